From an optimization exercise on the open Yosys and OpenROAD flow, aimed at small area; shortcuts taken in it are not production practice. Function was checked by simulation only, so behaviour that the tests miss may differ from the original. Order is by start time. A run may have started before the one above it ended, and the first run may already hold edits. Some runs may be left out. An edit can pass the tests and still lose a function that they never use. The clock port is modelled as an ideal driver; clocking choices that lean on that would not hold on a real chip. Power and IR drop assume default switching activity.

`run.sh`:
```
#!/bin/bash
# synth_recipe.tcl (not shown) runs the flow's synth.tcl, then flattens the netlist and writes it again
# the make line also repeats each setting of config.mk as NAME=value (left out here)
make -C /OpenROAD-flow-scripts/flow DESIGN_CONFIG=/design/flow/config.mk WORK_HOME=/design/flow/orfs CLKGATE_MAP_FILE= SYNTH_SCRIPT=/design/flow/synth_recipe.tcl finish
```
`constraint.sdc`:
```
create_clock -name core_clock -period 12.0 [get_ports {clk}]
set_input_delay 2.4000 -clock core_clock [delete_from_list [all_inputs] [get_ports {clk}]]
set_output_delay 2.4000 -clock core_clock [all_outputs]
set_load 0.01 [all_outputs]
```
`config.mk`:
```
export PLATFORM = sky130hd
export DESIGN_NAME = top
export DESIGN_NICKNAME = top
export VERILOG_FILES = /design/flow/design.v
export SDC_FILE = /design/flow/constraint.sdc
export NUM_CORES = 4
export LEC_CHECK = 0
export CAP_MARGIN = 20
export CORE_MARGIN = 2
export CORE_UTILIZATION = 40
export SLEW_MARGIN = 20
```
`design.v`:
```
`timescale 1ns / 1ps
module adder(
    input wire [7:0] in1,
    input wire [7:0] in2,
    input wire sub,  
    output wire [7:0] out
    );
    reg [7:0] tmp;
    wire s0,s1,s2,s3,s4,s5,s6,s7;
    wire co0,co1,co2,co3,co4,co5,co6,co7;
    fa f0(in1[0],in2[0],1'b0,s0,co0);
    fa f1(in1[1],in2[1],co0,s1,co1);
    fa f2(in1[2],in2[2],co1,s2,co2);
    fa f3(in1[3],in2[3],co2,s3,co3);
    fa f4(in1[4],in2[4],co3,s4,co4);
    fa f5(in1[5],in2[5],co4,s5,co5);
    fa f6(in1[6],in2[6],co5,s6,co6);
    fa f7(in1[7],in2[7],co6,s7,co7);  
    assign out = {s7,s6,s5,s4,s3,s2,s1,s0} + sub;
endmodule 
module fa( input A,
       input B,
       input CIN,
       output S,
       output COUT
       );
       assign S = A^B^CIN;
       assign COUT = (A&B) | (CIN&A) | (CIN&B);
endmodule
`timescale 1ns / 1ps
module multiplier(
    input wire [7:0] in1,
    input wire [7:0] in2,
    output wire [7:0] out 
    );
    wire [8:0] A_out1, A_out2, A_out3, A_out4, A_out5, A_out6, A_out7, A_out8;
    wire [7:0] Q_out1, Q_out2, Q_out3, Q_out4, Q_out5, Q_out6, Q_out7, Q_out8;
    wire q0_1, q0_2, q0_3, q0_4, q0_5, q0_6, q0_7, q0_8; 
    Booth B1 (
        9'h000,in1,in2,1'b0,
        A_out1,Q_out1,q0_1
        );
    Booth B2 (
        A_out1,in1,Q_out1,q0_1,
        A_out2,Q_out2,q0_2
        );
    Booth B3 (
        A_out2,in1,Q_out2,q0_2,
        A_out3,Q_out3,q0_3
        );
    Booth B4 (
        A_out3,in1,Q_out3,q0_3,
        A_out4,Q_out4,q0_4
        );
    Booth B5 (
        A_out4,in1,Q_out4,q0_4,
        A_out5,Q_out5,q0_5
        );
    Booth B6 (
        A_out5,in1,Q_out5,q0_5,
        A_out6,Q_out6,q0_6
        );
    Booth B7 (
        A_out6,in1,Q_out6,q0_6,
        A_out7,Q_out7,q0_7
        );
    Booth B8 (
        A_out7,in1,Q_out7,q0_7,
        A_out8,Q_out8,q0_8
        );
    assign out = A_out8[7:0];  
endmodule
module Booth(
    input [8:0] A_in,
    input [7:0] M,
    input [7:0] Q_in,
    input  q0,
    output reg [8:0] A_out,
    output reg [7:0] Q_out,
    output reg q0_out
    );
    wire [8:0] sum, diff;
    assign sum = A_in + {M[7], M};
    assign diff = A_in - {M[7], M};
    always@(A_in,Q_in,M,q0,sum,diff)
    begin
        case({Q_in[0],q0})
            2'b00,2'b11: {A_out, Q_out, q0_out} = {A_in[8], A_in, Q_in};
            2'b01: {A_out, Q_out, q0_out} = {sum[8], sum, Q_in};
            default: {A_out, Q_out, q0_out} = {diff[8], diff, Q_in};
        endcase
    end
endmodule
`timescale 1ns / 1ps
module register(
    input wire [7:0] din,
    input wire clk,
    input wire reset,
    input wire ld,
    output reg [7:0] data
    );
    always@(posedge clk or posedge reset)
    begin
        if(reset == 1)
            data <= 0;
        else if(ld == 1)
            data <= din;
    end
endmodule
`timescale 1ns / 1ps
module controller(
    input wire clk,
    input wire reset,
    output reg [3:0] state,
    output reg [9:0] load, mul_en, add1_en, add2_en, mul_read, add1_read, add2_read  
    );
    parameter [3:0] s1 = 4'b0000,
                    s2 = 4'b0001,
                    s3 = 4'b0011,
                    s4 = 4'b0010,
                    s5 = 4'b0110,
                    s6 = 4'b0111,
                    s7 = 4'b1111,
                    s8 = 4'b1110,
                    s9 = 4'b1010,
                    s10 = 4'b1011,
                    s11 = 4'b1001,
                    s12 = 4'b1000;
    reg not_first_flag;  
    always@(posedge clk or posedge reset)
    begin
        if(reset)
            begin
                state <= s1;
                not_first_flag <= 1'b0;
            end
        else
        begin
            if(state == s3)
                not_first_flag <= 1'b1;
            case(state)
                s1: state <= s2;
                s2: state <= s3;
                s3: state <= s4;
                s4: state <= s5;
                s5: state <= s6;
                s6: state <= s7;
                s7: state <= s8;
                s8: state <= s9;
                s9: state <= s10;
                s10: state <= s11;
                s11: state <= s12;
                s12: state <= s1;
                default: state <= s1;
            endcase
        end       
    end
    always@(*)
    begin
        load = 0;
        mul_en = 0;
        add1_en = 0;
        add2_en = 0;
        mul_read = 0;
        add1_read = 0;
        add2_read = 0;
        case(state)
            s1: 
                begin
                    load = 10'b0000000001;
                    if(not_first_flag)
                    begin
                        mul_en = 0; 
                        add1_en = 10'b1000001000; 
                        add2_en = 10'b0001000100; 
                        mul_read = 0; 
                        add1_read = 10'b0000000100;
                        add2_read = 0;
                    end
                end
            s2: 
                begin
                    load = 10'b0000000010;
                    if(not_first_flag)
                    begin
                        mul_en = 0; 
                        add1_en = 0; 
                        add2_en = 10'b0010001000; 
                        mul_read = 0; 
                        add1_read = 10'b0000001000;
                        add2_read = 0;
                    end
                end
            s3:
                begin
                    load = 10'b0000000100; 
                    mul_en = 0; 
                    add1_en = 0; 
                    add2_en = 0; 
                    mul_read = 0; 
                    add1_read = 0;
                    add2_read = 0;
                end
            s4:
                begin
                    load = 10'b0000001000;
                    mul_en = 0;
                    add1_en = 0; 
                    add2_en = 0; 
                    mul_read = 0;
                    add1_read = 0;
                    add2_read = 0;
                end
            s5:
                begin
                    load = 10'b0000010000;
                    mul_en = 0;
                    add1_en = 0; 
                    add2_en = 0; 
                    mul_read = 0;
                    add1_read = 0;
                    add2_read = 0;
                end
            s6:
                begin
                    load = 10'b0000100000;
                    mul_en = 10'b0000010001;  
                    add1_en = 0; 
                    add2_en = 0; 
                    mul_read = 0;
                    add1_read = 0;
                    add2_read = 0;
                end
            s7:
                begin
                    load = 10'b0001000000;
                    mul_en = 10'b0000100010;  
                    add1_en = 0; 
                    add2_en = 0; 
                    mul_read = 10'b0000000001;  
                    add1_read = 0;
                    add2_read = 0;
                end
            s8:
                begin
                    load = 10'b0010000000;  
                    mul_en = 10'b0001000100;  
                    add1_en = 0; 
                    add2_en = 0; 
                    mul_read = 10'b0000000010;  
                    add1_read = 0;
                    add2_read = 0;
                end
            s9:
                begin
                    load = 10'b0100000000;  
                    mul_en = 10'b0010001000;  
                    add1_en = 0; 
                    add2_en = 0; 
                    mul_read = 10'b0000000100;  
                    add1_read = 0;
                    add2_read = 0;
                end
            s10:
                begin
                    load = 10'b1000000000;  
                    mul_en = 0; 
                    add1_en = 10'b0100000001; 
                    add2_en = 0; 
                    mul_read = 10'b0000001000;  
                    add1_read = 0;
                    add2_read = 0;
                end
            s11:
                begin
                    load = 10'b0100000000;  
                    mul_en = 0; 
                    add1_en = 10'b1000000010; 
                    add2_en = 10'b0000010001; 
                    mul_read = 0; 
                    add1_read = 10'b0000000001;
                    add2_read = 0;
                end
            s12:
                begin
                    load = 10'b1000000000;  
                    mul_en = 0; 
                    add1_en = 10'b0100000100; 
                    add2_en = 10'b0000100010; 
                    mul_read = 0; 
                    add1_read = 10'b0000000010;
                    add2_read = 0;
                end
            default: 
                load = 0;
        endcase
    end
endmodule
`timescale 1ns / 1ps
module datapath(
    input wire clk,
    input wire reset,
    input wire [3:0] state,
    input wire [7:0] next_in,
    input wire [9:0] load, mul_en, add1_en, add2_en, mul_read, add1_read, add2_read,  
    output wire [7:0] r1,r2,r3,r4,r5,r6,r7,r8,r9,r10,  
    output reg [7:0] f
    );
    parameter [3:0] s1 = 4'b0000,
                    s2 = 4'b0001,
                    s3 = 4'b0011,
                    s4 = 4'b0010,
                    s5 = 4'b0110,
                    s6 = 4'b0111,
                    s7 = 4'b1111,
                    s8 = 4'b1110,
                    s9 = 4'b1010,
                    s10 = 4'b1011,
                    s11 = 4'b1001,
                    s12 = 4'b1000;
    wire [7:0] sum1,sum2,prod;  
    reg [7:0] add11,add12,add21,add22,mul1,mul2;
    reg not_first_flag;  
    adder A1(add11,add12,1'b0,sum1);  
    adder A2(add21,~add22,1'b1,sum2);  
    multiplier M1(mul1,mul2,prod);
    register reg1((load[0]) ? next_in : (mul_read[0]) ? prod : (add1_read[0]) ? sum1 : (add2_read[0]) ? sum2 : 8'b0,
        clk,reset,
        load[0] || mul_read[0] || add1_read[0] || add2_read[0],
        r1);
    register reg2((load[1]) ? next_in : (mul_read[1]) ? prod : (add1_read[1]) ? sum1 : (add2_read[1]) ? sum2 : 8'b0,
        clk,reset,
        load[1] || mul_read[1] || add1_read[1] || add2_read[1],
        r2);
    register reg3((load[2]) ? next_in : (mul_read[2]) ? prod : (add1_read[2]) ? sum1 : (add2_read[2]) ? sum2 : 8'b0,
        clk,reset,
        load[2] || mul_read[2] || add1_read[2] || add2_read[2],
        r3);
    register reg4((load[3]) ? next_in : (mul_read[3]) ? prod : (add1_read[3]) ? sum1 : (add2_read[3]) ? sum2 : 8'b0,
        clk,reset,
        load[3] || mul_read[3] || add1_read[3] || add2_read[3],
        r4);
    register reg5((load[4]) ? next_in : (mul_read[4]) ? prod : (add1_read[4]) ? sum1 : (add2_read[4]) ? sum2 : 8'b0,
        clk,reset,
        load[4] || mul_read[4] || add1_read[4] || add2_read[4],
        r5);
    register reg6((load[5]) ? next_in : (mul_read[5]) ? prod : (add1_read[5]) ? sum1 : (add2_read[5]) ? sum2 : 8'b0,
        clk,reset,
        load[5] || mul_read[5] || add1_read[5] || add2_read[5],
        r6);
    register reg7((load[6]) ? next_in : (mul_read[6]) ? prod : (add1_read[6]) ? sum1 : (add2_read[6]) ? sum2 : 8'b0,
        clk,reset,
        load[6] || mul_read[6] || add1_read[6] || add2_read[6],
        r7);
    register reg8((load[7]) ? next_in : (mul_read[7]) ? prod : (add1_read[7]) ? sum1 : (add2_read[7]) ? sum2 : 8'b0,
        clk,reset,
        load[7] || mul_read[7] || add1_read[7] || add2_read[7],
        r8);
    register reg9((load[8]) ? next_in : (mul_read[8]) ? prod : (add1_read[8]) ? sum1 : (add2_read[8]) ? sum2 : 8'b0,
        clk,reset,
        load[8] || mul_read[8] || add1_read[8] || add2_read[8],
        r9);
    register reg10((load[9]) ? next_in : (mul_read[9]) ? prod : (add1_read[9]) ? sum1 : (add2_read[9]) ? sum2 : 8'b0,
        clk,reset,
        load[9] || mul_read[9] || add1_read[9] || add2_read[9],
        r10);
    always@(posedge clk or posedge reset)
    begin
        if(reset)
        begin
            f <= 0;     
            not_first_flag <= 1'b0;
        end
        else
        begin
            case(state)
                s1, s2, s3:
                    if(not_first_flag)
                        f <= sum2;
                s4:
                    not_first_flag <= 1'b1;
                s12:
                    f <= sum2;
                default: ;
            endcase
        end
    end
    always@(posedge clk)
    begin
        case(state)
            s1:
                begin
                    if(not_first_flag)
                    begin
                        add11 <= r4;
                        add12 <= r10;
                        add21 <= sum1;
                        add22 <= r7;
                    end
                end
            s2:
                begin
                    if(not_first_flag)
                    begin
                        add21 <= sum1;
                        add22 <= r8;
                    end
                end
            s6:  
                begin
                    mul1 <= r1;
                    mul2 <= r5;
                end
            s7:  
                begin
                    mul1 <= r2;
                    mul2 <= r6;
                end
            s8:  
                begin
                    mul1 <= r3;
                    mul2 <= r7;
                end
            s9:  
                begin
                    mul1 <= r4;
                    mul2 <= r8;
                end
            s10:  
                begin
                    add11 <= r1;
                    add12 <= r9;
                end
            s11:  
                begin
                    add11 <= r2;
                    add12 <= r10;
                    add21 <= sum1;
                    add22 <= r5;
                end
            s12:  
                begin
                    add11 <= r3;
                    add12 <= r9;
                    add21 <= sum1;
                    add22 <= r6;
                end
            default: ;
        endcase
    end
endmodule
`timescale 1ns / 1ps
module top(
    input wire clk,
    input wire reset,
    input wire [7:0] next_in,
    output wire [7:0] f
    );
    wire [7:0] r1,r2,r3,r4,r5,r6,r7,r8,r9,r10;  
    wire [9:0] load, mul_en, add1_en, add2_en, mul_read, add1_read, add2_read;
    wire [3:0] state;
    controller C1(
        clk,
        reset,
        state,
        load, mul_en, add1_en, add2_en, mul_read, add1_read, add2_read  
    );
    datapath DP1(
        clk,
        reset,
        state,
        next_in,
        load, mul_en, add1_en, add2_en, mul_read, add1_read, add2_read,  
        r1,r2,r3,r4,r5,r6,r7,r8,r9,r10,  
        f
    );
endmodule
```
==> impl_metrics.csv, run 1 <==
group,metric,value,unit
timing,min_period,11400,ps
final_layout,multi_input_area,7560,um^2
run,cap_viol_max_count,0,
die,die_h,176,um
die,core-area,28900,um^2
final_layout,layout_commonest_cell,"nand2_1",
timing,period_share,95.0,%
route,ant_nets,0,
cts,clk_pin_slew,60,ps
logic_synthesis,syn_area,11800,um^2
global_route,grt_pass1_vias,9566,
route,vias_per_cell,5.90,
die,io_pins,18,
power,leakagePower,5.49,nW
timing,skew,9.40,ps
outcome,status,"finished clean",
critical_path,reg2reg_depth,47,
timing,drv_slew,0,
logic_synthesis,synth.distinct_cells,97,
power,totalPowerFinal,1.61,mW
critical_path,reg2reg_slack,600,ps
logic_synthesis,synth-edff-count,48,
cts,clk_latency,420,ps
hold_path,hold_class,"reg -> reg",
critical_path,slowest_delay,620,ps
logic_synthesis,ys.flop_type,"dfrtp_1",
logic_synthesis,avgSynthCellArea,9.17,um^2
critical_path,crit_required,12290,ps
route,avgRoutedWirePerCell,19.4,um
final_layout,drive_above_1_share,15.6,%
logic_synthesis,yosys_warnings,4,
cts,htree_levels,4,
critical_path,endpoint_kind,"flop",
timing,finalSetupTns,0,ps
timing,setup_viol,0,
cts,numCtsBuffers,17,
critical_path,cp.arrival,11690,ps
logic_synthesis,synth.net_count,1378,
hold_path,hp-start,"DP1.reg9.data[3]",
global_route,grt_max_degree,75,
final_layout,stdcell_count,1689,
cts,root_buffer,"clkbuf_16",
die,initial_core_util,40.8,%
global_route,grt_overflow,0,
cts,clock_sinks,142,
global_route,grt_pass1_wl,52400,um
die,rows,62,
die,die_x,176,um
placement,place_inst,1644,
die,die_area,30900,um^2
route,drt-initial-drc-count,1065,
logic_synthesis,ys_ff_latch,142,
critical_path,r2r_start,"DP1.mul1[0]",
cts,cts_buffer_depth,2,
final_layout,syn2layout_area_growth,11.6,%
critical_path,worst_path_max_delay_cell,"or4_4",
placement,numPortBuffers,17,
route,drc_errors,0,
final_layout,final_nets,1383,
power,p_per_area,122,nW/um^2
critical_path,start_kind,"flop",
cts,cts_tree,"built",
placement,hpwlAfterDp,24000,um
logic_synthesis,synth-seq-area-share,32.2,%
timing,max_freq,87.8,MHz
critical_path,cp_max_fo,13,
placement,gp_congestion,0.868,
final_layout,register_area,3790,um^2
route,routed_wl,32800,um
logic_synthesis,syn_inst,1286,
final_layout,final_cell_mix,"nand2_1, nor2_1, dfrtp_1, mux2_2, a21oi_1",
global_route,track_usage,21.4,%
timing,worst_pin_slew,1000,ps
global_route,grt_antenna_before_repair,1,
hold_path,whs_path_depth,1,
timing,hold_violations,0,
critical_path,crit_start,"DP1.mul1[0]",
final_layout,nFillCells,2771,
timing,maxSlewHeadroom,32.7,%
power,ir_drop,0.122,mV
route,dr.pass1.iters,8,
critical_path,cp_common_cell,"ha_1",
logic_synthesis,postSynth.asyncResetShare,66.2,%
route,vias,9965,
critical_path,setup.worst_path.class,"reg -> reg",
routing by layer:
layer / vias to the layer above / track usage, % / wire (um)
li1: 4715 / - / -
met1: 4837 / 28.8 / 14300
met2: 354 / 35.0 / 15500
met3: 59 / 3.35 / 2040
met4: 0 / 7.27 / 876
met5: - / 0 / 0
sequential cells by signal (all words and copies together) (netlist names):
| register | flops |
|---|---|
| DP1.mul2 | 8 |
| DP1.mul1 | 8 |
| DP1.reg5.data | 8 |
| DP1.add21 | 8 |
| DP1.reg2.data | 8 |
| DP1.reg8.data | 8 |
| DP1.reg3.data | 8 |
| DP1.reg9.data | 8 |
| DP1.f | 8 |
| C1.state | 4 |
| DP1.reg7.data | 8 |
| DP1.reg1.data | 8 |
| DP1.reg10.data | 8 |
| DP1.not_first_flag | 1 |
| DP1.add12 | 8 |
| DP1.add11 | 8 |
| DP1.reg6.data | 8 |
| C1.not_first_flag | 1 |
| DP1.add22 | 8 |
| DP1.reg4.data | 8 |
synth_stat cells (all sizes together) (4+ instances only):
master | instances | area, um^2
nand2 | 160 | 601
nor2 | 107 | 409
dfrtp | 94 | 2350
mux2 | 74 | 833
a21oi | 69 | 353
xnor2 | 66 | 578
o21ai | 65 | 337
ha | 63 | 788
inv | 63 | 236
a222oi | 56 | 561
clkbuf | 50 | 188
edfxtp | 48 | 1440
xor2 | 46 | 403
nor3 | 31 | 171
nand3 | 24 | 120
a21o | 22 | 165
buf | 20 | 97.6
fa | 19 | 380
nor2b | 14 | 87.6
or3 | 14 | 92.6
nor4 | 13 | 87.6
a31oi | 12 | 96.3
and3 | 12 | 80.1
o21a | 10 | 75.1
and2 | 9 | 57.6
mux2i | 9 | 93.8
o31ai | 9 | 114
a221oi | 7 | 85.1
nand4 | 7 | 43.8
a22oi | 6 | 50.1
a31o | 6 | 52.6
nand2b | 6 | 37.5
or2 | 6 | 40.0
or4 | 6 | 48.8
a21boi | 5 | 37.5
o21bai | 4 | 30.0
xnor3 | 4 | 90.1
critical path: cells and delay by family (launching register included):
kind / cells / cell delay (ps)
simple gates: 10 / 2940
xor+xnor: 5 / 1020
compound gates: 20 / 3480
fa+ha+maj: 7 / 2230
flops: 1 / 400
mux: 2 / 810
buf+inv: 3 / 350
area by class of cell:
class / instances / share of cell area [%]
multi-input cells: 1009 / 57.4
flip-flops and latches: 142 / 28.8
well taps: 384 / 3.65
repair buffers: 56 / 3.52
clock buffers: 20 / 3.47
inverters: 65 / 1.87
clock inverters: 12 / 1.21
diodes: 1 / 0.0190
power breakdown:
part / switching (mW) / leakage [nW] / internal (mW) / total [mW]
combinational: 0.203 / 3.64 / 0.177 / 0.379
sequential: 0.0677 / 1.55 / 0.614 / 0.681
clock: 0.207 / 0.299 / 0.340 / 0.547
final timing paths:
path	endpoint
max	DP1.reg2.data[7]
min	DP1.reg9.data[3]
max reg2reg	DP1.reg2.data[7]
min reg2reg	DP1.reg9.data[3]
max in group asynchronous	C1.state[3]
min in group asynchronous	DP1.reg7.data[7]
what timing repair did:
item                                    4_1_cts  5_1_grt
endpoints found under the setup margin        0        8
buffers inserted                              0       12
gates resized for setup                       0       15
hold buffers                                  0        0
cell families (layout without fill, tap and decap cells):
group | after synthesis | count (layout) | synth area share (%)
and+or+nand+nor | 421 | 421 | 16.8
AOI/OAI and AO/OA | 305 | 305 | 19.3
DFF | 142 | 142 | 32.2
buffers and inverters | 135 | 153 | 4.49
xor gates and xnor gates | 116 | 116 | 9.09
muxes | 85 | 85 | 8.25
adders and majority gates | 82 | 82 | 9.91
other | 0 | 1 | 0
through the flow:
stage	instance area [um^2]	util, %	hold WS (ps)	worst slack [ps]
6_report	13200	45.6	500	604
4_1_cts	13000	45.0	495	183
3_3_place_gp	12400	42.9	476	537
3_5_place_dp	12400	42.9	482	253
2_1_floorplan	11800	-	441	726
5_1_grt	13200	45.6	515	-66.9
==> run 2: changes to the inputs <==
==> design.v (replaced) <==
module fa(
    input wire a,
    input wire b,
    input wire c,
    output wire s,
    output wire co
    );
    assign s = a ^ b ^ c;
    assign co = (a & b) | (a & c) | (b & c);
endmodule
module ha(
    input wire a,
    input wire b,
    output wire s,
    output wire co
    );
    assign s = a ^ b;
    assign co = a & b;
endmodule
module top(
    input wire clk,
    input wire reset,
    input wire [7:0] next_in,
    output reg [7:0] f
    );
    reg [3:0] st;
    reg [7:0] r0, r1, r2, r3;
    wire pb = ~st[3] & st[2];
    wire pd = st[3] & ~st[2];
    wire [7:0] a = r0;
    wire [7:0] b = next_in;
    wire t0 = ~(~(a[0] & b[1])) & ~(~(a[1] & b[0]));
    wire t1, t2;
    fa ut1 (~(a[0] & b[2]), ~(a[1] & b[1]), ~(a[2] & b[0]), t1, t2);
    wire t3 = t0 & ~(t1);
    wire t4, t5;
    fa ut4 (~(a[0] & b[3]), ~(a[1] & b[2]), ~(a[2] & b[1]), t4, t5);
    wire t6, t7;
    fa ut6 (~(a[3] & b[0]), t2, t4, t6, t7);
    wire t8 = t3 & ~(t6);
    wire t9, t10;
    fa ut9 (~(a[0] & b[4]), ~(a[1] & b[3]), ~(a[2] & b[2]), t9, t10);
    wire t11, t12;
    fa ut11 (~(a[3] & b[1]), ~(a[4] & b[0]), t5, t11, t12);
    wire t13, t14;
    fa ut13 (t9, t7, t11, t13, t14);
    wire t15 = t8 & ~(t13);
    wire t16, t17;
    fa ut16 (~(a[0] & b[5]), ~(a[1] & b[4]), ~(a[2] & b[3]), t16, t17);
    wire t18, t19;
    fa ut18 (~(a[3] & b[2]), ~(a[4] & b[1]), ~(a[5] & b[0]), t18, t19);
    wire t20, t21;
    fa ut20 (t10, t16, t18, t20, t21);
    wire t22, t23;
    fa ut22 (t12, t20, t14, t22, t23);
    wire t24 = t15 & ~(t22);
    wire t25, t26;
    fa ut25 (~(a[0] & b[6]), ~(a[1] & b[5]), ~(a[2] & b[4]), t25, t26);
    wire t27, t28;
    fa ut27 (~(a[3] & b[3]), ~(a[4] & b[2]), ~(a[5] & b[1]), t27, t28);
    wire t29, t30;
    fa ut29 (~(a[6] & b[0]), t17, t19, t29, t30);
    wire t31, t32;
    fa ut31 (t25, t27, t21, t31, t32);
    wire t33, t34;
    fa ut33 (t29, t31, t23, t33, t34);
    wire t35 = t24 & ~(t33);
    wire t36, t37;
    fa ut36 (~(a[1] & b[6]), ~(a[2] & b[5]), ~(a[3] & b[4]), t36, t37);
    wire t38, t39;
    fa ut38 (~(a[4] & b[3]), ~(a[5] & b[2]), ~(a[6] & b[1]), t38, t39);
    wire t40, t41;
    fa ut40 ((a[7] & b[0]), (a[0] & b[7]), t26, t40, t41);
    wire t42, t43;
    fa ut42 (t28, t36, t38, t42, t43);
    wire t44, t45;
    fa ut44 (t30, t40, t42, t44, t45);
    wire t46, t47;
    fa ut46 (t32, t44, t34, t46, t47);
    wire t48 = t35 & ~(t46);
    wire t49, t50;
    fa ut49 (b[0], ~(a[2] & b[6]), ~(a[3] & b[5]), t49, t50);
    wire t51, t52;
    fa ut51 (~(a[4] & b[4]), ~(a[5] & b[3]), ~(a[6] & b[2]), t51, t52);
    wire t53, t54;
    fa ut53 ((a[7] & b[1]), (a[1] & b[7]), t37, t53, t54);
    wire t55, t56;
    fa ut55 (t39, t49, t51, t55, t56);
    wire t57, t58;
    fa ut57 (t41, t43, t53, t57, t58);
    wire t59, t60;
    fa ut59 (t55, t45, t57, t59, t60);
    wire t61 = ~(t48);
    wire t62, t63;
    fa ut62 (t59, t47, t61, t62, t63);
    wire t64, t65;
    fa ut64 (b[1], ~(a[3] & b[6]), ~(a[4] & b[5]), t64, t65);
    wire t66, t67;
    fa ut66 (~(a[5] & b[4]), ~(a[6] & b[3]), (a[7] & b[2]), t66, t67);
    wire t68, t69;
    fa ut68 ((a[2] & b[7]), t50, t52, t68, t69);
    wire t70, t71;
    fa ut70 (t64, t66, t54, t70, t71);
    wire t72, t73;
    fa ut72 (t56, t68, t58, t72, t73);
    wire t74, t75;
    fa ut74 (t70, t60, t72, t74, t75);
    wire t76 = t74 ^ t63;
    wire t77 = ~(t74) | ~(t63);
    wire t78, t79;
    fa ut78 (b[2], ~(a[4] & b[6]), ~(a[5] & b[5]), t78, t79);
    wire t80, t81;
    fa ut80 (~(a[6] & b[4]), (a[7] & b[3]), (a[3] & b[7]), t80, t81);
    wire t82, t83;
    fa ut82 (t65, t78, t67, t82, t83);
    wire t84, t85;
    fa ut84 (t80, t69, t82, t84, t85);
    wire t86, t87;
    fa ut86 (t71, t84, t73, t86, t87);
    wire t88 = ~(t77);
    wire t89, t90;
    fa ut89 (t75, t86, t88, t89, t90);
    wire t91, t92;
    fa ut91 (b[3], ~(a[5] & b[6]), ~(a[6] & b[5]), t91, t92);
    wire t93, t94;
    fa ut93 ((a[7] & b[4]), (a[4] & b[7]), t79, t93, t94);
    wire t95, t96;
    fa ut95 (t91, t81, t93, t95, t96);
    wire t97, t98;
    fa ut97 (t83, t95, t85, t97, t98);
    wire t99, t100;
    fa ut99 (t97, t87, t90, t99, t100);
    wire t101, t102;
    fa ut101 (b[4], ~(a[6] & b[6]), (a[7] & b[5]), t101, t102);
    wire t103, t104;
    fa ut103 ((a[5] & b[7]), t92, t101, t103, t104);
    wire t105, t106;
    fa ut105 (t94, t103, t96, t105, t106);
    wire t107, t108;
    fa ut107 (t105, t98, t100, t107, t108);
    wire t109, t110;
    fa ut109 (b[5], (a[7] & b[6]), (a[6] & b[7]), t109, t110);
    wire t111, t112;
    fa ut111 (t102, t109, t104, t111, t112);
    wire t113, t114;
    fa ut113 (t111, t106, t108, t113, t114);
    wire t115, t116;
    fa ut115 (b[6], ~(a[7] & b[7]), t110, t115, t116);
    wire t117, t118;
    fa ut117 (t115, t112, t114, t117, t118);
    wire t119 = b[7] ^ t116 ^ t118;
    wire [7:0] q = {t119, ~(t117), ~(t113), ~(t107), ~(t99), ~(t89), ~(t76), ~(t62)};
    wire [7:0] sc;
    wire [7:0] s;
    assign s[0] = r0[0] ^ next_in[0];
    assign sc[0] = r0[0] & next_in[0];
    genvar i;
    generate
        for (i = 1; i < 8; i = i + 1) begin : add
            assign s[i] = r0[i] ^ next_in[i] ^ sc[i-1];
            assign sc[i] = (r0[i] & next_in[i]) | (r0[i] & sc[i-1]) | (next_in[i] & sc[i-1]);
        end
    endgenerate
    wire [7:0] nx = pb ? q : pd ? s : next_in;
    always @(posedge clk) begin
        r0 <= r1;
        r1 <= r2;
        r2 <= r3;
        r3 <= nx;
    end
    always @(posedge clk or posedge reset)
        if (reset)
            st <= 4'b0000;
        else begin
            st[1:0] <= st[1:0] + 2'd1;
            if (&st[1:0])
                st[3:2] <= {st[3] ^ st[2], st[3] | ~st[2]};
        end
    wire fen = (st == 4'b1011) | (st[3:2] == 2'b11 && st[1:0] != 2'b11);
    always @(posedge clk or posedge reset)
        if (reset)
            f <= 8'd0;
        else if (fen)
            f <= r1;
endmodule
--- a/config.mk
+++ b/config.mk
@@ -9,3 +9,5 @@
 export CORE_MARGIN = 2
 export CORE_UTILIZATION = 40
 export SLEW_MARGIN = 20
+export SYNTH_HIERARCHICAL = 1
+export SYNTH_MINIMUM_KEEP_SIZE = 0
==> run 2 against run 1 <==
Compared with the run above: still clean; utilization up 0.70 points; global-route usage down 6.1 points; via count down 83%; cell area down 75%; wire length down 84%; first-iteration DRC count down 93%; synthesized cell count down 82%; area after synthesis down 75%; worst setup slack better by 2100 ps; hold slack worse by 170 ps; critical endpoint is now r3[7]; largest cell class unchanged.
==> impl_metrics.csv, run 2 <==
group,metric,value,unit
cts,cts_buffer_depth,2,
timing,hold_slack,327,ps
cts,htree_levels,2,
logic_synthesis,synth-seq-area-share,32.3,%
logic_synthesis,syn_area,2920,um^2
hold_path,whs_endpoint,"r1[3]",
critical_path,setup.worst_path.class,"in -> reg",
critical_path,path_buf_inv,1,
logic_synthesis,synth.net_count,311,
timing,finalSetupTns,0,ps
hold_path,hp-start,"r2[3]",
timing,worst_pin_slew,566,ps
critical_path,r2r_start,"r0[1]",
die,die_h,89.4,um
die,die_x,89.4,um
cts,clock_sinks,44,
critical_path,crit_required,12190,ps
critical_path,endpoint_kind,"flop",
timing,hold_violations,0,
logic_synthesis,yosys.area.top_type,"fa_1",
timing,setup_viol,0,
cts,cts_tree,"built",
logic_synthesis,yosysMostFrequentCell,"fa_1",
logic_synthesis,yosys.area.top_type_share,41.2,%
global_route,grt_max_degree,18,
logic_synthesis,postSynth.asyncResetShare,27.3,%
critical_path,cp_max_fo,11,
route,drt-initial-drc-count,74,
timing,period_share,77.7,%
logic_synthesis,avgSynthCellArea,12.8,um^2
cts,post_cts_buffers,0,
final_layout,antenna_cells,0,
final_layout,nFillCells,681,
timing,skew,5.03,ps
placement,gp_congestion,0.764,
route,routed_wl,5170,um
die,core-area,7140,um^2
global_route,track_usage,15.2,%
hold_path,whs_path_depth,0,
final_layout,drive_above_1_share,6.40,%
timing,rsz0062_at_grt,"no",
critical_path,reg2reg_depth,19,
logic_synthesis,syn_inst,228,
route,vias,1687,
critical_path,critical-path-top-delay-family,"adder cells",
critical_path,start_kind,"primary input",
global_route,grt_pass1_wl,9000,um
placement,preCtsSetupSlack,2370,ps
logic_synthesis,yosys-top-cells-count,"fa_1, nand2_1, dfxtp_1",
final_layout,final_nets,332,
global_route,grt_pass1_vias,1840,
cts,root_buffer,"clkbuf_8",
final_layout,syn2layout_area_growth,13.3,%
cts,numCtsBuffers,5,
cts,clk_latency,280,ps
logic_synthesis,yosys_warnings,7,
route,drc_errors,0,
critical_path,slowest_delay,810,ps
die,rows,31,
placement,hpwlAfterDp,4010,um
final_layout,layout_commonest_cell,"fa_1",
logic_synthesis,ys_ff_latch,44,
route,vias_per_cell,4.83,
critical_path,worstPathCellList,"clkdlybuf4s50_1 -> nand2_1 -> fa_1 -> fa_1 -> fa_1 -> fa_1 -> fa_1 -> fa_1 -> or4_1 -> fa_1 -> ha_1 -> fa_1 -> fa_1 -> fa_1 -> fa_1 -> fa_1 -> xnor2_1 -> xnor2_1 -> a21o_1",
logic_synthesis,ys.flop_type,"dfxtp_1",
run,cap_viol_max_count,0,
critical_path,cp.arrival,9510,ps
timing,min_period,9320,ps
critical_path,reg2reg_slack,5030,ps
critical_path,r2r_end,"r3[7]",
timing,layout_setup_ws,2680,ps
cts,postCtsHoldBufs,0,
critical_path,cp_common_cell,"fa_1",
die,initial_core_util,40.8,%
die,io_pins,18,
route,avgRoutedWirePerCell,14.8,um
cts,cts.repair.resized,0,
logic_synthesis,synth.area.top_cells,"fa_1, dfxtp_1, dfrtp_1",
route,dr.pass1.iters,4,
critical_path,worst_path_max_delay_cell,"clkdlybuf4s50_1",
logic_synthesis,synth.distinct_cells,19,
global_route,grt_antenna_before_repair,0,
timing,max_freq,107,MHz
route,ant_nets,0,
cts,clk_pin_slew,80,ps
global_route,grt_overflow,0,
hold_path,hold_class,"reg -> reg",
die,die_area,7990,um^2
placement,numPortBuffers,17,
outcome,status,"finished clean",
timing,drv_slew,0,
logic_synthesis,synth-edff-count,0,
final_layout,final_cell_mix,"fa_1, nand2_1, dfxtp_1, clkdlybuf4s50_1, and2_1",
timing,maxSlewHeadroom,61.5,%
run 2: changes by cell type after synthesis, sizes merged, moves of 50 or more:
cell / delta
nand2: -120
xnor2: -63
ha: -50
inv: -52
a21oi: -60
a222oi: -56
mux2: -66
dfrtp: -82
o21ai: -65
nor2: -104
run 2: worst max-delay path by stage:
| stage | startpoint | endpoint | cells after the start |
|---|---|---|---|
| after floorplan | next_in[1] | r3[7] | 19 |
| after global placement | next_in[1] | r3[7] | 20 |
| after detailed placement | next_in[3] | r3[7] | 19 |
| after CTS | next_in[3] | r3[7] | 19 |
| after global routing | next_in[3] | r3[7] | 19 |
| final | next_in[3] | r3[7] | 19 |
run 2: Yosys stat by module, one instance, submodules excluded:
module / cell area, um^2 / copies in the design / flip-flops and latches
fa: 20.0 / 54 / 0
top: 1830 / 1 / 44
run 2: per-layer routing:
metal	vias to the layer above	track usage, %	wire length [um]
met2	33	25.4	2670
met5	-	0	0
met4	0	3.66	25
met3	5	3.23	200
met1	884	20.6	2270
li1	765	-	-
run 2: through the flow:
step | instances | utilization, % | instance area (um^2)
5_1_grt | 349 | 46.3 | 3300
2_1_floorplan | 228 | - | 2920
3_3_place_gp | 341 | 44.8 | 3200
6_report | 349 | 46.3 | 3300
4_1_cts | 349 | 46.3 | 3300
3_5_place_dp | 341 | 44.8 | 3200
run 2: cell type report:
| class | instances | area [um^2] | share of cell area, % |
|---|---|---|---|
| Tap cell | 99 | 124 | 3.75 |
| Timing Repair Buffer | 17 | 170 | 5.15 |
| Inverter | 11 | 41.3 | 1.25 |
| Clock buffer | 6 | 72.6 | 2.20 |
| Sequential cell | 44 | 941 | 28.5 |
| Multi-Input combinational cell | 170 | 1920 | 58.1 |
| Clock inverter | 2 | 35.0 | 1.06 |
run 2: cells by family after synthesis:
group / Yosys count / synth area share (%)
muxes: 9 / 3.56
DFF: 44 / 32.3
adders and majority gates: 73 / 46.8
buffers and inverters: 14 / 1.85
AOI/OAI and AO/OA: 18 / 3.86
xor gates and xnor gates: 3 / 0.901
and+or+nand+nor: 67 / 10.8
Power of run 2 is left out: the tool's default activity adds up to more than one toggle a clock period on the data nets, which glitch-free logic cannot reach.
==> run 3: changes to the inputs <==
--- a/config.mk
+++ b/config.mk
@@ -8,6 +8,7 @@
 export CAP_MARGIN = 20
 export CORE_MARGIN = 2
 export CORE_UTILIZATION = 40
+export CTS_BUF_LIST = sky130_fd_sc_hd__clkbuf_4
 export SLEW_MARGIN = 20
 export SYNTH_HIERARCHICAL = 1
 export SYNTH_MINIMUM_KEEP_SIZE = 0
==> run 3 against run 2 <==
Compared with the run above: register-to-register slack is essentially flat; area after synthesis did not move; synthesized cell count is the same; global-route usage is 0.081 points higher; clock skew is 2.0 ps higher; count of clock-buffer cells in the layout unchanged; fmax up 0.58%; die area did not move; wire length up 1.1%; critical path type unchanged.
==> impl_metrics.csv, run 3 <==
group,metric,value,unit
final_layout,drive_above_1_share,6.80,%
critical_path,endpoint_kind,"flop",
cts,cts_buffer_depth,2,
cts,postCtsHoldBufs,0,
final_layout,syn2layout_area_growth,12.4,%
route,drt-initial-drc-count,82,
timing,drv_slew,0,
logic_synthesis,yosys.area.top_type,"fa_1",
logic_synthesis,synth-seq-area-share,32.3,%
logic_synthesis,synth_fa_ha_area_share,46.8,%
route,dr_wl_met3,220,um
global_route,track_usage,15.3,%
cts,cts_tree,"built",
logic_synthesis,yosysMostFrequentCell,"fa_1",
critical_path,cp.arrival,9520,ps
final_layout,final_nets,332,
timing,rsz0062_at_grt,"no",
logic_synthesis,synth_xor_area_share,0.901,%
logic_synthesis,muxShareOfSynthArea,3.56,%
cts,post_cts_buffers,0,
logic_synthesis,ys_ff_latch,44,
logic_synthesis,yosys_warnings,7,
die,core-area,7140,um^2
hold_path,hold_class,"reg -> reg",
global_route,grt_pass1_vias,1834,
cts,root_buffer,"clkbuf_4",
outcome,status,"finished clean",
cts,cts.repair.resized,0,
logic_synthesis,synth-compound-area-share,3.86,%
route,ant_nets,0,
logic_synthesis,avgSynthCellArea,12.8,um^2
cts,numCtsBuffers,5,
cts,clk_latency,340,ps
timing,skew,7.00,ps
placement,hpwlAfterDp,4010,um
logic_synthesis,syn_area,2920,um^2
die,initial_core_util,40.8,%
critical_path,crit_required,12250,ps
die,rows,31,
global_route,grt_max_degree,18,
route,routed_wl,5220,um
route,wl_met1,2250,um
route,vias,1693,
die,die_h,89.4,um
logic_synthesis,synth.area.top_cells,"fa_1, dfxtp_1, dfrtp_1",
route,avgRoutedWirePerCell,15.0,um
route,dr.max_layer_used,"met4",
route,dr.pass1.iters,4,
cts,clk_pin_slew,120,ps
cts,clock_sinks,44,
logic_synthesis,synth-edff-count,0,
timing,maxSlewHeadroom,61.4,%
logic_synthesis,synth.net_count,311,
logic_synthesis,postSynth.asyncResetShare,27.3,%
placement,gp_congestion,0.764,
critical_path,setup.worst_path.class,"in -> reg",
timing,max_freq,108,MHz
global_route,grt_pass1_wl,9000,um
global_route,grt_antenna_before_repair,0,
die,die_x,89.4,um
global_route,grt_overflow,0,
placement,numPortBuffers,17,
logic_synthesis,ys.flop_type,"dfxtp_1",
timing,worst_pin_slew,568,ps
route,drc_errors,0,
run,cap_viol_max_count,0,
logic_synthesis,synth_top_family_by_area,"adder cells",
critical_path,start_kind,"primary input",
timing,finalSetupTns,0,ps
final_layout,nFillCells,684,
timing,setup_viol,0,
route,dr_wl_met2,2720,um
cts,htree_levels,2,
final_layout,layout_commonest_cell,"fa_1",
timing,hold_violations,0,
logic_synthesis,yosys.area.top_type_share,41.2,%
logic_synthesis,synth.distinct_cells,19,
die,io_pins,18,
logic_synthesis,synthSimpleGateAreaFrac,10.8,%
die,die_area,7990,um^2
timing,min_period,9270,ps
timing,period_share,77.2,%
final_layout,antenna_cells,0,
logic_synthesis,syn_inst,228,
final_layout,final_cell_mix,"fa_1, nand2_1, dfxtp_1, clkdlybuf4s50_1, and2_1",
logic_synthesis,yosys-top-cells-count,"fa_1, nand2_1, dfxtp_1",
route,vias_per_cell,4.85,
critical_path,cp_max_fo,11,
## run 3: worst max-delay path: stages
cell and delay (ps):
clkdlybuf4s50_1 820, nand2_1 170, fa_1 530, fa_1 400
fa_1 430, fa_1 410, fa_1 390, fa_1 420
or4_1 550, fa_1 400, ha_1 220, fa_1 370
fa_1 390, fa_1 390, fa_1 390, fa_1 380
xnor2_1 150, xnor2_1 120, a21o_1 180
## run 3: stage by stage
| step | hold WS (ps) | setup slack (ps) | instance area (um^2) | cells | util, % |
|---|---|---|---|---|---|
| final | 335 | 2730 | 3280 | 349 | 45.9 |
| after global routing | 346 | 2530 | 3280 | 349 | 45.9 |
| after CTS | 335 | 2730 | 3280 | 349 | 45.9 |
| after detailed placement | 314 | 2370 | 3200 | 341 | 44.8 |
| after global placement | 310 | 2490 | 3200 | 341 | 44.8 |
| after floorplan | 310 | 3510 | 2920 | 228 | - |
## run 3: area by class of cell
class,instances,area (um^2),share of cell area [%]
inverter,11,41.3,1.26
tap,99,124,3.78
timing repair buffer,17,170,5.19
clock inverter,2,35.0,1.07
clock buffer,6,45.0,1.37
multi-input combinational,170,1920,58.6
sequential,44,941,28.7
## run 3: metal layers
metal	global-route usage (%)	vias up
met5	0	-
li1	-	766
met2	25.3	34
met1	20.7	888
met4	4.07	0
met3	3.23	5
## run 3: per-module statistics from Yosys, one instance, submodules excluded
module	flip-flops and latches	copies in the design	cells	cell area (um^2)
top	44	1	174	1830
fa	0	54	1	20.0
## run 3: final timing paths
path                            startpoint    end  slack [ps]  depth (start not counted)
max in group asynchronous            reset  st[1]        9340                          2
min in group asynchronous            reset   f[0]        2350                          2
worst min register to register       r2[3]  r1[3]         340                          0
worst max register to register       r0[1]  r3[7]        5020                         19
worst max-delay path            next_in[3]  r3[7]        2730                         19
worst min-delay path                 r2[3]  r1[3]         340                          0
## run 3: logic make-up (layout without fill, tap and decap cells)
kind of cell,after synthesis,count (layout)
AND/OR/NAND/NOR,67,67
buffers and inverters,14,36
XOR/XNOR,3,3
multiplexers,9,9
flip-flops,44,44
AO/OA/AOI/OAI,18,18
adder cells (fa/ha/maj),73,73
Power of run 3 is left out for the same reason.
==> run 4: changes to the inputs <==
==> flow/run.sh (new file) <==
#!/bin/bash
# The standard layout (standard.sh), with two changes:
#  - the port buffers are the smallest buffer (buf_1) instead of the
#    resizer's default pick;
#  - CTS uses clkbuf_4 for the root and leaf buffers and inserts no dummy
#    loads.
# Everything else (synthesis, floorplan, power grid, placement, routing)
# is the standard flow's. make's full output goes to standard.log; ORFS's
# per-step logs stay under orfs/logs/.
set -euo pipefail
export BUFFER_PORTS_ARGS="-buffer_cell sky130_fd_sc_hd__buf_1"
export CTS_ARGS="-sink_clustering_enable -repair_clock_nets -buf_list sky130_fd_sc_hd__clkbuf_4 -root_buf sky130_fd_sc_hd__clkbuf_4 -dont_use_dummy_load"
bash standard.sh > standard.log 2>&1
==> standard.sh (new file) <==
#!/bin/bash
# synth_recipe.tcl (not shown) runs the flow's synth.tcl, then flattens the netlist and writes it again
# the make line also repeats each setting of config.mk as NAME=value (left out here)
make -C /OpenROAD-flow-scripts/flow DESIGN_CONFIG=/design/flow/config.mk WORK_HOME=/design/flow/orfs CLKGATE_MAP_FILE= SYNTH_SCRIPT=/design/flow/synth_recipe.tcl "${@:-finish}"
--- a/config.mk
+++ b/config.mk
@@ -8,7 +8,6 @@
 export CAP_MARGIN = 20
 export CORE_MARGIN = 2
 export CORE_UTILIZATION = 40
-export CTS_BUF_LIST = sky130_fd_sc_hd__clkbuf_4
 export SLEW_MARGIN = 20
 export SYNTH_HIERARCHICAL = 1
 export SYNTH_MINIMUM_KEEP_SIZE = 0
removed: run.sh
==> run 4 against run 3 <==
Compared with the run above: critical path type unchanged; die area is the same; largest cell class unchanged; synthesized cell count stayed put; critical path depth increased by 1.
==> impl_metrics.csv, run 4 <==
group,metric,value,unit
critical_path,cp_common_cell,"fa_1",
final_layout,syn2layout_area_growth,7.30,%
timing,period_share,74.3,%
route,routed_wl,5120,um
route,vias_per_cell,4.86,
critical_path,critical-path-top-delay-family,"adder cells",
placement,numPortBuffers,17,
critical_path,slowest_delay,530,ps
critical_path,endpoint_kind,"flop",
final_layout,final_cell_mix,"fa_1, nand2_1, dfxtp_1, buf_1, and2_1",
route,drc_errors,0,
route,avgRoutedWirePerCell,14.8,um
timing,rsz0062_at_grt,"no",
critical_path,cp.arrival,9170,ps
cts,cts.repair.resized,0,
die,die_x,89.4,um
logic_synthesis,yosys_warnings,7,
cts,post_cts_buffers,0,
logic_synthesis,yosys-top-cells-count,"fa_1, nand2_1, dfxtp_1",
final_layout,drive_above_1_share,5.67,%
logic_synthesis,ys_ff_latch,44,
cts,clk_latency,340,ps
logic_synthesis,yosysMostFrequentCell,"fa_1",
logic_synthesis,synth.area.top_cells,"fa_1, dfxtp_1, dfrtp_1",
cts,cts_tree,"built",
die,die_area,7990,um^2
cts,clock_sinks,44,
timing,worst_pin_slew,687,ps
logic_synthesis,avgSynthCellArea,12.8,um^2
logic_synthesis,syn_inst,228,
global_route,grt_pass1_wl,8890,um
timing,drv_slew,0,
global_route,grt_antenna_before_repair,0,
final_layout,postLayoutCellArea,3130,um^2
placement,place_area,3090,um^2
hold_path,hold_class,"reg -> reg",
global_route,grt_overflow,0,
placement,gp_congestion,0.790,
run,cap_viol_max_count,0,
critical_path,cp_max_fo,11,
die,io_pins,18,
die,initial_core_util,40.8,%
global_route,track_usage,15.3,%
critical_path,worst_path_max_delay_cell,"or4_1",
critical_path,setup.worst_path.class,"in -> reg",
logic_synthesis,postSynth.asyncResetShare,27.3,%
critical_path,path_buf_inv,2,
logic_synthesis,syn_area,2920,um^2
logic_synthesis,synth-edff-count,0,
timing,max_freq,112,MHz
logic_synthesis,yosys.area.top_type,"fa_1",
route,ant_nets,0,
final_layout,final_nets,332,
logic_synthesis,synth.distinct_cells,19,
final_layout,layout_commonest_cell,"fa_1",
logic_synthesis,yosys.area.top_type_share,41.2,%
critical_path,crit_required,12250,ps
final_layout,antenna_cells,0,
timing,hold_violations,0,
die,core-area,7140,um^2
route,drt-initial-drc-count,31,
logic_synthesis,synth-seq-area-share,32.3,%
route,dr.pass1.iters,4,
critical_path,start_kind,"primary input",
route,vias,1680,
cts,cts_buffer_depth,2,
critical_path,worstPathCellList,"buf_1 -> ha_1 -> inv_1 -> fa_1 -> fa_1 -> fa_1 -> fa_1 -> fa_1 -> fa_1 -> or4_1 -> fa_1 -> ha_1 -> fa_1 -> fa_1 -> fa_1 -> fa_1 -> fa_1 -> xnor2_1 -> xnor2_1 -> a21o_1",
timing,finalSetupTns,0,ps
cts,postCtsHoldBufs,0,
timing,skew,21.7,ps
logic_synthesis,synth.net_count,311,
cts,htree_levels,2,
timing,setup_viol,0,
outcome,status,"finished clean",
timing,maxSlewHeadroom,54.2,%
die,rows,31,
logic_synthesis,ys.flop_type,"dfxtp_1",
die,die_h,89.4,um
placement,hpwlAfterDp,3920,um
timing,min_period,8920,ps
cts,root_buffer,"clkbuf_4",
cts,clk_pin_slew,120,ps
global_route,grt_pass1_vias,1877,
global_route,grt_max_degree,18,
cts,numCtsBuffers,5,
-- run 4: area by class of cell --
cell class / instances / area, um^2
fill: 696 / 4010
multi-input combinational: 170 / 1920
sequential: 44 / 941
tap: 99 / 124
timing repair buffer: 17 / 63.8
inverter: 11 / 41.3
clock buffer: 5 / 37.5
-- run 4: path summary, 6_finish.rpt --
kind                            start    end  slack [ps]  cells past startpoint
max in group asynchronous       reset   f[5]        9650                      2
hold / removal                  r2[3]  r1[3]         330                      0
min in group asynchronous       reset   f[0]        2020                      2
hold reg to reg                 r2[3]  r1[3]         330                      0
setup reg to reg                r0[1]  r3[7]        5060                     19
setup / recovery           next_in[1]  r3[7]        3080                     20
-- run 4: logic make-up (layout without fill, tap and decap cells) --
family                     count (synthesis)  count (layout)  share of synthesized area [%]
DFF                                       44              44                           32.3
adders and majority gates                 73              73                           46.8
muxes                                      9               9                           3.56
and+or+nand+nor                           67              67                           10.8
buffers and inverters                     14              33                           1.85
xor gates and xnor gates                   3               3                          0.901
AOI/OAI and AO/OA                         18              18                           3.86
-- run 4: worst reg2reg max path, delay by kind of cell, from the launching register on --
family / cells / cell delay [ps]
AO/OA/AOI/OAI: 1 / 190
XOR/XNOR: 2 / 280
adder cells (fa/ha/maj): 14 / 5240
buffers and inverters: 1 / 50
flip-flops: 1 / 590
AND/OR/NAND/NOR: 1 / 530
-- run 4: stage by stage --
| step | std cells | util (%) | hold WS, ps | setup WS [ps] |
|---|---|---|---|---|
| after floorplan | 228 | - | 310 | 3510 |
| after global placement | 341 | 43.3 | 310 | 2780 |
| after detailed placement | 341 | 43.3 | 312 | 2690 |
| after CTS | 346 | 43.8 | 334 | 3070 |
| after global routing | 346 | 43.8 | 344 | 2860 |
| final | 346 | 43.8 | 330 | 3080 |
-- run 4: metal layers --
metal  GRT usage [%]  vias up  wire length (um)
met5               0        -                 0
met4            3.66        0                22
met3            3.97        5               195
met2            26.2       33              2630
met1            19.4      877              2270
li1                -      765                 -
-- run 4: modules after synthesis, one instance, submodules excluded --
module | cell area, um^2 | flops+latches | times used
top | 1830 | 44 | 1
fa | 20.0 | 0 | 54
Power of run 4 is left out for the same reason.
==> run 5: changes to the inputs <==
--- a/design.v
+++ b/design.v
@@ -152,31 +152,34 @@
     wire [7:0] q = {t119, ~(t117), ~(t113), ~(t107), ~(t99), ~(t89), ~(t76), ~(t62)};
     wire [7:0] sc;
     wire [7:0] s;
-    assign s[0] = r0[0] ^ next_in[0];
-    assign sc[0] = r0[0] & next_in[0];
+    wire [7:0] m = r0 & {8{pd}};
+    ha sa0 (m[0], next_in[0], s[0], sc[0]);
     genvar i;
     generate
-        for (i = 1; i < 8; i = i + 1) begin : add
-            assign s[i] = r0[i] ^ next_in[i] ^ sc[i-1];
-            assign sc[i] = (r0[i] & next_in[i]) | (r0[i] & sc[i-1]) | (next_in[i] & sc[i-1]);
+        for (i = 1; i < 7; i = i + 1) begin : add
+            fa sa (m[i], next_in[i], sc[i-1], s[i], sc[i]);
         end
     endgenerate
-    wire [7:0] nx = pb ? q : pd ? s : next_in;
+    assign s[7] = m[7] ^ next_in[7] ^ sc[6];
+    assign sc[7] = 1'b0;
+    wire [7:0] nx = pb ? q : s;
     always @(posedge clk) begin
         r0 <= r1;
         r1 <= r2;
         r2 <= r3;
         r3 <= nx;
     end
+    wire c = st[1] & st[0];
     always @(posedge clk or posedge reset)
         if (reset)
             st <= 4'b0000;
         else begin
-            st[1:0] <= st[1:0] + 2'd1;
-            if (&st[1:0])
-                st[3:2] <= {st[3] ^ st[2], st[3] | ~st[2]};
+            st[0] <= ~st[0];
+            st[1] <= st[1] ^ st[0];
+            st[2] <= st[2] ^ (c & ~(st[2] & st[3]));
+            st[3] <= st[3] ^ (c & st[2]);
         end
-    wire fen = (st == 4'b1011) | (st[3:2] == 2'b11 && st[1:0] != 2'b11);
+    wire fen = st[3] & (st[2] ^ c);
     always @(posedge clk or posedge reset)
         if (reset)
             f <= 8'd0;
==> run 5 against run 4 <==
Compared with the run above: register-to-register slack better by 250 ps; cell count down 2.0%; non-clock buffer count unchanged; sequential share of layout area up 0.84 points; still clean on timing, DRC and antenna.
==> impl_metrics.csv, run 5 <==
group,metric,value,unit
critical_path,endpoint_kind,"flop",
route,routed_wl,5080,um
route,avgRoutedWirePerCell,15.0,um
global_route,grt_pass1_vias,1806,
final_layout,antenna_cells,0,
critical_path,setup.worst_path.class,"in -> reg",
final_layout,stdcell_count,339,
critical_path,slowest_delay,530,ps
timing,setup_viol,0,
timing,rsz0062_at_grt,"no",
critical_path,crit_required,12210,ps
timing,maxSlewHeadroom,55.9,%
final_layout,syn2layout_area_growth,5.69,%
cts,post_cts_buffers,0,
logic_synthesis,synth.area.top_cells,"fa_1, dfxtp_1, dfrtp_1",
placement,numPortBuffers,17,
timing,min_period,8710,ps
cts,clock_sinks,44,
global_route,track_usage,15.4,%
outcome,status,"finished clean",
cts,clk_latency,340,ps
placement,place_inst,334,
logic_synthesis,synthSimpleGateAreaFrac,15.3,%
placement,gp_congestion,0.759,
logic_synthesis,yosysMostFrequentCell,"fa_1",
timing,skew,35.2,ps
critical_path,worstPathCellList,"buf_1 -> nand2_1 -> fa_1 -> fa_1 -> fa_1 -> fa_1 -> fa_1 -> fa_1 -> nor3_1 -> nand4b_1 -> fa_1 -> ha_1 -> fa_1 -> fa_1 -> fa_1 -> fa_1 -> fa_1 -> xnor2_1 -> mux2i_1 -> nand4_1",
logic_synthesis,yosys.area.top_type_share,41.7,%
final_layout,multi_input_area,1870,um^2
logic_synthesis,syn_area,2880,um^2
logic_synthesis,yosys.area.top_type,"fa_1",
cts,postCtsHoldBufs,0,
die,io_pins,18,
critical_path,r2r_start,"r0[0]",
route,vias_per_cell,4.86,
cts,cts_tree,"built",
route,ant_nets,0,
logic_synthesis,muxShareOfSynthArea,3.87,%
final_layout,drive_above_1_share,9.05,%
die,die_h,88.8,um
route,drc_errors,0,
route,dr.pass1.iters,5,
die,die_area,7890,um^2
timing,hold_violations,0,
logic_synthesis,synth.net_count,308,
final_layout,register_area,941,um^2
die,rows,30,
cts,cts.repair.resized,0,
logic_synthesis,synth-seq-area-share,32.7,%
logic_synthesis,ys.flop_type,"dfxtp_1",
critical_path,reg2reg_slack,5310,ps
run,cap_viol_max_count,0,
final_layout,final_cell_mix,"fa_1, nand2_1, dfxtp_1, buf_1, and2_1",
final_layout,nFillCells,655,
cts,root_buffer,"clkbuf_4",
logic_synthesis,synth-compound-area-share,1.83,%
route,drt-initial-drc-count,61,
global_route,grt_antenna_before_repair,0,
logic_synthesis,yosys-top-cells-count,"fa_1, nand2_1, dfxtp_1",
logic_synthesis,ys_ff_latch,44,
cts,cts_buffer_depth,2,
timing,finalSetupTns,0,ps
logic_synthesis,synth_fa_ha_area_share,43.5,%
hold_path,hp-start,"r3[4]",
die,core-area,6870,um^2
cts,clk_pin_slew,120,ps
hold_path,whs_endpoint,"r2[4]",
logic_synthesis,synth_xor_area_share,0.608,%
critical_path,cp.arrival,8930,ps
hold_path,whs_path_depth,0,
placement,hpwlAfterDp,4100,um
route,vias,1647,
timing,drv_slew,0,
logic_synthesis,avgSynthCellArea,12.3,um^2
critical_path,worst_path_max_delay_cell,"fa_1",
die,initial_core_util,41.9,%
global_route,grt_overflow,0,
cts,numCtsBuffers,5,
final_layout,final_nets,319,
logic_synthesis,synth_top_family_by_area,"adder cells",
logic_synthesis,synth-edff-count,0,
hold_path,hold_class,"reg -> reg",
critical_path,cp_max_fo,10,
timing,worst_pin_slew,662,ps
logic_synthesis,postSynth.asyncResetShare,27.3,%
critical_path,reg2reg_depth,19,
global_route,grt_max_degree,16,
critical_path,cp_common_cell,"fa_1",
critical_path,r2r_end,"r3[7]",
logic_synthesis,yosys_warnings,7,
timing,max_freq,115,MHz
critical_path,start_kind,"primary input",
logic_synthesis,synth.distinct_cells,29,
cts,htree_levels,2,
timing,period_share,72.6,%
logic_synthesis,syn_inst,234,
die,die_x,88.8,um
global_route,grt_pass1_wl,8980,um
final_layout,layout_commonest_cell,"fa_1",
-- run 5: worst max path at each step --
stage	startpoint	end	cells after the start
6_report	next_in[3]	r3[7]	20
5_1_grt	next_in[3]	r3[7]	20
4_1_cts	next_in[3]	r3[7]	20
3_5_place_dp	next_in[3]	r3[7]	20
3_3_place_gp	next_in[3]	r3[7]	20
2_1_floorplan	next_in[3]	r3[7]	20
-- run 5: per-module statistics from Yosys (local to each module, per instance) --
module  cells inside  flip-flops and latches  area [um^2]
top              173                      44         1670
fa                 1                       0         20.0
ha                 1                       0         12.5
-- run 5: worst max-delay path: cells and delay by family --
kind / cells / cell delay (ps)
adder cells (fa/ha/maj): 13 / 5130
AND/OR/NAND/NOR: 4 / 570
buffers and inverters: 1 / 450
multiplexers: 1 / 190
XOR/XNOR: 1 / 180
-- run 5: logic make-up after synthesis --
family / count (synthesis)
and+or+nand+nor: 89
adders and majority gates: 64
xor gates and xnor gates: 2
DFF: 44
buffers and inverters: 15
AOI/OAI and AO/OA: 10
muxes: 10
-- run 5: layout make-up --
cell class | instances | share of cell area (%)
flip-flops and latches | 44 | 30.9
well taps | 96 | 3.95
inverters | 2 | 0.247
multi-input cells | 175 | 61.6
repair buffers | 17 | 2.10
clock buffers | 5 | 1.23
-- run 5: metal layers --
metal | track usage (%) | part of all wire [%]
met1 | 21.9 | 46
met2 | 24.7 | 50
met3 | 3.08 | 3.3
met4 | 3.31 | 0.49
met5 | 0 | 0
-- run 5: per-stage QoR --
| step | setup WS [ps] | instance area, um^2 | hold slack (ps) | util, % |
|---|---|---|---|---|
| final | 3290 | 3040 | 289 | 44.3 |
| after global placement | 3060 | 3010 | 312 | 43.8 |
| after CTS | 3300 | 3040 | 293 | 44.3 |
| after global routing | 3030 | 3040 | 292 | 44.3 |
| after detailed placement | 2930 | 3010 | 312 | 43.8 |
| after floorplan | 3490 | 2880 | 310 | - |
Power of run 5 is left out for the same reason.
==> run 6: changes to the inputs <==
--- a/design.v
+++ b/design.v
@@ -17,6 +17,23 @@
     assign s = a ^ b;
     assign co = a & b;
 endmodule
+module selq(
+    input wire seln,
+    input wire qn,
+    input wire s,
+    output wire y
+    );
+    assign y = (~qn & ~seln) | (s & seln);
+endmodule
+module hold(
+    input wire en,
+    input wire enb,
+    input wire d,
+    input wire q,
+    output wire y
+    );
+    assign y = (en & d) | (enb & q);
+endmodule
 module top(
     input wire clk,
     input wire reset,
@@ -26,7 +43,7 @@
     reg [3:0] st;
     reg [7:0] r0, r1, r2, r3;
     wire pb = ~st[3] & st[2];
-    wire pd = st[3] & ~st[2];
+    wire pd = st[3] & st[2];
     wire [7:0] a = r0;
     wire [7:0] b = next_in;
     wire t0 = ~(~(a[0] & b[1])) & ~(~(a[1] & b[0]));
@@ -148,8 +165,9 @@
     fa ut115 (b[6], ~(a[7] & b[7]), t110, t115, t116);
     wire t117, t118;
     fa ut117 (t115, t112, t114, t117, t118);
-    wire t119 = b[7] ^ t116 ^ t118;
-    wire [7:0] q = {t119, ~(t117), ~(t113), ~(t107), ~(t99), ~(t89), ~(t76), ~(t62)};
+    wire t119, t120;
+    fa ut119 (b[7], t116, t118, t119, t120);
+    wire [7:0] qn = ~{t119, ~(t117), ~(t113), ~(t107), ~(t99), ~(t89), ~(t76), ~(t62)};
     wire [7:0] sc;
     wire [7:0] s;
     wire [7:0] m = r0 & {8{pd}};
@@ -160,29 +178,41 @@
             fa sa (m[i], next_in[i], sc[i-1], s[i], sc[i]);
         end
     endgenerate
-    assign s[7] = m[7] ^ next_in[7] ^ sc[6];
-    assign sc[7] = 1'b0;
-    wire [7:0] nx = pb ? q : s;
+    fa sa7 (m[7], next_in[7], sc[6], s[7], sc[7]);
+    wire pbn = ~pb;
+    wire [7:0] nx;
+    generate
+        for (i = 0; i < 8; i = i + 1) begin : sel
+            selq u (pbn, qn[i], s[i], nx[i]);
+        end
+    endgenerate
     always @(posedge clk) begin
         r0 <= r1;
         r1 <= r2;
         r2 <= r3;
         r3 <= nx;
     end
-    wire c = st[1] & st[0];
+    wire c = st[1] & ~st[0];
     always @(posedge clk or posedge reset)
         if (reset)
             st <= 4'b0000;
         else begin
-            st[0] <= ~st[0];
-            st[1] <= st[1] ^ st[0];
-            st[2] <= st[2] ^ (c & ~(st[2] & st[3]));
-            st[3] <= st[3] ^ (c & st[2]);
-        end
-    wire fen = st[3] & (st[2] ^ c);
+            st[0] <= ~st[1];
+            st[1] <= st[0];
+            st[2] <= c ? ~(st[3] & st[2]) : st[2];
+            st[3] <= c ? st[2] : st[3];
+        end
+    wire fen = st[3] & ~(st[2] ^ c);
+    wire fenb = ~fen;
+    wire [7:0] fd;
+    generate
+        for (i = 0; i < 8; i = i + 1) begin : fh
+            hold u (fen, fenb, r1[i], f[i], fd[i]);
+        end
+    endgenerate
     always @(posedge clk or posedge reset)
         if (reset)
             f <= 8'd0;
-        else if (fen)
-            f <= r1;
-endmodule
+        else
+            f <= fd;
+endmodule
==> flow/run.sh (replaced) <==
#!/bin/bash
# The standard layout (standard.sh), with these changes:
#  - the port buffers are the smallest buffer (buf_1) instead of the
#    resizer's default pick;
#  - CTS inserts no dummy loads, and after CTS flow/post_cts.tcl resizes
#    its buffers: a clkbuf_2 root, and clkbuf_8 leaves for leaves driving
#    more than 10 flip-flops, clkbuf_4 for the others.
# Everything else (synthesis, floorplan, power grid, placement, routing)
# is the standard flow's. make's full output goes to standard.log; ORFS's
# per-step logs stay under orfs/logs/.
set -euo pipefail
export BUFFER_PORTS_ARGS="-buffer_cell sky130_fd_sc_hd__buf_1"
export CTS_ARGS="-sink_clustering_enable -repair_clock_nets -buf_list sky130_fd_sc_hd__clkbuf_4 -root_buf sky130_fd_sc_hd__clkbuf_4 -dont_use_dummy_load"
export POST_CTS_TCL="$PWD/flow/post_cts.tcl"
export CTS_ROOT_CELL=sky130_fd_sc_hd__clkbuf_2
export CTS_LEAF_BIG=sky130_fd_sc_hd__clkbuf_8
export CTS_LEAF_SMALL=sky130_fd_sc_hd__clkbuf_4
export CTS_LEAF_SPLIT=10
bash standard.sh > standard.log 2>&1
==> flow/post_cts.tcl (new file) <==
# Resize the clock tree that CTS built: the root buffer becomes
# $::env(CTS_ROOT_CELL); each leaf buffer becomes $::env(CTS_LEAF_BIG) if
# it drives more than $::env(CTS_LEAF_SPLIT) sinks, else
# $::env(CTS_LEAF_SMALL). The tree's shape and placement stay as CTS made
# them.
set block [ord::get_db_block]
set db [ord::get_db]
set clk_net [$block findNet clk]
set root ""
foreach it [$clk_net getITerms] {
  if { [$it isInputSignal] } { set root [$it getInst] }
}
if { $root eq "" } { error "post_cts: no clock root buffer" }
set root_out ""
foreach it [$root getITerms] {
  if { [$it isOutputSignal] } { set root_out [$it getNet] }
}
foreach it [$root_out getITerms] {
  if { ![$it isInputSignal] } { continue }
  set leaf [$it getInst]
  if { ![string match "sky130_fd_sc_hd__clkbuf_*" [[$leaf getMaster] getName]] } { continue }
  set n 0
  foreach lt [$leaf getITerms] {
    if { [$lt isOutputSignal] } {
      foreach st [[$lt getNet] getITerms] {
        if { [$st isInputSignal] } { incr n }
      }
    }
  }
  if { $n > $::env(CTS_LEAF_SPLIT) } { set cell $::env(CTS_LEAF_BIG) } else { set cell $::env(CTS_LEAF_SMALL) }
  $leaf swapMaster [$db findMaster $cell]
  puts "post_cts: leaf [$leaf getName] drives $n sinks: $cell"
}
$root swapMaster [$db findMaster $::env(CTS_ROOT_CELL)]
puts "post_cts: root [$root getName]: $::env(CTS_ROOT_CELL)"
detailed_placement
check_placement -verbose
estimate_parasitics -placement
==> run 6 against run 5 <==
Compared with the run above: hold slack better by 29 ps; still clean; count of clock-buffer cells in the layout did not move; cell count is 1.5% lower; first-iteration DRC count fell by 38%; sequential share of layout area is 0.33 points higher; die area down 2.0%; critical path type unchanged; clock skew down 8.4 ps; largest cell class unchanged; register-to-register slack worse by 70 ps.
==> impl_metrics.csv, run 6 <==
group,metric,value,unit
outcome,status,"finished clean",
final_layout,drive_above_1_share,4.62,%
route,drt-initial-drc-count,38,
critical_path,cp.arrival,9050,ps
timing,finalSetupTns,0,ps
logic_synthesis,yosys-top-cells-count,"fa_1, nand2_1, dfxtp_1",
die,initial_core_util,41.5,%
final_layout,final_nets,314,
global_route,grt_pass1_vias,1860,
route,avgRoutedWirePerCell,15.6,um
timing,period_share,73.2,%
placement,numPortBuffers,17,
timing,maxSlewHeadroom,57.7,%
logic_synthesis,yosysMostFrequentCell,"fa_1",
timing,max_freq,114,MHz
final_layout,multi_input_area,1830,um^2
die,io_pins,18,
hold_path,whs_path_depth,0,
logic_synthesis,avgSynthCellArea,12.6,um^2
logic_synthesis,synth.area.top_cells,"fa_1, dfxtp_1, dfrtp_1",
run,cap_viol_max_count,0,
critical_path,endpoint_kind,"flop",
route,ant_nets,0,
global_route,grt_antenna_before_repair,0,
final_layout,final_cell_mix,"fa_1, nand2_1, dfxtp_1, buf_1, and2_1",
cts,cts_tree,"built",
timing,drv_slew,0,
cts,clk_pin_slew,100,ps
critical_path,crit_required,12270,ps
critical_path,start_kind,"primary input",
die,die_h,88.0,um
hold_path,hold_class,"reg -> reg",
final_layout,register_area,941,um^2
placement,place_area,2960,um^2
logic_synthesis,ys.flop_type,"dfxtp_1",
die,rows,30,
route,vias,1629,
critical_path,reg2reg_depth,19,
final_layout,stdcell_count,334,
die,die_x,88.0,um
timing,skew,26.8,ps
placement,place_inst,329,
logic_synthesis,syn_area,2820,um^2
logic_synthesis,synth-edff-count,0,
critical_path,r2r_end,"r3[7]",
route,dr.pass1.iters,4,
logic_synthesis,synth.net_count,298,
cts,clock_sinks,44,
final_layout,syn2layout_area_growth,6.79,%
timing,hold_violations,0,
critical_path,cp_max_fo,10,
timing,worst_pin_slew,635,ps
logic_synthesis,yosys_warnings,7,
global_route,grt_max_degree,17,
final_layout,layout_commonest_cell,"fa_1",
route,drc_errors,0,
final_layout,antenna_cells,0,
final_layout,fin_util,44.3,%
global_route,grt_pass1_wl,9070,um
final_layout,nFillCells,632,
placement,hpwlAfterDp,3990,um
die,core-area,6790,um^2
logic_synthesis,synth.distinct_cells,22,
timing,min_period,8780,ps
final_layout,postLayoutCellArea,3010,um^2
placement,gp_congestion,0.775,
logic_synthesis,yosys.area.top_type,"fa_1",
cts,clk_latency,350,ps
route,vias_per_cell,4.88,
die,die_area,7740,um^2
timing,rsz0062_at_grt,"no",
critical_path,r2r_start,"r0[0]",
critical_path,reg2reg_slack,5240,ps
hold_path,hp-start,"r2[5]",
global_route,track_usage,15.6,%
logic_synthesis,syn_inst,224,
timing,setup_viol,0,
logic_synthesis,ys_ff_latch,44,
logic_synthesis,postSynth.asyncResetShare,27.3,%
logic_synthesis,synth-seq-area-share,33.4,%
logic_synthesis,yosys.area.top_type_share,44.0,%
critical_path,setup.worst_path.class,"in -> reg",
route,routed_wl,5220,um
hold_path,whs_endpoint,"r1[5]",
global_route,grt_overflow,0,
[run 6: per-module statistics from Yosys (local to each module, per instance)]
module / cells / flip-flops and latches
fa: 1 / 0
ha: 1 / 0
hold: 1 / 0
selq: 2 / 0
top: 137 / 44
[run 6: per-stage QoR]
stage	hold slack, ps	setup WS, ps
detailed placement	312	2840
floorplan	310	3630
global route	338	2990
finish	318	3220
global placement	310	2950
[run 6: how the worst max path moves through the flow]
stage,slack [ps],startpoint,end
finish,3220,next_in[3],r3[7]
global route,2990,next_in[3],r3[7]
detailed placement,2840,next_in[3],r3[7]
global placement,2950,next_in[2],r3[7]
floorplan,3630,next_in[3],r3[7]
[run 6: cell families (layout without fill, tap and decap cells)]
group           Yosys count  after routing  share of synthesized area [%]
compound gates           18             18                           4.35
mux                       1              1                          0.532
buf+inv                  11             25                           1.82
flops                    44             44                           33.4
simple gates             86             86                           15.0
fa+ha+maj                64             64                           44.9
[run 6: final cells by class]
type	instances	share of cell area, %
Tap cell	96	3.99
Clock buffer	5	1.58
Timing Repair Buffer	17	2.12
Multi-Input combinational cell	169	60.7
Sequential cell	44	31.3
Inverter	3	0.374
[run 6: critical path: stages]
cell,delay [ps]
buf_1,440
nand2_1,180
fa_1,510
fa_1,400
fa_1,420
fa_1,390
fa_1,390
fa_1,450
nor3_2,170
nand4b_1,130
fa_1,380
ha_1,220
fa_1,370
fa_1,390
fa_1,380
fa_1,390
fa_1,390
fa_1,490
inv_1,40
o21ai_1,110
[run 6: routing by layer]
layer  vias to the layer above  share of wire [%]  GRT usage, %
li1                        739                  -             -
met2                        26                 50          26.5
met4                         0               0.69          4.06
met1                       860                 46          21.2
met5                         -                  0             0
met3                         4                3.0          2.07
Power of run 6 is left out for the same reason.
==> run 7: changes to the inputs <==
==> design.v (replaced) <==
module fa(
    input wire a,
    input wire b,
    input wire c,
    output wire s,
    output wire co
    );
    assign s = a ^ b ^ c;
    assign co = (a & b) | (a & c) | (b & c);
endmodule
module ha(
    input wire a,
    input wire b,
    output wire s,
    output wire co
    );
    assign s = a ^ b;
    assign co = a & b;
endmodule
module selx(
    input wire seln,
    input wire pn,
    input wire en,
    input wire r,
    output wire y
    );
    assign y = (~pn & ~seln) | (r & en);
endmodule
module xr(
    input wire a,
    input wire b,
    output wire y
    );
    assign y = a ^ b;
endmodule
module nr(
    input wire a,
    input wire b,
    output wire y
    );
    assign y = ~(a | b);
endmodule
module anb(
    input wire a,
    input wire b,
    output wire y
    );
    assign y = a & ~b;
endmodule
module selxp(
    input wire sel,
    input wire p,
    input wire en,
    input wire r,
    output wire y
    );
    assign y = (p & sel) | (r & en);
endmodule
module hold(
    input wire en,
    input wire enb,
    input wire d,
    input wire q,
    output wire y
    );
    assign y = (en & d) | (enb & q);
endmodule
module top(
    input wire clk,
    input wire reset,
    input wire [7:0] next_in,
    output reg [7:0] f
    );
    reg [3:0] st;
    reg [7:0] r0, r1, r2, r3;
    wire pb = ~st[3] & st[2];
    wire pd = st[3] & st[2];
    wire [7:0] a = r0;
    wire [7:0] b = next_in;
    wire t0 = ~(~(a[0] & b[1])) & ~(~(a[1] & b[0]));
    wire t1, t2;
    fa ut1 (~(a[0] & b[2]), ~(a[1] & b[1]), ~(a[2] & b[0]), t1, t2);
    wire t3 = t0 & ~(t1);
    wire t4, t5;
    fa ut4 (~(a[0] & b[3]), ~(a[1] & b[2]), ~(a[2] & b[1]), t4, t5);
    wire t6, t7;
    fa ut6 (~(a[3] & b[0]), t2, t4, t6, t7);
    wire t8 = t3 & ~(t6);
    wire t9, t10;
    fa ut9 (~(a[0] & b[4]), ~(a[1] & b[3]), ~(a[2] & b[2]), t9, t10);
    wire t11, t12;
    fa ut11 (~(a[3] & b[1]), ~(a[4] & b[0]), t5, t11, t12);
    wire t13, t14;
    fa ut13 (t9, t7, t11, t13, t14);
    wire t15 = t8 & ~(t13);
    wire t16, t17;
    fa ut16 (~(a[0] & b[5]), ~(a[1] & b[4]), ~(a[2] & b[3]), t16, t17);
    wire t18, t19;
    fa ut18 (~(a[3] & b[2]), ~(a[4] & b[1]), ~(a[5] & b[0]), t18, t19);
    wire t20, t21;
    fa ut20 (t10, t16, t18, t20, t21);
    wire t22, t23;
    fa ut22 (t12, t20, t14, t22, t23);
    wire t24 = t15 & ~(t22);
    wire t25, t26;
    fa ut25 (~(a[0] & b[6]), ~(a[1] & b[5]), ~(a[2] & b[4]), t25, t26);
    wire t27, t28;
    fa ut27 (~(a[3] & b[3]), ~(a[4] & b[2]), ~(a[5] & b[1]), t27, t28);
    wire t29, t30;
    fa ut29 (~(a[6] & b[0]), t17, t19, t29, t30);
    wire t31, t32;
    fa ut31 (t25, t27, t21, t31, t32);
    wire t33, t34;
    fa ut33 (t29, t31, t23, t33, t34);
    wire t35 = t24 & ~(t33);
    wire t36, t37;
    fa ut36 (~(a[1] & b[6]), ~(a[2] & b[5]), ~(a[3] & b[4]), t36, t37);
    wire t38, t39;
    fa ut38 (~(a[4] & b[3]), ~(a[5] & b[2]), ~(a[6] & b[1]), t38, t39);
    wire t40, t41;
    fa ut40 ((a[7] & b[0]), (a[0] & b[7]), t26, t40, t41);
    wire t42, t43;
    fa ut42 (t28, t36, t38, t42, t43);
    wire t44, t45;
    fa ut44 (t30, t40, t42, t44, t45);
    wire t46, t47;
    fa ut46 (t32, t44, t34, t46, t47);
    wire t48 = t35 & ~(t46);
    wire t49, t50;
    fa ut49 (~(a[2] & b[6]), ~(a[3] & b[5]), ~(a[4] & b[4]), t49, t50);
    wire t51, t52;
    fa ut51 (~(a[5] & b[3]), ~(a[6] & b[2]), (a[7] & b[1]), t51, t52);
    wire t53, t54;
    fa ut53 ((a[1] & b[7]), t37, t39, t53, t54);
    wire t55, t56;
    fa ut55 (t49, t51, t41, t55, t56);
    wire t57, t58;
    fa ut57 (t43, t53, t45, t57, t58);
    wire t59, t60;
    fa ut59 (t55, t57, t47, t59, t60);
    wire t61;
    xr ut61 (t48, t59, t61);
    wire t62;
    anb ut62 (t48, t59, t62);
    wire t63, t64;
    fa ut63 (~(a[3] & b[6]), ~(a[4] & b[5]), ~(a[5] & b[4]), t63, t64);
    wire t65, t66;
    fa ut65 (~(a[6] & b[3]), (a[7] & b[2]), (a[2] & b[7]), t65, t66);
    wire t67, t68;
    fa ut67 (t50, t63, t52, t67, t68);
    wire t69, t70;
    fa ut69 (t65, t54, t67, t69, t70);
    wire t71, t72;
    fa ut71 (t56, t69, t58, t71, t72);
    wire t73 = ~(t62);
    wire t74, t75;
    fa ut74 (t71, t60, t73, t74, t75);
    wire t76, t77;
    fa ut76 (~(a[4] & b[6]), ~(a[5] & b[5]), ~(a[6] & b[4]), t76, t77);
    wire t78, t79;
    fa ut78 ((a[7] & b[3]), (a[3] & b[7]), t64, t78, t79);
    wire t80, t81;
    fa ut80 (t76, t66, t78, t80, t81);
    wire t82, t83;
    fa ut82 (t68, t80, t70, t82, t83);
    wire t84, t85;
    fa ut84 (t82, t72, t75, t84, t85);
    wire t86;
    xr ut86 (t74, t84, t86);
    wire t87;
    nr ut87 (t74, t84, t87);
    wire t88, t89;
    fa ut88 (~(a[5] & b[6]), ~(a[6] & b[5]), (a[7] & b[4]), t88, t89);
    wire t90, t91;
    fa ut90 ((a[4] & b[7]), t77, t88, t90, t91);
    wire t92, t93;
    fa ut92 (t79, t90, t81, t92, t93);
    wire t94, t95;
    fa ut94 (t92, t83, t85, t94, t95);
    wire t96;
    xr ut96 (t87, t94, t96);
    wire t97;
    anb ut97 (t87, t94, t97);
    wire t98, t99;
    fa ut98 (~(a[6] & b[6]), (a[7] & b[5]), (a[5] & b[7]), t98, t99);
    wire t100, t101;
    fa ut100 (t89, t98, t91, t100, t101);
    wire t102, t103;
    fa ut102 (t100, t93, t95, t102, t103);
    wire t104;
    xr ut104 (t97, t102, t104);
    wire t105;
    anb ut105 (t97, t102, t105);
    wire t106, t107;
    fa ut106 ((a[7] & b[6]), (a[6] & b[7]), t99, t106, t107);
    wire t108, t109;
    fa ut108 (t106, t101, t103, t108, t109);
    wire t110;
    xr ut110 (t105, t108, t110);
    wire t111;
    anb ut111 (t105, t108, t111);
    wire t112, t113;
    fa ut112 (~(a[7] & b[7]), t107, t109, t112, t113);
    wire t114;
    xr ut114 (t111, t112, t114);
    wire t115;
    anb ut115 (t111, t112, t115);
    wire t116 = t113 ^ t115;
    wire pbn = ~pb;
    wire [7:0] x;
    wire [7:0] y = next_in ^ {8{pb}};
    selx u_x0 (pbn, t61, pd, r0[0], x[0]);
    selxp u_x1 (pb, t74, pd, r0[1], x[1]);
    selxp u_x2 (pb, t86, pd, r0[2], x[2]);
    selx u_x3 (pbn, t96, pd, r0[3], x[3]);
    selx u_x4 (pbn, t104, pd, r0[4], x[4]);
    selx u_x5 (pbn, t110, pd, r0[5], x[5]);
    selx u_x6 (pbn, t114, pd, r0[6], x[6]);
    selxp u_x7 (pb, t116, pd, r0[7], x[7]);
    genvar i;
    wire [7:0] sc;
    wire [7:0] nx;
    ha sa0 (x[0], y[0], nx[0], sc[0]);
    generate
        for (i = 1; i < 8; i = i + 1) begin : add
            fa sa (x[i], y[i], sc[i-1], nx[i], sc[i]);
        end
    endgenerate
    always @(posedge clk) begin
        r0 <= r1;
        r1 <= r2;
        r2 <= r3;
        r3 <= nx;
    end
    wire c = st[1] & ~st[0];
    always @(posedge clk or posedge reset)
        if (reset)
            st <= 4'b0000;
        else begin
            st[0] <= ~st[1];
            st[1] <= st[0];
            st[2] <= c ? ~(st[3] & st[2]) : st[2];
            st[3] <= c ? st[2] : st[3];
        end
    wire fen = st[3] & ~(st[2] ^ c);
    wire fenb = ~fen;
    wire [7:0] fd;
    generate
        for (i = 0; i < 8; i = i + 1) begin : fh
            hold u (fen, fenb, r1[i], f[i], fd[i]);
        end
    endgenerate
    always @(posedge clk or posedge reset)
        if (reset)
            f <= 8'd0;
        else
            f <= fd;
endmodule
--- a/flow/run.sh
+++ b/flow/run.sh
@@ -5,6 +5,9 @@
 #  - CTS inserts no dummy loads, and after CTS flow/post_cts.tcl resizes
 #    its buffers: a clkbuf_2 root, and clkbuf_8 leaves for leaves driving
 #    more than 10 flip-flops, clkbuf_4 for the others.
+#  - synthesis tells ABC that each output of a module drives 1 fF instead
+#    of the platform's 5 (ABC_LOAD_IN_FF), so that the small kept modules
+#    in rtl/adder.v are not mapped to oversized cells.
 # Everything else (synthesis, floorplan, power grid, placement, routing)
 # is the standard flow's. make's full output goes to standard.log; ORFS's
 # per-step logs stay under orfs/logs/.
@@ -16,4 +19,4 @@
 export CTS_LEAF_BIG=sky130_fd_sc_hd__clkbuf_8
 export CTS_LEAF_SMALL=sky130_fd_sc_hd__clkbuf_4
 export CTS_LEAF_SPLIT=10
-bash standard.sh > standard.log 2>&1
+bash standard.sh ABC_LOAD_IN_FF=1 finish > standard.log 2>&1
==> run 7 against run 6 <==
Compared with the run above: still clean; register-to-register slack worse by 900 ps; sequential share of layout area up 0.50 points; clock skew down 6.2 ps; critical path type unchanged; critical endpoint unchanged.
==> impl_metrics.csv, run 7 <==
group,metric,value,unit
outcome,status,"finished clean",
logic_synthesis,ys.flop_type,"dfxtp_1",
critical_path,cp.arrival,9820,ps
logic_synthesis,syn_area,2800,um^2
critical_path,endpoint_kind,"flop",
timing,worst_pin_slew,882,ps
final_layout,drive_above_1_share,3.81,%
placement,hpwlAfterDp,3730,um
logic_synthesis,ys_ff_latch,44,
final_layout,layout_commonest_cell,"fa_1",
cts,clock_sinks,44,
logic_synthesis,yosys.area.top_type,"fa_1",
critical_path,cp_max_fo,9,
global_route,grt_pass1_vias,1743,
final_layout,final_cell_mix,"fa_1, nand2_1, dfxtp_1, buf_1, and2_0",
logic_synthesis,syn_inst,227,
critical_path,reg2reg_depth,20,
route,drt-initial-drc-count,59,
die,initial_core_util,41.2,%
route,routed_wl,4920,um
global_route,track_usage,14.4,%
global_route,grt_max_degree,15,
route,dr.pass1.iters,4,
logic_synthesis,yosys.area.top_type_share,39.4,%
die,die_x,87.6,um
timing,skew,20.6,ps
hold_path,whs_path_depth,0,
run,cap_viol_max_count,0,
timing,finalSetupTns,0,ps
timing,drv_slew,0,
final_layout,syn2layout_area_growth,5.90,%
timing,period_share,79.9,%
die,die_h,87.6,um
timing,hold_violations,0,
logic_synthesis,postSynth.asyncResetShare,27.3,%
logic_synthesis,synth.area.top_cells,"fa_1, dfxtp_1, dfrtp_1",
final_layout,antenna_cells,0,
logic_synthesis,yosysMostFrequentCell,"fa_1",
die,die_area,7680,um^2
critical_path,setup.worst_path.class,"in -> reg",
route,avgRoutedWirePerCell,14.8,um
critical_path,crit_required,12220,ps
logic_synthesis,synth.distinct_cells,28,
placement,gp_congestion,0.813,
cts,clk_pin_slew,90,ps
logic_synthesis,yosys_warnings,7,
logic_synthesis,yosys-top-cells-count,"fa_1, nand2_1, dfxtp_1",
die,rows,30,
route,vias,1589,
final_layout,nFillCells,635,
timing,max_freq,104,MHz
final_layout,final_nets,304,
global_route,grt_antenna_before_repair,0,
logic_synthesis,synth-seq-area-share,33.6,%
cts,clk_latency,360,ps
route,ant_nets,0,
global_route,grt_overflow,0,
hold_path,hold_class,"reg -> reg",
global_route,grt_pass1_wl,8400,um
route,vias_per_cell,4.79,
die,io_pins,18,
cts,cts_tree,"built",
critical_path,start_kind,"primary input",
route,drc_errors,0,
timing,rsz0062_at_grt,"no",
die,core-area,6790,um^2
logic_synthesis,synth.net_count,293,
logic_synthesis,avgSynthCellArea,12.3,um^2
timing,min_period,9590,ps
placement,numPortBuffers,17,
logic_synthesis,synth-edff-count,0,
timing,maxSlewHeadroom,40.6,%
timing,setup_viol,0,
[run 7: cell type report]
cell class                      count  area [um^2]  share of cell area (%)
Multi-Input combinational cell    166         1780                    59.9
Tap cell                           96          120                    4.05
Timing Repair Buffer               17         63.8                    2.15
Inverter                            4         15.0                   0.507
Clock buffer                        5         47.5                    1.60
Sequential cell                    44          941                    31.8
[run 7: path summary, 6_finish.rpt]
check,start,to,slack [ps]
max in group asynchronous,reset,f[4],9680
hold reg to reg,r2[4],r1[4],310
hold / removal,r2[4],r1[4],310
min in group asynchronous,reset,f[2],2000
setup / recovery,next_in[3],r3[7],2410
setup reg to reg,r0[2],r3[7],4340
[run 7: per-module statistics from Yosys (local to each module, per instance)]
module / times used / cells
anb: 5 / 1
fa: 55 / 1
ha: 1 / 1
hold: 8 / 1
nr: 1 / 1
selx: 5 / 1
selxp: 3 / 1
top: 1 / 143
xr: 6 / 1
[run 7: cell families after synthesis]
group	synth area share, %
AOI/OAI and AO/OA	5.63
xor gates and xnor gates	4.70
adders and majority gates	39.8
buffers and inverters	2.91
DFF	33.6
muxes	0.402
and+or+nand+nor	12.9
[run 7: through the flow]
step	utilization (%)	cell area, um^2	hold slack (ps)	std cells	setup WS [ps]
2_1_floorplan	-	2800	310	227	2570
3_3_place_gp	42.9	2920	310	327	2160
3_5_place_dp	42.9	2920	312	327	2010
5_1_grt	43.6	2960	322	332	2020
6_report	43.6	2960	312	332	2410
[run 7: worst max-delay path, stage by stage]
cell	delay, ps
buf_1	360
nand2_1	160
fa_1	520
fa_1	400
fa_1	420
fa_1	390
fa_1	400
fa_1	400
fa_1	470
nor2b_1	130
inv_1	60
fa_1	370
fa_1	480
xor2_1	180
a22o_1	250
fa_1	430
fa_1	380
fa_1	390
fa_1	390
fa_1	400
fa_1	430
[run 7: layer usage]
layer	GRT usage, %	vias up	share of wire, %
met5	0	-	0
met3	2.26	7	2.4
met1	20.2	831	48
li1	-	728	-
met4	3.92	0	1.2
met2	23.3	23	48
Power of run 7 is left out for the same reason.
==> run 8: changes to the inputs <==
--- a/design.v
+++ b/design.v
@@ -17,44 +17,27 @@
     assign s = a ^ b;
     assign co = a & b;
 endmodule
-module selx(
+module sxa(
+    input wire sel,
     input wire seln,
-    input wire pn,
     input wire en,
+    input wire enn,
+    input wire p,
     input wire r,
     output wire y
     );
-    assign y = (~pn & ~seln) | (r & en);
-endmodule
-module xr(
-    input wire a,
-    input wire b,
-    output wire y
-    );
-    assign y = a ^ b;
-endmodule
-module nr(
-    input wire a,
-    input wire b,
-    output wire y
-    );
-    assign y = ~(a | b);
-endmodule
-module anb(
-    input wire a,
-    input wire b,
-    output wire y
-    );
-    assign y = a & ~b;
-endmodule
-module selxp(
+    assign y = (p & sel) | (~r & ~enn);
+endmodule
+module sxb(
     input wire sel,
+    input wire seln,
+    input wire en,
+    input wire enn,
     input wire p,
-    input wire en,
     input wire r,
     output wire y
     );
-    assign y = (p & sel) | (r & en);
+    assign y = ~((p | seln) & (r | enn));
 endmodule
 module hold(
     input wire en,
@@ -138,10 +121,8 @@
     fa ut57 (t43, t53, t45, t57, t58);
     wire t59, t60;
     fa ut59 (t55, t57, t47, t59, t60);
-    wire t61;
-    xr ut61 (t48, t59, t61);
-    wire t62;
-    anb ut62 (t48, t59, t62);
+    wire t61 = t48 ^ t59;
+    wire t62 = t48 | ~(t59);
     wire t63, t64;
     fa ut63 (~(a[3] & b[6]), ~(a[4] & b[5]), ~(a[5] & b[4]), t63, t64);
     wire t65, t66;
@@ -165,58 +146,38 @@
     fa ut82 (t68, t80, t70, t82, t83);
     wire t84, t85;
     fa ut84 (t82, t72, t75, t84, t85);
-    wire t86;
-    xr ut86 (t74, t84, t86);
-    wire t87;
-    nr ut87 (t74, t84, t87);
+    wire t86, t87;
+    fa ut86 (~(a[5] & b[6]), ~(a[6] & b[5]), (a[7] & b[4]), t86, t87);
     wire t88, t89;
-    fa ut88 (~(a[5] & b[6]), ~(a[6] & b[5]), (a[7] & b[4]), t88, t89);
+    fa ut88 ((a[4] & b[7]), t77, t86, t88, t89);
     wire t90, t91;
-    fa ut90 ((a[4] & b[7]), t77, t88, t90, t91);
+    fa ut90 (t79, t88, t81, t90, t91);
     wire t92, t93;
-    fa ut92 (t79, t90, t81, t92, t93);
+    fa ut92 (t90, t83, t85, t92, t93);
     wire t94, t95;
-    fa ut94 (t92, t83, t85, t94, t95);
-    wire t96;
-    xr ut96 (t87, t94, t96);
-    wire t97;
-    anb ut97 (t87, t94, t97);
+    fa ut94 (~(a[6] & b[6]), (a[7] & b[5]), (a[5] & b[7]), t94, t95);
+    wire t96, t97;
+    fa ut96 (t87, t94, t89, t96, t97);
     wire t98, t99;
-    fa ut98 (~(a[6] & b[6]), (a[7] & b[5]), (a[5] & b[7]), t98, t99);
+    fa ut98 (t96, t91, t93, t98, t99);
     wire t100, t101;
-    fa ut100 (t89, t98, t91, t100, t101);
+    fa ut100 ((a[7] & b[6]), (a[6] & b[7]), t95, t100, t101);
     wire t102, t103;
-    fa ut102 (t100, t93, t95, t102, t103);
-    wire t104;
-    xr ut104 (t97, t102, t104);
-    wire t105;
-    anb ut105 (t97, t102, t105);
-    wire t106, t107;
-    fa ut106 ((a[7] & b[6]), (a[6] & b[7]), t99, t106, t107);
-    wire t108, t109;
-    fa ut108 (t106, t101, t103, t108, t109);
-    wire t110;
-    xr ut110 (t105, t108, t110);
-    wire t111;
-    anb ut111 (t105, t108, t111);
-    wire t112, t113;
-    fa ut112 (~(a[7] & b[7]), t107, t109, t112, t113);
-    wire t114;
-    xr ut114 (t111, t112, t114);
-    wire t115;
-    anb ut115 (t111, t112, t115);
-    wire t116 = t113 ^ t115;
+    fa ut102 (t100, t97, t99, t102, t103);
+    wire t104, t105;
+    fa ut104 (~(a[7] & b[7]), t101, t103, t104, t105);
     wire pbn = ~pb;
+    wire pdn = ~pd;
     wire [7:0] x;
-    wire [7:0] y = next_in ^ {8{pb}};
-    selx u_x0 (pbn, t61, pd, r0[0], x[0]);
-    selxp u_x1 (pb, t74, pd, r0[1], x[1]);
-    selxp u_x2 (pb, t86, pd, r0[2], x[2]);
-    selx u_x3 (pbn, t96, pd, r0[3], x[3]);
-    selx u_x4 (pbn, t104, pd, r0[4], x[4]);
-    selx u_x5 (pbn, t110, pd, r0[5], x[5]);
-    selx u_x6 (pbn, t114, pd, r0[6], x[6]);
-    selxp u_x7 (pb, t116, pd, r0[7], x[7]);
+    wire [7:0] y = next_in;
+    sxb u_x0 (pb, pbn, pd, pdn, t61, r0[0], x[0]);
+    sxa u_x1 (pb, pbn, pd, pdn, t74, r0[1], x[1]);
+    sxa u_x2 (pb, pbn, pd, pdn, t84, r0[2], x[2]);
+    sxa u_x3 (pb, pbn, pd, pdn, t92, r0[3], x[3]);
+    sxa u_x4 (pb, pbn, pd, pdn, t98, r0[4], x[4]);
+    sxa u_x5 (pb, pbn, pd, pdn, t102, r0[5], x[5]);
+    sxa u_x6 (pb, pbn, pd, pdn, t104, r0[6], x[6]);
+    sxb u_x7 (pb, pbn, pd, pdn, t105, r0[7], x[7]);
     genvar i;
     wire [7:0] sc;
     wire [7:0] nx;
==> run 8 against run 7 <==
Compared with the run above: still clean; wire length down 4.8%; die area shrank 7.1%; clock skew grew 6.7 ps; sequential share of layout area grew 2.0 points; cell area is 6.0% lower; flip-flop and latch count is the same; fmax up 3.4%; worst setup slack better by 310 ps; critical path depth is 2 lower; area after synthesis shrank 7.5%; via count shrank 5.8%; non-clock buffer count unchanged; critical path type unchanged.
==> impl_metrics.csv, run 8 <==
group,metric,value,unit
logic_synthesis,yosysMostFrequentCell,"fa_1",
route,drc_errors,0,
logic_synthesis,ys.flop_type,"dfxtp_1",
logic_synthesis,synth-edff-count,0,
route,vias,1497,
timing,maxSlewHeadroom,30.0,%
timing,worst_pin_slew,1040,ps
critical_path,reg2reg_slack,4640,ps
logic_synthesis,synth.net_count,264,
cts,cts_tree,"built",
logic_synthesis,syn_area,2590,um^2
final_layout,final_nets,286,
route,avgRoutedWirePerCell,15.9,um
logic_synthesis,synth.area.top_cells,"fa_1, dfxtp_1, dfrtp_1",
final_layout,layout_commonest_cell,"fa_1",
final_layout,syn2layout_area_growth,7.64,%
critical_path,crit_required,12220,ps
die,die_area,7130,um^2
logic_synthesis,yosys.area.top_type,"fa_1",
hold_path,hold_class,"reg -> reg",
timing,min_period,9280,ps
timing,hold_slack,312,ps
die,rows,29,
logic_synthesis,synth-seq-area-share,36.3,%
route,dr.max_layer_used,"met4",
critical_path,start_kind,"primary input",
cts,clock_sinks,44,
route,routed_wl,4690,um
global_route,grt_pass1_wl,7980,um
timing,finalSetupTns,0,ps
critical_path,r2r_start,"r0[2]",
hold_path,whs_endpoint,"r1[5]",
route,wl_met1,2220,um
route,drt-initial-drc-count,53,
placement,numPortBuffers,17,
cts,clk_latency,370,ps
route,dr.pass1.iters,4,
final_layout,final_cell_mix,"fa_1, nand2_1, dfxtp_1, buf_1, and2_0",
critical_path,r2r_end,"r3[7]",
timing,period_share,77.3,%
critical_path,reg2reg_depth,18,
die,die_x,84.4,um
die,io_pins,18,
hold_path,whs_path_depth,0,
run,cap_viol_max_count,0,
global_route,grt_overflow,0,
placement,hpwlAfterDp,3630,um
logic_synthesis,postSynth.asyncResetShare,27.3,%
timing,skew,27.2,ps
timing,setup_viol,0,
timing,rsz0062_at_grt,"no",
timing,max_freq,108,MHz
global_route,grt_max_degree,17,
route,vias_per_cell,5.09,
die,core-area,6310,um^2
global_route,track_usage,14.5,%
final_layout,drive_above_1_share,3.69,%
route,ant_nets,0,
final_layout,antenna_cells,0,
critical_path,setup.worst_path.class,"in -> reg",
die,initial_core_util,41.0,%
logic_synthesis,yosys-top-cells-count,"fa_1, nand2_1, dfxtp_1",
hold_path,hp-start,"r2[5]",
placement,gp_congestion,0.830,
final_layout,fin_util,44.1,%
logic_synthesis,avgSynthCellArea,13.1,um^2
critical_path,endpoint_kind,"flop",
route,dr_wl_met3,135,um
logic_synthesis,yosys.area.top_type_share,42.5,%
logic_synthesis,ys_ff_latch,44,
logic_synthesis,syn_inst,197,
cts,clk_pin_slew,80,ps
timing,drv_slew,0,
logic_synthesis,synth.distinct_cells,22,
route,dr_wl_met2,2290,um
critical_path,cp_max_fo,8,
logic_synthesis,yosys_warnings,7,
timing,hold_violations,0,
die,die_h,84.4,um
global_route,grt_antenna_before_repair,0,
critical_path,cp.arrival,9500,ps
outcome,status,"finished clean",
global_route,grt_pass1_vias,1648,
==> run 8: cell count changes after synthesis, moves of 2 or more <==
cell      previous run  this run
nor2b_1              5         0
and2_1               2         0
xnor2_1              8         0
buf_2                5         2
clkbuf_1             6         0
o22ai_1              0         2
xor2_1               7         0
a22o_1              11         8
==> run 8: worst max path at each step <==
stage | start | end | slack (ps) | cells after the start
6_report | next_in[1] | r3[7] | 2720 | 19
5_1_grt | next_in[2] | r3[7] | 2460 | 19
3_5_place_dp | next_in[2] | r3[7] | 2320 | 19
3_3_place_gp | next_in[2] | r3[7] | 2350 | 19
2_1_floorplan | next_in[3] | r3[7] | 3020 | 18
==> run 8: stage by stage <==
step                setup WS, ps  area (um^2)  instances
floorplan                   3020         2590        197
global placement            2350         2740        289
detailed placement          2320         2740        289
global route                2460         2790        294
finish                      2720         2790        294
==> run 8: per-module statistics from Yosys, one instance, submodules excluded <==
module	cells	cell area, um^2	copies in the design	flops+latches
sxb	1	6.26	2	0
ha	1	12.5	1	0
sxa	1	8.76	6	0
fa	1	20.0	55	0
top	125	1340	1	44
hold	1	8.76	8	0
==> run 8: critical path: stages <==
cell and delay (ps):
buf_1 380, nand2_1 190, fa_1 450, fa_1 430, fa_1 410, fa_1 380, fa_1 390, fa_1 390
fa_1 450, ha_1 220, fa_1 370, fa_1 390, fa_1 390, fa_1 390, fa_1 390, fa_1 440
o2bb2ai_1 150, fa_1 450, fa_1 420
==> run 8: per-layer routing <==
layer  track usage (%)  up-vias
met5                 0        -
met3              2.36        4
li1                  -      671
met2              24.1       25
met1              20.1      797
met4              3.90        0
==> run 8: cells by family (layout without fill, tap and decap cells) <==
| kind of cell | after synthesis | in the layout | share of synthesized area [%] |
|---|---|---|---|
| simple gates | 69 | 69 | 12.7 |
| fa+ha+maj | 57 | 57 | 43.5 |
| flops | 44 | 44 | 36.3 |
| compound gates | 19 | 19 | 5.90 |
| buf+inv | 7 | 27 | 1.11 |
| mux | 1 | 1 | 0.435 |
==> run 8: cell type report <==
class	instances	area, um^2
fill	613	3530
tap	77	96.3
sequential	44	941
multi-input combinational	146	1620
inverter	5	18.8
clock buffer	5	47.5
timing repair buffer	17	63.8
Power of run 8 is left out for the same reason.
==> run 9: changes to the inputs <==
--- a/design.v
+++ b/design.v
@@ -101,83 +101,89 @@
     wire t38, t39;
     fa ut38 (~(a[4] & b[3]), ~(a[5] & b[2]), ~(a[6] & b[1]), t38, t39);
     wire t40, t41;
-    fa ut40 ((a[7] & b[0]), (a[0] & b[7]), t26, t40, t41);
+    fa ut40 (t26, t28, t36, t40, t41);
     wire t42, t43;
-    fa ut42 (t28, t36, t38, t42, t43);
+    fa ut42 (t38, t30, t40, t42, t43);
     wire t44, t45;
-    fa ut44 (t30, t40, t42, t44, t45);
+    fa ut44 (t32, t42, t34, t44, t45);
     wire t46, t47;
-    fa ut46 (t32, t44, t34, t46, t47);
-    wire t48 = t35 & ~(t46);
+    fa ut46 (~(a[7] & b[0]), ~(a[0] & b[7]), t35, t46, t47);
+    wire t48 = ~(t44) & t46;
     wire t49, t50;
     fa ut49 (~(a[2] & b[6]), ~(a[3] & b[5]), ~(a[4] & b[4]), t49, t50);
     wire t51, t52;
-    fa ut51 (~(a[5] & b[3]), ~(a[6] & b[2]), (a[7] & b[1]), t51, t52);
+    fa ut51 (~(a[5] & b[3]), ~(a[6] & b[2]), t37, t51, t52);
     wire t53, t54;
-    fa ut53 ((a[1] & b[7]), t37, t39, t53, t54);
+    fa ut53 (t39, t49, t41, t53, t54);
     wire t55, t56;
-    fa ut55 (t49, t51, t41, t55, t56);
+    fa ut55 (t51, t43, t53, t55, t56);
     wire t57, t58;
-    fa ut57 (t43, t53, t45, t57, t58);
-    wire t59, t60;
-    fa ut59 (t55, t57, t47, t59, t60);
-    wire t61 = t48 ^ t59;
-    wire t62 = t48 | ~(t59);
-    wire t63, t64;
-    fa ut63 (~(a[3] & b[6]), ~(a[4] & b[5]), ~(a[5] & b[4]), t63, t64);
-    wire t65, t66;
-    fa ut65 (~(a[6] & b[3]), (a[7] & b[2]), (a[2] & b[7]), t65, t66);
-    wire t67, t68;
-    fa ut67 (t50, t63, t52, t67, t68);
-    wire t69, t70;
-    fa ut69 (t65, t54, t67, t69, t70);
-    wire t71, t72;
-    fa ut71 (t56, t69, t58, t71, t72);
-    wire t73 = ~(t62);
-    wire t74, t75;
-    fa ut74 (t71, t60, t73, t74, t75);
-    wire t76, t77;
-    fa ut76 (~(a[4] & b[6]), ~(a[5] & b[5]), ~(a[6] & b[4]), t76, t77);
-    wire t78, t79;
-    fa ut78 ((a[7] & b[3]), (a[3] & b[7]), t64, t78, t79);
-    wire t80, t81;
-    fa ut80 (t76, t66, t78, t80, t81);
-    wire t82, t83;
-    fa ut82 (t68, t80, t70, t82, t83);
-    wire t84, t85;
-    fa ut84 (t82, t72, t75, t84, t85);
+    fa ut57 (~(a[7] & b[1]), ~(a[1] & b[7]), t47, t57, t58);
+    wire t59 = ~(t48);
+    wire t60, t61;
+    fa ut60 (t55, t45, t59, t60, t61);
+    wire t62 = t57 ^ t60;
+    wire t63 = t57 | ~(t60);
+    wire t64, t65;
+    fa ut64 (~(a[3] & b[6]), ~(a[4] & b[5]), ~(a[5] & b[4]), t64, t65);
+    wire t66, t67;
+    fa ut66 (~(a[6] & b[3]), t50, t64, t66, t67);
+    wire t68, t69;
+    fa ut68 (t52, t66, t54, t68, t69);
+    wire t70, t71;
+    fa ut70 (~(a[7] & b[2]), ~(a[2] & b[7]), t58, t70, t71);
+    wire t72, t73;
+    fa ut72 (t56, t68, t61, t72, t73);
+    wire t74 = ~(t72);
+    wire t75, t76;
+    fa ut75 (t63, t70, t74, t75, t76);
+    wire t77, t78;
+    fa ut77 (~(a[4] & b[6]), ~(a[5] & b[5]), ~(a[6] & b[4]), t77, t78);
+    wire t79, t80;
+    fa ut79 (t65, t77, t67, t79, t80);
+    wire t81, t82;
+    fa ut81 (~(a[7] & b[3]), ~(a[3] & b[7]), t71, t81, t82);
+    wire t83, t84;
+    fa ut83 (t79, t69, t73, t83, t84);
+    wire t85 = ~(t83);
     wire t86, t87;
-    fa ut86 (~(a[5] & b[6]), ~(a[6] & b[5]), (a[7] & b[4]), t86, t87);
+    fa ut86 (t81, t76, t85, t86, t87);
     wire t88, t89;
-    fa ut88 ((a[4] & b[7]), t77, t86, t88, t89);
+    fa ut88 (~(a[5] & b[6]), ~(a[6] & b[5]), t78, t88, t89);
     wire t90, t91;
-    fa ut90 (t79, t88, t81, t90, t91);
+    fa ut90 (~(a[7] & b[4]), ~(a[4] & b[7]), t82, t90, t91);
     wire t92, t93;
-    fa ut92 (t90, t83, t85, t92, t93);
-    wire t94, t95;
-    fa ut94 (~(a[6] & b[6]), (a[7] & b[5]), (a[5] & b[7]), t94, t95);
-    wire t96, t97;
-    fa ut96 (t87, t94, t89, t96, t97);
-    wire t98, t99;
-    fa ut98 (t96, t91, t93, t98, t99);
-    wire t100, t101;
-    fa ut100 ((a[7] & b[6]), (a[6] & b[7]), t95, t100, t101);
+    fa ut92 (t88, t80, t84, t92, t93);
+    wire t94 = ~(t92);
+    wire t95, t96;
+    fa ut95 (t90, t87, t94, t95, t96);
+    wire t97, t98;
+    fa ut97 (~(a[7] & b[5]), ~(a[5] & b[7]), t91, t97, t98);
+    wire t99, t100;
+    fa ut99 (~(a[6] & b[6]), t89, t93, t99, t100);
+    wire t101 = ~(t99);
     wire t102, t103;
-    fa ut102 (t100, t97, t99, t102, t103);
+    fa ut102 (t97, t96, t101, t102, t103);
     wire t104, t105;
-    fa ut104 (~(a[7] & b[7]), t101, t103, t104, t105);
+    fa ut104 (~(a[7] & b[6]), ~(a[6] & b[7]), t98, t104, t105);
+    wire t106 = ~(t100);
+    wire t107, t108;
+    fa ut107 (t106, t104, t103, t107, t108);
+    wire t109 = ~(~(a[7] & b[7]));
+    wire t110, t111;
+    fa ut110 (t109, t105, t108, t110, t111);
     wire pbn = ~pb;
     wire pdn = ~pd;
     wire [7:0] x;
     wire [7:0] y = next_in;
-    sxb u_x0 (pb, pbn, pd, pdn, t61, r0[0], x[0]);
-    sxa u_x1 (pb, pbn, pd, pdn, t74, r0[1], x[1]);
-    sxa u_x2 (pb, pbn, pd, pdn, t84, r0[2], x[2]);
-    sxa u_x3 (pb, pbn, pd, pdn, t92, r0[3], x[3]);
-    sxa u_x4 (pb, pbn, pd, pdn, t98, r0[4], x[4]);
-    sxa u_x5 (pb, pbn, pd, pdn, t102, r0[5], x[5]);
-    sxa u_x6 (pb, pbn, pd, pdn, t104, r0[6], x[6]);
-    sxb u_x7 (pb, pbn, pd, pdn, t105, r0[7], x[7]);
+    sxb u_x0 (pb, pbn, pd, pdn, t62, r0[0], x[0]);
+    sxb u_x1 (pb, pbn, pd, pdn, t75, r0[1], x[1]);
+    sxb u_x2 (pb, pbn, pd, pdn, t86, r0[2], x[2]);
+    sxb u_x3 (pb, pbn, pd, pdn, t95, r0[3], x[3]);
+    sxb u_x4 (pb, pbn, pd, pdn, t102, r0[4], x[4]);
+    sxb u_x5 (pb, pbn, pd, pdn, t107, r0[5], x[5]);
+    sxb u_x6 (pb, pbn, pd, pdn, t110, r0[6], x[6]);
+    sxa u_x7 (pb, pbn, pd, pdn, t111, r0[7], x[7]);
     genvar i;
     wire [7:0] sc;
     wire [7:0] nx;
==> run 9 against run 8 <==
Compared with the run above: area after synthesis hardly changed; synthesized cell count is 8.6% higher; non-clock buffer count stayed put; cell area is 1.0% lower; die area hardly changed; via count is 1.8% higher; critical path depth is 4 higher; flip-flop and latch count stayed put; highest routed layer unchanged.
==> impl_metrics.csv, run 9 <==
group,metric,value,unit
logic_synthesis,postSynth.asyncResetShare,27.3,%
critical_path,cp_max_fo,9,
placement,hpwlAfterDp,3640,um
critical_path,reg2reg_slack,3600,ps
final_layout,layout_commonest_cell,"nand2_1",
die,initial_core_util,41.0,%
critical_path,path_buf_inv,2,
final_layout,syn2layout_area_growth,6.58,%
timing,worst_pin_slew,953,ps
timing,setup_viol,0,
timing,skew,23.1,ps
critical_path,crit_start,"next_in[3]",
timing,max_freq,97.3,MHz
run,cap_viol_max_count,0,
critical_path,setup.worst_path.class,"in -> reg",
critical_path,r2r_start,"r0[2]",
route,vias_per_cell,5.03,
placement,numPortBuffers,17,
critical_path,endpoint_kind,"flop",
logic_synthesis,ys_ff_latch,44,
route,routed_wl,4580,um
die,core-area,6310,um^2
logic_synthesis,syn_area,2590,um^2
critical_path,reg2reg_depth,22,
critical_path,cp_common_cell,"fa_1",
global_route,grt_overflow,0,
hold_path,hold_class,"reg -> reg",
final_layout,final_cell_mix,"nand2_1, fa_1, dfxtp_1, buf_1",
critical_path,worst_path_max_delay_cell,"fa_1",
timing,rsz0062_at_grt,"no",
timing,period_share,85.7,%
critical_path,crit_end,"r3[7]",
cts,clk_latency,360,ps
cts,cts_tree,"built",
logic_synthesis,syn_inst,214,
critical_path,path_depth,23,
critical_path,start_kind,"primary input",
logic_synthesis,yosys_warnings,7,
critical_path,cp.arrival,10500,ps
route,drt-initial-drc-count,85,
critical_path,r2r_end,"r3[7]",
critical_path,slowest_delay,510,ps
logic_synthesis,yosysMostFrequentCell,"nand2_1",
die,die_x,84.4,um
global_route,grt_max_degree,14,
global_route,track_usage,15.0,%
logic_synthesis,yosys.area.top_type_share,42.6,%
global_route,grt_pass1_wl,8380,um
critical_path,critical-path-top-delay-family,"adder cells",
timing,hold_violations,0,
timing,maxSlewHeadroom,35.8,%
critical_path,worstPathCellList,"buf_1 -> nand2_1 -> fa_1 -> fa_1 -> fa_1 -> fa_1 -> fa_1 -> or4b_1 -> nor3_1 -> fa_1 -> nand2b_1 -> fa_1 -> fa_1 -> inv_1 -> fa_1 -> fa_1 -> fa_1 -> fa_1 -> fa_1 -> fa_1 -> o22ai_1 -> fa_1 -> fa_1",
route,vias,1524,
global_route,grt_pass1_vias,1710,
timing,finalSetupTns,0,ps
logic_synthesis,synth.area.top_cells,"fa_1, dfxtp_1, dfrtp_1",
logic_synthesis,synth-edff-count,0,
die,io_pins,18,
route,avgRoutedWirePerCell,15.1,um
die,die_h,84.4,um
logic_synthesis,synth-seq-area-share,36.4,%
logic_synthesis,yosys.area.top_type,"fa_1",
timing,min_period,10280,ps
route,drc_errors,0,
die,die_area,7130,um^2
global_route,grt_antenna_before_repair,0,
critical_path,crit_required,12220,ps
cts,clk_pin_slew,100,ps
timing,drv_slew,0,
outcome,status,"finished clean",
final_layout,drive_above_1_share,2.65,%
die,rows,29,
cts,clock_sinks,44,
route,dr.pass1.iters,5,
logic_synthesis,avgSynthCellArea,12.1,um^2
placement,gp_congestion,0.752,
logic_synthesis,synth.net_count,281,
final_layout,antenna_cells,0,
route,ant_nets,0,
logic_synthesis,synth.distinct_cells,21,
final_layout,final_nets,295,
logic_synthesis,yosys-top-cells-count,"nand2_1, fa_1, dfxtp_1",
logic_synthesis,ys.flop_type,"dfxtp_1",
## run 9: cell types whose count changed after synthesis, moves of 2 or more
cell | before | now
clkbuf_1 | 0 | 10
buf_2 | 2 | 0
inv_1 | 5 | 12
o2bb2ai_1 | 6 | 1
o22ai_1 | 2 | 7
nand2_1 | 48 | 62
and2_0 | 14 | 1
## run 9: area by class of cell
class	count	area, um^2
Clock buffer	5	47.5
Sequential cell	44	941
Multi-Input combinational cell	148	1560
Fill cell	604	3560
Inverter	12	45.0
Tap cell	77	96.3
Timing Repair Buffer	17	63.8
## run 9: Yosys stat by module, one instance, submodules excluded
module	cells	area (um^2)	flops+latches
top	142	1350	44
hold	1	8.76	0
sxb	1	6.26	0
ha	1	12.5	0
fa	1	20.0	0
sxa	1	8.76	0
## run 9: logic make-up (layout without fill, tap and decap cells)
| group | after synthesis | after routing | synth area share [%] |
|---|---|---|---|
| buf+inv | 22 | 34 | 3.19 |
| fa+ha+maj | 57 | 57 | 43.5 |
| simple gates | 71 | 71 | 11.1 |
| compound gates | 19 | 19 | 5.42 |
| mux | 1 | 1 | 0.435 |
| flops | 44 | 44 | 36.4 |
## run 9: worst min-delay path by stage
| stage | start | endpoint | cells after the start |
|---|---|---|---|
| finish | r1[2] | r0[2] | 0 |
| global route | r1[2] | r0[2] | 0 |
| detailed placement | r2[1] | r1[1] | 0 |
| global placement | r2[5] | r1[5] | 0 |
| floorplan | r2[0] | r1[0] | 0 |
## run 9: worst reg2reg max path, stage by stage (launching register included)
cell      delay [ps]
dfxtp_1          600
nand2_1          130
fa_1             460
fa_1             400
fa_1             420
fa_1             390
fa_1             420
or4b_1           460
nor3_1           250
fa_1             210
nand2b_1          70
fa_1             390
fa_1             490
inv_1             50
fa_1             390
fa_1             420
fa_1             420
fa_1             420
fa_1             390
fa_1             510
o22ai_1          100
fa_1             460
fa_1             420
## run 9: through the flow
| step | hold slack, ps | util, % | worst slack, ps | area, um^2 | std cells |
|---|---|---|---|---|---|
| floorplan | 310 | - | 1830 | 2590 | 214 |
| global placement | 310 | 42.9 | 1370 | 2710 | 298 |
| global route | 330 | 43.7 | 1320 | 2760 | 303 |
| detailed placement | 312 | 42.9 | 1250 | 2710 | 298 |
| finish | 327 | 43.7 | 1720 | 2760 | 303 |
## run 9: layer usage
layer	GRT usage [%]	share of wire [%]	up-vias
met4	4.33	0.59	0
met1	20.9	46	798
met2	24.8	50	33
li1	-	-	691
met3	2.16	3.5	2
met5	0	0	-
Power of run 9 is left out for the same reason.
==> run 10: changes to the inputs <==
--- a/design.v
+++ b/design.v
@@ -26,7 +26,7 @@
     input wire r,
     output wire y
     );
-    assign y = (p & sel) | (~r & ~enn);
+    assign y = (p & ~seln) | (~r & ~enn);
 endmodule
 module sxb(
     input wire sel,
@@ -38,6 +38,48 @@
     output wire y
     );
     assign y = ~((p | seln) & (r | enn));
+endmodule
+module xr(
+    input wire a,
+    input wire b,
+    output wire y
+    );
+    assign y = a ^ b;
+endmodule
+module nr(
+    input wire a,
+    input wire b,
+    output wire y
+    );
+    assign y = ~(a | b);
+endmodule
+module nd(
+    input wire a,
+    input wire b,
+    output wire y
+    );
+    assign y = ~(a & b);
+endmodule
+module o2(
+    input wire a,
+    input wire b,
+    output wire y
+    );
+    assign y = a | b;
+endmodule
+module anb(
+    input wire a,
+    input wire b,
+    output wire y
+    );
+    assign y = a & ~b;
+endmodule
+module onb(
+    input wire a,
+    input wire b,
+    output wire y
+    );
+    assign y = a | ~b;
 endmodule
 module hold(
     input wire en,
@@ -122,8 +164,10 @@
     wire t59 = ~(t48);
     wire t60, t61;
     fa ut60 (t55, t45, t59, t60, t61);
-    wire t62 = t57 ^ t60;
-    wire t63 = t57 | ~(t60);
+    wire t62;
+    xr ut62 (t57, t60, t62);
+    wire t63;
+    onb ut63 (t57, t60, t63);
     wire t64, t65;
     fa ut64 (~(a[3] & b[6]), ~(a[4] & b[5]), ~(a[5] & b[4]), t64, t65);
     wire t66, t67;
==> run 10 against run 9 <==
Compared with the run above: cell area down 0.59%; critical path depth unchanged; register-to-register slack worse by 100 ps; first-iteration DRC count down 61%; area after synthesis down 0.63%; hold slack worse by 5.4 ps; still clean on timing, DRC and antenna.
==> impl_metrics.csv, run 10 <==
group,metric,value,unit
global_route,track_usage,14.9,%
timing,setup_viol,0,
final_layout,final_nets,291,
die,rows,29,
global_route,grt_antenna_before_repair,0,
logic_synthesis,syn_inst,211,
timing,worst_pin_slew,952,ps
critical_path,endpoint_kind,"flop",
logic_synthesis,yosys_warnings,7,
cts,clk_pin_slew,100,ps
placement,gp_congestion,0.793,
cts,clock_sinks,44,
logic_synthesis,syn_area,2570,um^2
placement,place_inst,295,
run,cap_viol_max_count,0,
critical_path,worst_path_max_delay_cell,"fa_1",
route,vias,1501,
route,vias_per_cell,5.00,
placement,hpwlAfterDp,3590,um
die,io_pins,18,
global_route,grt_pass1_vias,1720,
route,ant_nets,0,
critical_path,crit_required,12220,ps
logic_synthesis,synth.net_count,277,
final_layout,antenna_cells,0,
timing,drv_slew,0,
timing,period_share,86.7,%
route,avgRoutedWirePerCell,15.3,um
final_layout,layout_commonest_cell,"nand2_1",
timing,min_period,10410,ps
die,initial_core_util,41.0,%
final_layout,multi_input_area,1560,um^2
critical_path,cp.arrival,10620,ps
die,die_h,84.2,um
critical_path,cp_max_fo,9,
die,core-area,6280,um^2
critical_path,slowest_delay,500,ps
outcome,status,"finished clean",
cts,cts_tree,"built",
hold_path,whs_path_depth,0,
timing,rsz0062_at_grt,"no",
final_layout,nFillCells,585,
final_layout,final_cell_mix,"nand2_1, fa_1, dfxtp_1, buf_1, dfrtp_1",
final_layout,stdcell_count,300,
placement,numPortBuffers,17,
route,routed_wl,4580,um
die,die_x,84.2,um
critical_path,start_kind,"primary input",
critical_path,reg2reg_slack,3500,ps
final_layout,drive_above_1_share,2.69,%
cts,clk_latency,360,ps
die,die_area,7090,um^2
critical_path,setup.worst_path.class,"in -> reg",
global_route,grt_overflow,0,
final_layout,syn2layout_area_growth,6.62,%
placement,place_area,2690,um^2
critical_path,cp_common_cell,"fa_1",
hold_path,hold_class,"reg -> reg",
global_route,grt_pass1_wl,8320,um
critical_path,worstPathCellList,"buf_1 -> nand2_1 -> fa_1 -> fa_1 -> fa_1 -> fa_1 -> fa_1 -> or4_1 -> nor4_1 -> fa_1 -> nand2b_1 -> fa_1 -> fa_1 -> inv_1 -> fa_1 -> fa_1 -> fa_1 -> fa_1 -> fa_1 -> o22ai_1 -> fa_1 -> fa_1 -> fa_1",
final_layout,fin_util,43.7,%
logic_synthesis,avgSynthCellArea,12.2,um^2
timing,finalSetupTns,0,ps
timing,max_freq,96.1,MHz
critical_path,reg2reg_depth,22,
global_route,grt_max_degree,15,
timing,hold_violations,0,
route,dr.pass1.iters,4,
final_layout,postLayoutCellArea,2740,um^2
timing,skew,25.2,ps
final_layout,register_area,941,um^2
timing,maxSlewHeadroom,35.8,%
route,drt-initial-drc-count,33,
route,drc_errors,0,
## run 10: layer usage
metal	global-route usage [%]	up-vias	wire length, um
li1	-	681	-
met1	21.2	793	2170
met2	24.3	23	2260
met3	2.75	4	100
met4	3.08	0	46
met5	0	-	0
## run 10: cell type report
type | count | area share, %
Multi-Input combinational cell | 148 | 56.9
Sequential cell | 44 | 34.3
Tap cell | 77 | 3.51
Timing Repair Buffer | 17 | 2.33
Clock buffer | 5 | 1.73
Inverter | 9 | 1.23
## run 10: final timing paths
path | from | end
setup / recovery | next_in[3] | r3[7]
hold / removal | r3[3] | r2[3]
setup reg to reg | r0[1] | r3[7]
hold reg to reg | r3[3] | r2[3]
max in group asynchronous | reset | f[5]
min in group asynchronous | reset | f[4]
## run 10: stage by stage
step / hold WS (ps) / worst slack (ps)
finish: 321 / 1590
global route: 333 / 1200
detailed placement: 312 / 1170
global placement: 310 / 1270
floorplan: 310 / 1760
## run 10: worst max-delay path, delay by kind of cell
family          cells  cell delay (ps)
fa+ha+maj          16             6650
simple gates        4             1060
buf+inv             2              430
compound gates      1              100
Power of run 10 is left out for the same reason.

-- static timing again, ports no longer ideal --
No port has a modelled driver above. Below, the same layouts with a new extraction and two added sets of constraints. Step 1 sets driving cells, clkbuf_16 on the clock port and buf_2 on the other inputs (assumed; they add their load-dependent delay and slew). Step 2 times the ports against the registers' clock, not the clock port: input delays grow and output delays shrink by t, the midpoint of the rising clock arrivals with the driver on. Three values: ideal ports, drivers, drivers and shift; two values: the first two.
| run | t (ns) | setup slack, ns | worst register clock-pin slew, ns |
|---|---|---|---|
| run 1 | 0.464 | 0.604 / 0.604 / 0.604 | 0.06 / 0.06 |
| run 2 | 0.305 | 2.680 / 2.676 / 2.371 | 0.08 / 0.08 |
| run 3 | 0.360 | 2.734 / 2.727 / 2.367 | 0.12 / 0.12 |
| run 4 | 0.351 | 3.079 / 3.076 / 2.725 | 0.12 / 0.12 |
| run 5 | 0.344 | 3.286 / 3.286 / 2.943 | 0.12 / 0.12 |
| run 6 | 0.363 | 3.221 / 3.221 / 2.858 | 0.10 / 0.10 |
| run 7 | 0.367 | 2.408 / 2.408 / 2.041 | 0.09 / 0.09 |
| run 8 | 0.371 | 2.720 / 2.711 / 2.340 | 0.09 / 0.09 |
| run 9 | 0.368 | 1.719 / 1.703 / 1.335 | 0.10 / 0.10 |
| run 10 | 0.363 | 1.593 / 1.574 / 1.211 | 0.10 / 0.10 |
After both steps setup and hold are still met in every run listed. For run 9, which loses most, drivers alone change the setup slack by -0.016 ns; drivers and shift together by -0.384 ns.
